Background: an optimization exercise with open tools, aiming at small area. Do not read the settings as production practice. In this exercise RTL edits were held to simulation tests only and were not proved equivalent to the original. Order is by start time. A run may have started before the one above it ended, and the first run may already hold edits. Not every run is shown, and edits may drop behaviour that the tests do not exercise. Power figures rest on the tool's default switching activity, not on a simulated workload.

==> design/flow/design.v <==
module dlc_fifo #(parameter W = 32) (
	input clk, input reset_n,
	input wr_en, input rd_en,
	input [W-1:0] din,
	output [W-1:0] rdata,    
	output popped,           
	output [3:0] count,
	output empty, output full, output wr_err, output rd_err
);
	reg [3:0] cnt;
	reg [2:0] last, tail;    
	reg rd_q, werr_q, rerr_q;
	reg [W-1:0] mem [0:7];
	wire do_wr = wr_en & ~rd_en & ~cnt[3];
	wire do_rd = rd_en & ~wr_en & (cnt != 4'd0);
	always @(posedge clk or negedge reset_n) begin
		if (!reset_n) begin
			cnt <= 4'd0; last <= 3'd7; tail <= 3'd0;
			rd_q <= 1'b0; werr_q <= 1'b0; rerr_q <= 1'b0;
		end else begin
			if (do_wr) begin cnt <= cnt + 4'd1; tail <= tail + 3'd1; end
			if (do_rd) begin cnt <= cnt - 4'd1; last <= last + 3'd1; end
			rd_q <= do_rd;
			werr_q <= wr_en & ~rd_en & cnt[3];
			rerr_q <= rd_en & ~wr_en & (cnt == 4'd0);
		end
	end
	always @(posedge clk)
		if (do_wr) mem[tail] <= din;
	assign rdata = mem[last];
	assign popped = rd_q;
	assign count = cnt;
	assign empty = (cnt == 4'd0);
	assign full = cnt[3];
	assign wr_err = werr_q;
	assign rd_err = rerr_q;
endmodule
module dlc_top(clk, reset_n, M0_req, M0_wr, M0_address, M0_dout, M0_grant, F_interrupt, D_interrupt, M_din);
	input clk, reset_n;
	input M0_req, M0_wr;
	input [7:0] M0_address;
	input [31:0] M0_dout;
	output M0_grant;
	output F_interrupt;
	output D_interrupt;
	output [31:0] M_din;
	reg arb;                          
	wire M1_req, M1_wr;
	wire [7:0] M1_address;
	wire [31:0] M1_dout;
	always @(posedge clk or negedge reset_n)
		if (!reset_n) arb <= 1'b0;
		else if (!arb) arb <= ~M0_req & M1_req;
		else arb <= ~(~M1_req & M0_req);
	assign M0_grant = ~arb;
	wire S_wr = arb ? M1_wr : M0_wr;
	wire [7:0] S_address = arb ? M1_address : M0_address;
	wire [31:0] S_din = arb ? M1_dout : M0_dout;
	wire [3:0] off = S_address[3:0];
	wire sel0 = (S_address[7:4] == 4'h0);
	wire sel1 = (S_address[7:4] == 4'h1);
	wire sel2 = (S_address[7:5] == 3'b001);
	wire sel3 = (S_address[7:5] == 3'b010);
	reg sel1_q, selr_q, p2, p3;
	always @(posedge clk or negedge reset_n)
		if (!reset_n) begin sel1_q <= 1'b0; selr_q <= 1'b0; end
		else begin sel1_q <= sel1; selr_q <= sel0 | sel2 | sel3; end
	always @(posedge clk) begin p2 <= sel2; p3 <= sel3; end
	reg [31:0] mem [0:63];
	wire [5:0] maddr = {S_address[6], S_address[4:0]};
	always @(posedge clk)
		if ((sel2 | sel3) & S_wr) mem[maddr] <= S_din;
	wire d_wsel = sel0 & S_wr;
	reg [2:0] mstate;
	reg [2:0] m_next;
	wire d_op_done = (mstate == 3'd5);
	reg d_oc0, d_os0, d_push, d_done_q;
	reg [31:0] d_ien, d_src, d_dst, d_dsz, d_size, d_mode;
	wire d_op_clear = d_op_done & d_oc0;
	always @(posedge clk or negedge reset_n) begin
		if (!reset_n) begin
			d_oc0 <= 1'b0; d_os0 <= 1'b0; d_push <= 1'b0; d_done_q <= 1'b0;
			d_ien <= 32'd0; d_src <= 32'd0; d_dst <= 32'd0; d_dsz <= 32'd0;
			d_size <= 32'd0; d_mode <= 32'd0;
		end else if (d_op_clear) begin
			d_oc0 <= 1'b0; d_os0 <= 1'b0; d_push <= 1'b0; d_done_q <= 1'b0;
			d_ien <= 32'd0; d_src <= 32'd0; d_dst <= 32'd0; d_dsz <= 32'd0;
			d_size <= 32'd0; d_mode <= 32'd0;
		end else begin
			if (d_wsel && off == 4'h0) d_oc0 <= S_din[0];
			if (d_wsel && off == 4'h1) d_os0 <= S_din[0];
			if (d_wsel && off == 4'h2) d_ien <= S_din;
			if (d_wsel && off == 4'h3) d_src <= S_din;
			if (d_wsel && off == 4'h4) d_dst <= S_din;
			d_push <= d_wsel && off == 4'h5 && S_din[0];
			if (d_wsel && off == 4'h5 && S_din[0]) d_dsz <= d_dsz + 32'd1;
			else if (m_next == 3'd1) d_dsz <= d_dsz - 32'd1;
			if (d_wsel && off == 4'h7) d_size <= S_din;
			if (d_wsel && off == 4'h8) d_mode <= S_din;
			d_done_q <= d_op_done;
		end
	end
	assign D_interrupt = d_ien[0] & d_op_done;
	reg [31:0] d_rd;
	always @(*) begin
		d_rd = 32'd0;
		if (!S_wr)
			case (off)
				4'h2: d_rd = d_ien;
				4'h3: d_rd = d_src;
				4'h4: d_rd = d_dst;
				4'h6: d_rd = d_dsz;
				4'h7: d_rd = d_size;
				4'h8: d_rd = d_mode;
				4'h9: d_rd = {31'd0, d_done_q};
				default: d_rd = 32'd0;
			endcase
	end
	wire [47:0] df_rdata;
	wire df_popped;
	wire df_rd = (m_next == 3'd1);
	dlc_fifo #(.W(48)) u_dfifo(.clk(clk), .reset_n(reset_n), .wr_en(d_push), .rd_en(df_rd),
		.din({d_size, d_dst[7:0], d_src[7:0]}), .rdata(df_rdata), .popped(df_popped),
		.count(), .empty(), .full(), .wr_err(), .rd_err());
	wire [31:0] df_size = df_popped ? df_rdata[47:16] : 32'd0;
	reg [7:0] m_src, m_dst;
	reg [31:0] m_size;
	wire d_cnt_nz = (d_dsz[3:0] != 4'd0);
	wire m_size_nz = (m_size != 32'd0);
	wire df_size_nz = (df_size != 32'd0);
	wire M1_grant = arb;
	always @(*) begin
		case (mstate)
			3'd0: m_next = d_os0 ? 3'd1 : 3'd0;
			3'd1: m_next = df_size_nz ? 3'd2 : (d_cnt_nz ? 3'd1 : 3'd5);
			3'd2: m_next = M1_grant ? 3'd3 : 3'd2;
			3'd3: m_next = 3'd4;
			3'd4: m_next = m_size_nz ? 3'd3 : (d_cnt_nz ? 3'd1 : 3'd5);
			3'd5: m_next = d_op_clear ? 3'd0 : 3'd5;
			default: m_next = 3'd0;
		endcase
	end
	always @(posedge clk or negedge reset_n)
		if (!reset_n) mstate <= 3'd0;
		else mstate <= m_next;
	always @(posedge clk) begin
		case (mstate)
			3'd1: begin m_src <= df_rdata[7:0]; m_dst <= df_rdata[15:8]; m_size <= df_size; end
			3'd3: m_size <= m_size - 32'd1;
			3'd4: begin
				if (d_mode[0]) m_src <= m_src + 8'd1;
				if (d_mode[1] | d_mode[2]) m_dst <= m_dst + 8'd1;
			end
			default: ;
		endcase
	end
	assign M1_req = (mstate == 3'd2) | (mstate == 3'd3) | (mstate == 3'd4);
	assign M1_wr = (mstate == 3'd4);
	assign M1_address = (mstate == 3'd3) ? m_src : (mstate == 3'd4) ? m_dst : 8'd0;
	assign M1_dout = (mstate == 3'd4 && !d_mode[2]) ? M_din : 32'd0;
	localparam F_IDLE = 4'd0, F_POP = 4'd1, F_EXEC = 4'd2, F_PUSH1 = 4'd3, F_PUSH2 = 4'd4,
	           F_MW1 = 4'd5, F_MW2 = 4'd6, F_STOP1 = 4'd7, F_DONE = 4'd8, F_STOP2 = 4'd9;
	reg [3:0] fstate, f_next;
	wire f_wsel = sel1 & S_wr;
	wire f_rsel = sel1 & ~S_wr;
	wire f_rd4 = f_rsel & (off == 4'h4);
	reg f_oc0, f_oc1, f_ien, f_os0, f_nwr, f_done;
	reg [31:0] f_ndin;
	wire n_popped, n_empty, n_full, n_werr, n_rerr;
	wire [3:0] n_count;
	wire [31:0] n_rdata;
	dlc_fifo #(.W(32)) u_nfifo(.clk(clk), .reset_n(reset_n), .wr_en(f_nwr), .rd_en(f_next == F_POP),
		.din(f_ndin), .rdata(n_rdata), .popped(n_popped),
		.count(n_count), .empty(n_empty), .full(n_full), .wr_err(n_werr), .rd_err(n_rerr));
	wire [31:0] n_dout = n_popped ? n_rdata : 32'd0;
	reg [63:0] fac;
	reg [5:0] fmul;
	reg f_fod;
	wire r1_popped, r2_popped, r2_empty, r2_full, r2_werr, r2_rerr;
	wire [3:0] r1_count, r2_count;
	wire [31:0] r1_rdata, r2_rdata;
	dlc_fifo #(.W(32)) u_r1fifo(.clk(clk), .reset_n(reset_n), .wr_en(f_next == F_PUSH1), .rd_en(f_next == F_MW1),
		.din(fac[63:32]), .rdata(r1_rdata), .popped(r1_popped),
		.count(r1_count), .empty(), .full(), .wr_err(), .rd_err());
	dlc_fifo #(.W(32)) u_r2fifo(.clk(clk), .reset_n(reset_n), .wr_en(f_next == F_PUSH2), .rd_en(f_next == F_MW2),
		.din(fac[31:0]), .rdata(r2_rdata), .popped(r2_popped),
		.count(r2_count), .empty(r2_empty), .full(r2_full), .wr_err(r2_werr), .rd_err(r2_rerr));
	always @(*) begin
		case (fstate)
			F_IDLE: f_next = (f_os0 & ~n_empty) ? F_POP : F_IDLE;
			F_POP: f_next = F_EXEC;
			F_EXEC: f_next = f_fod ? F_PUSH1 : F_EXEC;
			F_PUSH1: f_next = F_PUSH2;
			F_PUSH2: f_next = (f_done & f_rd4) ? F_MW1 : f_done ? F_STOP1 : F_POP;
			F_MW1: f_next = (~r2_empty & f_rd4) ? F_MW2 : F_STOP2;
			F_STOP2: f_next = (~r2_empty & f_rd4) ? F_MW2 : F_STOP2;
			F_MW2: f_next = (~r2_empty & f_rd4) ? F_MW1 : r2_empty ? F_DONE : F_STOP1;
			F_STOP1: f_next = (~r2_empty & f_rd4) ? F_MW1 : F_STOP1;
			F_DONE: f_next = f_oc1 ? F_IDLE : F_DONE;
			default: f_next = F_IDLE;
		endcase
	end
	always @(posedge clk or negedge reset_n) begin
		if (!reset_n) begin
			fstate <= F_IDLE;
			f_oc0 <= 1'b0; f_oc1 <= 1'b0; f_ien <= 1'b0; f_os0 <= 1'b0; f_nwr <= 1'b0; f_done <= 1'b0;
		end else begin
			fstate <= f_next;
			f_oc0 <= f_wsel & (off == 4'h0) & (fstate == F_DONE) & S_din[0];
			f_oc1 <= f_wsel & (off == 4'h0) & (fstate == F_DONE) & (S_din == 32'd1);
			if (f_wsel && off == 4'h1 && !f_oc0) f_ien <= S_din[0];
			else if (f_oc0) f_ien <= 1'b0;
			f_os0 <= f_wsel & (off == 4'h2) & (fstate == F_IDLE) & ~f_oc0 & S_din[0];
			f_nwr <= f_wsel & (off == 4'h3) & (fstate == F_IDLE) & ~f_oc0;
			if (f_next == F_PUSH1 && n_empty && !f_oc0) f_done <= 1'b1;
			else if (f_oc0) f_done <= 1'b0;
		end
	end
	always @(posedge clk) f_ndin <= S_din;
	assign F_interrupt = f_ien & f_done;
	reg [1:0] mstate_x;      
	reg [1:0] mcount;
	reg m_op_done;
	reg [6:0] mx;            
	reg [67:0] uv;           
	wire m_step = (mstate_x == 2'd1) & (mcount != 2'd3);
	wire [2:0] dig = mx[2:0];
	wire d_zero = (dig == 3'b000) | (dig == 3'b111);
	wire d_two = (dig == 3'b011) | (dig == 3'b100);
	wire d_neg = dig[2] & ~d_zero;
	wire [63:0] bsel = d_zero ? 64'd0 : d_two ? {fac[62:0], 1'b0} : fac;
	wire [63:0] usum = {uv[67], uv[67], uv[67:6]} + (bsel ^ {64{d_neg}}) + {63'd0, d_neg};
	wire [63:0] mtp_result = uv[63:0];
	always @(posedge clk or negedge reset_n)
		if (!reset_n) mstate_x <= 2'd0;
		else case (mstate_x)
			2'd0: mstate_x <= (fstate == F_EXEC) ? 2'd1 : 2'd0;
			2'd1: mstate_x <= (mcount == 2'd3) ? 2'd2 : 2'd1;
			2'd2: mstate_x <= (fmul != 6'd2) ? 2'd0 : 2'd2;
			default: mstate_x <= 2'd0;
		endcase
	always @(posedge clk) begin
		m_op_done <= (mstate_x == 2'd1) & (mcount == 2'd3);
		if (mstate_x == 2'd0) begin
			mx <= {fmul, 1'b0};
			mcount <= 2'd0;
			uv <= 68'd0;
		end else if (m_step) begin
			mx <= {2'b00, mx[6:2]};
			mcount <= mcount + 2'd1;
			uv <= {usum[63:0], uv[5:2]};
		end
	end
	wire f_m2 = (fmul == 6'd2);
	wire f_mgt2 = (fmul > 6'd2);
	always @(posedge clk) begin
		case (fstate)
			F_POP: begin fac <= {32'd0, n_dout}; fmul <= n_dout[5:0] - 6'd1; f_fod <= 1'b0; end
			F_EXEC: begin
				if (f_m2 & m_op_done) begin fac <= mtp_result; f_fod <= 1'b1; end
				else if (m_op_done & f_mgt2) begin fac <= mtp_result; fmul <= fmul - 6'd1; f_fod <= 1'b0; end
				else if (fac < 64'd3) f_fod <= 1'b1;
				else f_fod <= 1'b0;
			end
			default: begin fac <= 64'd0; fmul <= 6'd0; f_fod <= 1'b0; end
		endcase
	end
	wire f_mw = (fstate == F_MW1) | (fstate == F_MW2);
	wire [4:0] r_total = {1'b0, r1_count} + {1'b0, r2_count};
	reg [31:0] f_rd;
	always @(*) begin
		if (f_rsel && off == 4'h3 && !f_mw) f_rd = n_dout;
		else if (fstate == F_MW1) f_rd = r1_popped ? r1_rdata : 32'd0;
		else if (fstate == F_MW2) f_rd = r2_popped ? r2_rdata : 32'd0;
		else if (f_rsel && off == 4'h5) f_rd = {28'd0, n_count};
		else if (f_rsel && off == 4'h6) f_rd = {28'd0, n_empty, n_full, n_rerr, n_werr};
		else if (f_rsel && off == 4'h7) f_rd = {27'd0, r_total};
		else if (f_rsel && off == 4'h8) f_rd = {28'd0, r2_empty, r2_full, r2_rerr, r2_werr};
		else if (f_rsel && off == 4'h9) f_rd = {31'd0, f_done};
		else f_rd = 32'd0;
	end
	reg [31:0] rq;
	wire ram_wr = (sel2 | sel3) & S_wr;
	wire ram_keep = (sel2 & p2) | (sel3 & p3);
	always @(posedge clk)
		if (ram_wr) rq <= ram_keep ? rq : 32'd0;
		else if (sel0) rq <= d_rd;
		else rq <= mem[maddr];
	assign M_din = sel1_q ? f_rd : (selr_q ? rq : 32'd0);
endmodule
==> design/flow/run.sh <==
#!/bin/bash
# synth_recipe.tcl (not shown) runs the flow's synth.tcl, then flattens the netlist and writes it again
# the make line also repeats each setting of config.mk as NAME=value (left out here)
make -C /OpenROAD-flow-scripts/flow DESIGN_CONFIG=/design/flow/config.mk WORK_HOME=/design/flow/orfs CLKGATE_MAP_FILE= SYNTH_SCRIPT=/design/flow/synth_recipe.tcl finish
==> design/flow/config.mk <==
export PLATFORM = sky130hd
export DESIGN_NAME = dlc_top
export DESIGN_NICKNAME = dlc_top
export VERILOG_FILES = /design/flow/design.v
export SDC_FILE = /design/flow/constraint.sdc
export NUM_CORES = 4
export LEC_CHECK = 0
export CAP_MARGIN = 35
export CORE_MARGIN = 2
export CORE_UTILIZATION = 35
export SLEW_MARGIN = 35
==> design/flow/constraint.sdc <==
create_clock -name core_clock -period 20.0 [get_ports {clk}]
set_input_delay 4.0000 -clock core_clock [delete_from_list [all_inputs] [get_ports {clk}]]
set_output_delay 4.0000 -clock core_clock [all_outputs]
set_load 0.01 [all_outputs]
==> results of run 1 <==
-- area by class of cell --
cell class,instances,area share
multi-input cells,4251,0.237
inverters,77,0.00168
flip-flops and latches,3725,0.632
clock buffers,456,0.0561
well taps,5710,0.0413
repair buffers,381,0.0195
clock inverters,213,0.0122
diodes,9,0.000130
-- stage by stage --
| step | instances | instance area [um^2] | setup slack, ns |
|---|---|---|---|
| finish | 14800 | 173000 | 8.52 |
| global route | 14800 | 173000 | 8.39 |
| CTS | 14800 | 173000 | 8.41 |
| detailed placement | 14100 | 161000 | 8.41 |
| global placement | 14100 | 161000 | 8.51 |
| floorplan | 8554 | 152000 | 10.35 |
-- path summary, 6_finish.rpt --
kind	startpoint	end	slack (ns)	depth (start not counted)
min in group asynchronous	reset_n	u_r2fifo.cnt[0]	2.94	1
worst max register to register	mstate[1]	d_dsz[31]	12.09	24
worst min-delay path	uv[0]	uv[0]	0.46	2
worst min register to register	uv[0]	uv[0]	0.46	2
max in group asynchronous	reset_n	u_dfifo.tail[2]	15.82	3
worst max-delay path	M0_address[2]	M_din[2]	8.52	8
-- report_power, final --
part	leakage, nW	internal, mW	switching (mW)
registers	35.2	9.38	0.634
logic	15.0	2.32	4.08
clock network	5.78	3.90	2.96
total	56.0	15.6	7.68
-- metal layers --
layer / routed length (um) / vias up / GRT usage
met4: 17300 / 12 / 0.0682
met1: 171000 / 44700 / 0.255
met5: 232 / - / 0.00304
met2: 202000 / 3907 / 0.305
met3: 43500 / 683 / 0.0514
li1: - / 35100 / -
-- flip-flops by register name, summed over array words and instances (netlist names), 64 cells and up --
register	count
fac	64
mem	2048
u_dfifo.mem	384
u_nfifo.mem	256
u_r1fifo.mem	256
u_r2fifo.mem	256
uv	68
-- layout by cell type, fill, tap and decap left out, drive strengths merged, types with 41 or more instances in the layout --
cell,n
xor2,128
o21ai,259
nand2,541
xnor2,95
a21o,67
o22ai,107
nor2,454
nor3,44
mux4,800
a31oi,84
nand3,137
nor4,61
edfxtp,3356
and2,53
a211oi,181
clkinv,153
a21oi,269
dfxtp,107
a22oi,210
buf,304
clkbuf,456
ha,124
dfrtp,250
mux2,41
inv,91
mux2i,216
clkdlybuf4s50,77
-- tightest hold or removal path: stages, from the launching register on --
cell and delay, ns:
dfxtp_1 0.31, nand3_1 0.06, nand2_1 0.05
-- cell families (layout without fill, tap and decap cells) --
family,after synthesis,in the layout
buf+inv,578,1127
mux,1057,1057
flops,3725,3725
simple gates,1459,1459
xor+xnor,223,223
compound gates,1380,1380
other cells,1,10
fa+ha+maj,131,131
==> results by group, run 1 <==
Setup path
  • Cell family with most CP delay: compound AO/OA/AOI/OAI gates
  • WS Path Type: in2out
  • CP required: 16.00 ns
  • Crit path top cell by count: clkdlybuf4s50_1
  • Crit start category: primary input
  • WP buf/inv: 2
  • Endpoint type of the worst setup path: output port
  • CP arrival: 7.48 ns
  • Crit-path cells: clkdlybuf4s50_1 -> nor3_1 -> a31o_4 -> nand2_2 -> or3_1 -> o22a_1 -> a31oi_1 -> clkdlybuf4s50_1
  • CP max stage delay: 0.62 ns
  • CP max FO: 21
  • CP max stage cell: a31o_4

Global route
  • First-pass GRT wire length: 616 mm
  • Initial antenna violation count: 25
  • Grt ovf: 0
  • GR Util All Layers: 0.192
  • Largest net degree at the start of global routing: 154
  • Vias in the first global route: 83600

Clock network
  • Max clock buf depth: 4
  • Htree depth: 5
  • Total CTS buffers: 368
  • Clock Latency Late Sink: 0.96 ns
  • # Post-CTS Setup Buffers: 0
  • Post-cts resize count: 0
  • CTS Hold Buffers Added: 0
  • CTS tree: yes
  • Clk root buf: clkbuf_16
  • CTS clock-pin slew for the worst setup and hold paths: 0.06 ns
  • CTS Sinks: 3725

Logic synthesis
  • Synth async-reset ratio: 0.0703
  • Top-count cell post-synth: edfxtp_1
  • Commonest cells post-synth: edfxtp_1, mux4_2, nand2_1, nor2_1, clkbuf_1
  • Synth cell types: 92
  • Most used DFF post-synth: edfxtp_1
  • Largest family of logic cells by synthesized area: multiplexers
  • Post-Synth Simple-Gate Area: 0.0433
  • Cells after Synth: 8554
  • Synth Register Bits: 3725
  • Syn. warnings: 3
  • Seq/Total Area, Yosys: 0.722
  • Synth area leaders: edfxtp_1, mux4_2, dfrtp_1, mux2i_1, dfxtp_1
  • Xor/xnor share of the synthesized area: 0.0129
  • Share of the synthesized area in the top cell type: 0.664
  • Post-synth top area cell: edfxtp_1
  • Adder-cell share of the synthesized area: 0.0111
  • Cell area after synthesis: 152000 um^2
  • Post-synthesis mux area share: 0.136
  • Post-synth EDFFs: 3356
  • Complex-gate fraction of the synthesized area: 0.0597
  • Avg Cell Area, Syn: 17.7 um^2

Detailed routing
  • Drt initial violations: 10800
  • TritonRoute pass-1 iters: 7
  • Remaining DRCs: 0
  • DRT Wirelength: 434 mm
  • Avg WL per Cell: 29.3 um
  • Final antenna-violating net count: 0
  • Vias per cell: 5.69
  • Vias: 84400

Placement
  • Input/output buffers: 78
  • Dpl hpwl: 260 mm
  • RD Place Congestion: 0.910

Timing
  • Hold slack: 0.461 ns
  • Final worst path period need: 11.48 ns
  • Setup TNS: 0 ns
  • Tcrit/Tclk final: 0.574
  • Final setup viols: 0
  • Fin. max-slew vios: 0
  • Fmax: 87.1 MHz
  • Skew final: 0.0800 ns
  • RSZ-0062 raised after global routing: no
  • Final Hold Fails: 0
  • Worst slew pin tran: 1.01 ns
  • Slew HR: 0.330

Die
  • Initial Util: 0.352
  • Core ar.: 431000 um^2
  • Num ports: 79
  • Die Height: 662 um
  • Die W: 662 um
  • Cell row count: 241
  • Die area: 439000 um^2

Finish
  • Post-layout net count: 8979
  • Layout cells sized above 1: 0.210
  • FILL cells: 38300
  • Layout Utilization: 0.402
  • Multi-input logic area: 41000 um^2
  • Area Overhead vs Synth: 14.1%
  • Flip-flop and latch area: 110000 um^2

Worst hold path
  • Hold Path Class: reg2reg

Power and ir drop
  • Peak VDD IR: 0.0899 mV
  • Power per cell area: 134 nW/um^2
  • Leak: 56.0 nW
  • Power Total: 23.3 mW

Status
  • Status: timing/DRC/antenna clean

Job
  • Max cap viols: 0
==> run 2, diff against run 1 <==
--- a/design/flow/design.v
+++ b/design/flow/design.v
@@ -27,7 +27,14 @@
 	end
 	always @(posedge clk)
 		if (do_wr) mem[tail] <= din;
-	assign rdata = mem[last];
+	reg [W-1:0] rd_or;
+	integer j;
+	always @(*) begin
+		rd_or = {W{1'b0}};
+		for (j = 0; j < 8; j = j + 1)
+			rd_or = rd_or | (mem[j] & {W{last == j}});
+	end
+	assign rdata = rd_or;
 	assign popped = rd_q;
 	assign count = cnt;
 	assign empty = (cnt == 4'd0);
@@ -45,6 +52,7 @@
 	output D_interrupt;
 	output [31:0] M_din;
 	reg arb;                          
+	reg [31:0] rq;                    
 	wire M1_req, M1_wr;
 	wire [7:0] M1_address;
 	wire [31:0] M1_dout;
@@ -75,31 +83,45 @@
 	reg [2:0] m_next;
 	wire d_op_done = (mstate == 3'd5);
 	reg d_oc0, d_os0, d_push, d_done_q;
-	reg [31:0] d_ien, d_src, d_dst, d_dsz, d_size, d_mode;
+	reg [31:0] d_dsz;
+	reg [31:0] d_ien_r, d_src_r, d_dst_r, d_size_r, d_mode_r;
+	reg v_ien, v_src, v_dst, v_size, v_mode;
 	wire d_op_clear = d_op_done & d_oc0;
 	always @(posedge clk or negedge reset_n) begin
 		if (!reset_n) begin
 			d_oc0 <= 1'b0; d_os0 <= 1'b0; d_push <= 1'b0; d_done_q <= 1'b0;
-			d_ien <= 32'd0; d_src <= 32'd0; d_dst <= 32'd0; d_dsz <= 32'd0;
-			d_size <= 32'd0; d_mode <= 32'd0;
+			d_dsz <= 32'd0;
+			v_ien <= 1'b0; v_src <= 1'b0; v_dst <= 1'b0; v_size <= 1'b0; v_mode <= 1'b0;
 		end else if (d_op_clear) begin
 			d_oc0 <= 1'b0; d_os0 <= 1'b0; d_push <= 1'b0; d_done_q <= 1'b0;
-			d_ien <= 32'd0; d_src <= 32'd0; d_dst <= 32'd0; d_dsz <= 32'd0;
-			d_size <= 32'd0; d_mode <= 32'd0;
+			d_dsz <= 32'd0;
+			v_ien <= 1'b0; v_src <= 1'b0; v_dst <= 1'b0; v_size <= 1'b0; v_mode <= 1'b0;
 		end else begin
 			if (d_wsel && off == 4'h0) d_oc0 <= S_din[0];
 			if (d_wsel && off == 4'h1) d_os0 <= S_din[0];
-			if (d_wsel && off == 4'h2) d_ien <= S_din;
-			if (d_wsel && off == 4'h3) d_src <= S_din;
-			if (d_wsel && off == 4'h4) d_dst <= S_din;
+			if (d_wsel && off == 4'h2) v_ien <= 1'b1;
+			if (d_wsel && off == 4'h3) v_src <= 1'b1;
+			if (d_wsel && off == 4'h4) v_dst <= 1'b1;
 			d_push <= d_wsel && off == 4'h5 && S_din[0];
 			if (d_wsel && off == 4'h5 && S_din[0]) d_dsz <= d_dsz + 32'd1;
 			else if (m_next == 3'd1) d_dsz <= d_dsz - 32'd1;
-			if (d_wsel && off == 4'h7) d_size <= S_din;
-			if (d_wsel && off == 4'h8) d_mode <= S_din;
+			if (d_wsel && off == 4'h7) v_size <= 1'b1;
+			if (d_wsel && off == 4'h8) v_mode <= 1'b1;
 			d_done_q <= d_op_done;
 		end
 	end
+	always @(posedge clk) begin
+		if (d_wsel && off == 4'h2) d_ien_r <= S_din;
+		if (d_wsel && off == 4'h3) d_src_r <= S_din;
+		if (d_wsel && off == 4'h4) d_dst_r <= S_din;
+		if (d_wsel && off == 4'h7) d_size_r <= S_din;
+		if (d_wsel && off == 4'h8) d_mode_r <= S_din;
+	end
+	wire [31:0] d_ien = d_ien_r & {32{v_ien}};
+	wire [31:0] d_src = d_src_r & {32{v_src}};
+	wire [31:0] d_dst = d_dst_r & {32{v_dst}};
+	wire [31:0] d_size = d_size_r & {32{v_size}};
+	wire [31:0] d_mode = d_mode_r & {32{v_mode}};
 	assign D_interrupt = d_ien[0] & d_op_done;
 	reg [31:0] d_rd;
 	always @(*) begin
@@ -122,12 +144,12 @@
 	dlc_fifo #(.W(48)) u_dfifo(.clk(clk), .reset_n(reset_n), .wr_en(d_push), .rd_en(df_rd),
 		.din({d_size, d_dst[7:0], d_src[7:0]}), .rdata(df_rdata), .popped(df_popped),
 		.count(), .empty(), .full(), .wr_err(), .rd_err());
-	wire [31:0] df_size = df_popped ? df_rdata[47:16] : 32'd0;
+	wire [31:0] df_size = df_rdata[47:16];
 	reg [7:0] m_src, m_dst;
 	reg [31:0] m_size;
 	wire d_cnt_nz = (d_dsz[3:0] != 4'd0);
 	wire m_size_nz = (m_size != 32'd0);
-	wire df_size_nz = (df_size != 32'd0);
+	wire df_size_nz = df_popped & (df_size != 32'd0);
 	wire M1_grant = arb;
 	always @(*) begin
 		case (mstate)
@@ -165,12 +187,11 @@
 	wire f_rsel = sel1 & ~S_wr;
 	wire f_rd4 = f_rsel & (off == 4'h4);
 	reg f_oc0, f_oc1, f_ien, f_os0, f_nwr, f_done;
-	reg [31:0] f_ndin;
 	wire n_popped, n_empty, n_full, n_werr, n_rerr;
 	wire [3:0] n_count;
 	wire [31:0] n_rdata;
 	dlc_fifo #(.W(32)) u_nfifo(.clk(clk), .reset_n(reset_n), .wr_en(f_nwr), .rd_en(f_next == F_POP),
-		.din(f_ndin), .rdata(n_rdata), .popped(n_popped),
+		.din(rq), .rdata(n_rdata), .popped(n_popped),
 		.count(n_count), .empty(n_empty), .full(n_full), .wr_err(n_werr), .rd_err(n_rerr));
 	wire [31:0] n_dout = n_popped ? n_rdata : 32'd0;
 	reg [63:0] fac;
@@ -216,7 +237,6 @@
 			else if (f_oc0) f_done <= 1'b0;
 		end
 	end
-	always @(posedge clk) f_ndin <= S_din;
 	assign F_interrupt = f_ien & f_done;
 	reg [1:0] mstate_x;      
 	reg [1:0] mcount;
@@ -279,12 +299,19 @@
 		else if (f_rsel && off == 4'h9) f_rd = {31'd0, f_done};
 		else f_rd = 32'd0;
 	end
-	reg [31:0] rq;
+	reg [31:0] memrd;
+	integer j;
+	always @(*) begin
+		memrd = 32'd0;
+		for (j = 0; j < 64; j = j + 1)
+			memrd = memrd | (mem[j] & {32{maddr == j}});
+	end
 	wire ram_wr = (sel2 | sel3) & S_wr;
 	wire ram_keep = (sel2 & p2) | (sel3 & p3);
 	always @(posedge clk)
 		if (ram_wr) rq <= ram_keep ? rq : 32'd0;
 		else if (sel0) rq <= d_rd;
-		else rq <= mem[maddr];
+		else if (sel1) rq <= S_din;
+		else rq <= memrd;
 	assign M_din = sel1_q ? f_rd : (selr_q ? rq : 32'd0);
 endmodule
==> design/flow/flow/run.sh (new file) <==
#!/bin/bash
# Standard layout (standard.sh, unchanged synthesis and steps) with one change to clock
# tree synthesis: clkbuf_8 buffers, sink clusters of at most 16 flops within 60 um, and no
# dummy loads. Each step's full log stays in orfs/logs/; make's own output goes to standard.log.
set -euo pipefail
export CTS_ARGS="-sink_clustering_enable -repair_clock_nets -dont_use_dummy_load -buf_list sky130_fd_sc_hd__clkbuf_8 -sink_clustering_size 16 -sink_clustering_max_diameter 60"
bash standard.sh > standard.log 2>&1
==> design/flow/standard.sh (new file) <==
#!/bin/bash
# synth_recipe.tcl (not shown) runs the flow's synth.tcl, then flattens the netlist and writes it again
# the make line also repeats each setting of config.mk as NAME=value (left out here)
make -C /OpenROAD-flow-scripts/flow DESIGN_CONFIG=/design/flow/config.mk WORK_HOME=/design/flow/orfs CLKGATE_MAP_FILE= SYNTH_SCRIPT=/design/flow/synth_recipe.tcl "${@:-finish}"
==> design/flow/config.mk (replaced) <==
export PLATFORM = sky130hd
export DESIGN_NAME = dlc_top
export DESIGN_NICKNAME = dlc_top
export VERILOG_FILES = /design/flow/design.v
export SDC_FILE = /design/flow/constraint.sdc
export NUM_CORES = 4
export LEC_CHECK = 0
export CAP_MARGIN = 10
export CORE_MARGIN = 2
export CORE_UTILIZATION = 65
export PLACE_DENSITY = 0.75
export SLEW_MARGIN = 10
removed: design/flow/run.sh
==> run 2 against run 1 <==
- the layout now fails its checks (capacitance limit, slew limit)
- cell area decreased by 9.4%
- die area decreased by 48%
- fmax decreased by 11%
- cell count decreased by 17%
- critical path type unchanged
- core utilization increased by 30 points
- critical path depth increased by 3
- sequential cell count decreased by 27
- worst setup slack got worse by 1.4 ns
- sequential share of layout area increased by 6.8 points
- combinational power decreased by about 30%
- global-route usage increased by 26 points
- clock power decreased by 47%
==> results by group, run 2 <==
Power and ir drop
  • Switching power share of the total: 0.334 (+0.00438)
  • Logic pwr share: 0.252 (-0.023)
  • Flop pwr share: 0.543 (+0.113)
  • Int Pwr: 11.8 mW (-24%)
  • Leak: 50.5 nW (-9.9%)
  • Clock Power Share: 0.205 (-0.090)
  • Peak VDD IR: 0.118 mV (+32%)
  • Psw: 5.95 mW (-23%)
  • Power per cell area: 113 nW/um^2 (-16%)

Finish
  • Layout cells sized above 1: 0.131 (-0.0791)
  • Fin cells: 12400 (-17%)
  • Commonest non-fill, non-tap cells in the layout: edfxtp_1, a22oi_1, nand2_1
  • Biggest register: mem
  • Commonest non-fill, non-tap cell in the layout: edfxtp_1
  • FILL cells: 14300 (-63%)
  • Max FFs per register: 2048 (unchanged)
  • Post-layout net count: 9522 (+6.0%)
  • Area Overhead vs Synth: 7.34%
  • Regs by FF count: mem x2048, u_dfifo.mem x384

Clock network
  • # Post-CTS Setup Buffers: 0 (unchanged)
  • CTS clock-pin slew for the worst setup and hold paths: 0.05 ns (about the same)
  • CTS Sinks: 3698 (-0.72%)
  • Max clock buf depth: 4 (unchanged)
  • Clk root buf: clkbuf_8
  • CTS tree: yes
  • Clock Latency Late Sink: 1.16 ns (+0.20 ns)
  • Total CTS buffers: 292 (-21%)
  • CTS Hold Buffers Added: 0 (unchanged)
  • Htree depth: 5 (unchanged)
  • Post-cts resize count: 0 (unchanged)

Status
  • Status: failed layout checks
  • Layout Check Fails: capacitance limit, slew limit

Detailed routing
  • DR WL met3: 90.2 mm (+110%)
  • Final antenna-violating net count: 0 (unchanged)
  • Vias per cell: 7.87 (+38%)
  • DRT Wirelength: 520 mm (+20%)
  • TritonRoute pass-1 iters: 10 (+3)
  • Avg WL per Cell: 42.1 um (+44%)
  • Vias: 97200 (+15%)
  • Remaining DRCs: 0 (unchanged)
  • M1 WL: 166 mm (-3.4%)
  • Drt initial violations: 19000 (+76%)
  • Metal2 WL: 216 mm (+7.2%)
  • Max layer used: met5

Global route
  • GR Util All Layers: 0.449 (+0.257)
  • Grt ovf: 0 (unchanged)
  • Vias in the first global route: 89800 (+7.4%)
  • Largest net degree at the start of global routing: 72 (-53%)
  • First-pass GRT wire length: 707 mm (+15%)
  • Initial antenna violation count: 42 (+68%)

Timing
  • Skew final: 0.113 ns (+0.0330 ns)
  • Fin. max-slew vios: 2 (+2)
  • Final setup viols: 0 (unchanged)
  • Fmax: 77.4 MHz (-11%)
  • Final worst path period need: 12.93 ns (+1.44 ns)
  • RSZ-0062 raised after global routing: no
  • Tcrit/Tclk final: 0.646 (+0.0722)
  • Final Hold Fails: 0 (unchanged)
  • Hold slack: 0.458 ns (-0.00353 ns)
  • Setup TNS: 0 ns (unchanged)
  • Setup ws final: 7.07 ns (-1.44 ns)
  • Slew HR: -0.0204 (-0.350)
  • Worst slew pin tran: 1.52 ns (+0.514 ns)

Logic synthesis
  • Most used DFF post-synth: edfxtp_1
  • Synth area leaders: edfxtp_1, a22oi_1, mux2_2, dfrtp_1, a221oi_1
  • Synth async-reset ratio: 0.0289 (-0.0414)
  • Cell area after synthesis: 146000 um^2 (-3.7%)
  • Seq/Total Area, Yosys: 0.751 (+0.0299)
  • Avg Cell Area, Syn: 16.0 um^2 (-9.8%)
  • Share of the synthesized area in the top cell type: 0.723 (+0.0586)
  • Post-synth EDFFs: 3516 (+4.8%)
  • Post-synth top area cell: edfxtp_1
  • Cells after Synth: 9132 (+6.8%)
  • Commonest cells post-synth: edfxtp_1, a22oi_1, clkbuf_1, nand2_1, a21oi_1
  • Syn. warnings: 3 (unchanged)
  • Synth Register Bits: 3698 (-0.72%)
  • Synth cell types: 99 (+7.6%)
  • Top-count cell post-synth: edfxtp_1

Placement
  • RD Place Congestion: 0.965 (+6.0%)
  • Dpl hpwl: 307 mm (+18%)
  • DP Cell Count: 12000 (-15%)
  • Input/output buffers: 78 (unchanged)
  • Dpl ws: 7.36 ns (-1.05 ns)

Die
  • Die area: 229000 um^2 (-48%)
  • Die W: 478 um (-28%)
  • Initial Util: 0.652 (+0.300)
  • Die Height: 478 um (-28%)
  • Cell row count: 174 (-28%)
  • Num ports: 79 (unchanged)
  • Core ar.: 224000 um^2 (-48%)

Setup path
  • CP max stage cell: and3_1
  • Cell family with most CP delay: simple AND/OR/NAND/NOR gates
  • Crit start category: primary input
  • CP max FO: 33 (+57%)
  • WP buf/inv: 3 (+1)
  • CP arrival: 8.93 ns (+1.45 ns)
  • CP max stage delay: 0.82 ns (+0.20 ns)
  • Endpoint type of the worst setup path: output port
  • WS Path Type: in2out
  • CP required: 16.00 ns (about the same)
  • Crit-path cells: clkdlybuf4s50_1 -> nor2b_1 -> a221oi_2 -> nand2b_2 -> buf_4 -> nor3_2 -> and3_1 -> a21oi_1 -> nor2b_1 -> o21ai_0 -> clkdlybuf4s50_1

Worst hold path
  • Hold Path Class: reg2reg

Job
  • Max cap viols: 2 (+2)
[run 2: cell types whose count changed after synthesis, moves of 194 or more]
cell | previous run | this run
a222oi_1 | 11 | 208
a22o_1 | 21 | 215
mux4_2 | 800 | 0
a221oi_1 | 39 | 257
a22oi_1 | 209 | 730
mux2_2 | 41 | 270
[run 2: tightest hold or removal path, cell delays in order, from the launching register on]
cell and delay [ns]:
dfxtp_1 0.33, nand2_1 0.05, o21ai_0 0.05
[run 2: logic make-up (layout without fill, tap and decap cells)]
logic type / after synthesis / after routing / synth area share
xor+xnor: 211 / 211 / 0.0127
flops: 3698 / 3698 / 0.751
mux: 342 / 342 / 0.0258
simple gates: 1681 / 1681 / 0.0579
buf+inv: 634 / 834 / 0.0167
other cells: 1 / 28 / 0.0000257
fa+ha+maj: 144 / 144 / 0.0127
compound gates: 2421 / 2421 / 0.123
[run 2: final cells by class]
type | count | area [um^2] | share of cell area
Multi-Input combinational cell | 4800 | 35300 | 0.225
Clock buffer | 292 | 4020 | 0.0256
Sequential cell | 3698 | 110000 | 0.700
Timing Repair Buffer | 447 | 3550 | 0.0227
Inverter | 95 | 357 | 0.00227
Antenna cell | 27 | 67.6 | 0.000431
Tap cell | 2992 | 3740 | 0.0239
[run 2: worst paths after layout]
path | cells past startpoint | from | end | slack (ns)
worst max-delay path | 11 | M0_address[4] | M_din[1] | 7.07
worst min-delay path | 2 | uv[66] | uv[66] | 0.46
worst max register to register | 22 | u_r2fifo.last[2] | d_dsz[30] | 12.57
worst min register to register | 2 | uv[66] | uv[66] | 0.46
max in group asynchronous | 2 | reset_n | d_dsz[17] | 15.80
min in group asynchronous | 1 | reset_n | arb | 2.85
[run 2: power groups by stage]
| stage | logic (mW) | clock network, mW | registers (mW) |
|---|---|---|---|
| after floorplan | 2.51 | 0 | 9.61 |
| after global placement | 4.16 | 0 | 9.79 |
| after detailed placement | 4.24 | 0 | 9.81 |
| after CTS | 4.26 | 3.61 | 9.64 |
| after global routing | 4.63 | 3.87 | 9.69 |
| final | 4.48 | 3.64 | 9.67 |
[run 2: per-stage QoR]
step	power [mW]	utilization	area (um^2)
after floorplan	12.1	-	146000
after global placement	13.9	0.682	153000
after detailed placement	14.1	0.682	153000
after CTS	17.5	0.700	157000
after global routing	18.2	0.700	157000
final	17.8	0.700	157000
[run 2: layer usage]
| metal | global-route usage | vias up |
|---|---|---|
| met1 | 0.572 | 47700 |
| met2 | 0.629 | 9708 |
| met4 | 0.315 | 51 |
| met5 | 0.00798 | - |
| li1 | - | 37300 |
| met3 | 0.184 | 2435 |
==> run 3, diff against run 2 <==
--- a/design/flow/design.v
+++ b/design/flow/design.v
@@ -5,7 +5,8 @@
 	output [W-1:0] rdata,    
 	output popped,           
 	output [3:0] count,
-	output empty, output full, output wr_err, output rd_err
+	output empty, output full, output wr_err, output rd_err,
+	output [2:0] tail_o, output [2:0] last_o
 );
 	reg [3:0] cnt;
 	reg [2:0] last, tail;    
@@ -41,6 +42,8 @@
 	assign full = cnt[3];
 	assign wr_err = werr_q;
 	assign rd_err = rerr_q;
+	assign tail_o = tail;
+	assign last_o = last;
 endmodule
 module dlc_top(clk, reset_n, M0_req, M0_wr, M0_address, M0_dout, M0_grant, F_interrupt, D_interrupt, M_din);
 	input clk, reset_n;
@@ -143,7 +146,7 @@
 	wire df_rd = (m_next == 3'd1);
 	dlc_fifo #(.W(48)) u_dfifo(.clk(clk), .reset_n(reset_n), .wr_en(d_push), .rd_en(df_rd),
 		.din({d_size, d_dst[7:0], d_src[7:0]}), .rdata(df_rdata), .popped(df_popped),
-		.count(), .empty(), .full(), .wr_err(), .rd_err());
+		.count(), .empty(), .full(), .wr_err(), .rd_err(), .tail_o(), .last_o());
 	wire [31:0] df_size = df_rdata[47:16];
 	reg [7:0] m_src, m_dst;
 	reg [31:0] m_size;
@@ -192,20 +195,32 @@
 	wire [31:0] n_rdata;
 	dlc_fifo #(.W(32)) u_nfifo(.clk(clk), .reset_n(reset_n), .wr_en(f_nwr), .rd_en(f_next == F_POP),
 		.din(rq), .rdata(n_rdata), .popped(n_popped),
-		.count(n_count), .empty(n_empty), .full(n_full), .wr_err(n_werr), .rd_err(n_rerr));
+		.count(n_count), .empty(n_empty), .full(n_full), .wr_err(n_werr), .rd_err(n_rerr), .tail_o(), .last_o());
 	wire [31:0] n_dout = n_popped ? n_rdata : 32'd0;
 	reg [63:0] fac;
 	reg [5:0] fmul;
 	reg f_fod;
-	wire r1_popped, r2_popped, r2_empty, r2_full, r2_werr, r2_rerr;
-	wire [3:0] r1_count, r2_count;
-	wire [31:0] r1_rdata, r2_rdata;
-	dlc_fifo #(.W(32)) u_r1fifo(.clk(clk), .reset_n(reset_n), .wr_en(f_next == F_PUSH1), .rd_en(f_next == F_MW1),
-		.din(fac[63:32]), .rdata(r1_rdata), .popped(r1_popped),
-		.count(r1_count), .empty(), .full(), .wr_err(), .rd_err());
+	wire r2_popped, r2_empty, r2_full, r2_werr, r2_rerr;
+	wire [3:0] r2_count;
+	wire [2:0] r2_tail, r2_last;
+	wire [31:0] r2_rdata;
 	dlc_fifo #(.W(32)) u_r2fifo(.clk(clk), .reset_n(reset_n), .wr_en(f_next == F_PUSH2), .rd_en(f_next == F_MW2),
 		.din(fac[31:0]), .rdata(r2_rdata), .popped(r2_popped),
-		.count(r2_count), .empty(r2_empty), .full(r2_full), .wr_err(r2_werr), .rd_err(r2_rerr));
+		.count(r2_count), .empty(r2_empty), .full(r2_full), .wr_err(r2_werr), .rd_err(r2_rerr),
+		.tail_o(r2_tail), .last_o(r2_last));
+	reg [31:0] rhi [0:7];
+	always @(posedge clk)
+		if ((f_next == F_PUSH1) & ~r2_full) rhi[r2_tail] <= fac[63:32];
+	wire [2:0] r1_idx = r2_last + 3'd1;
+	reg [31:0] r1_rdata;
+	integer ri;
+	always @(*) begin
+		r1_rdata = 32'd0;
+		for (ri = 0; ri < 8; ri = ri + 1)
+			r1_rdata = r1_rdata | (rhi[ri] & {32{r1_idx == ri}});
+	end
+	wire r1_ahead = (fstate == F_PUSH1) & ~r2_full;
+	wire r1_behind = (fstate == F_MW1) | (fstate == F_STOP2);
 	always @(*) begin
 		case (fstate)
 			F_IDLE: f_next = (f_os0 & ~n_empty) ? F_POP : F_IDLE;
@@ -286,11 +301,11 @@
 		endcase
 	end
 	wire f_mw = (fstate == F_MW1) | (fstate == F_MW2);
-	wire [4:0] r_total = {1'b0, r1_count} + {1'b0, r2_count};
+	wire [4:0] r_total = {r2_count, 1'b0} + {4'd0, r1_ahead} - {4'd0, r1_behind};
 	reg [31:0] f_rd;
 	always @(*) begin
 		if (f_rsel && off == 4'h3 && !f_mw) f_rd = n_dout;
-		else if (fstate == F_MW1) f_rd = r1_popped ? r1_rdata : 32'd0;
+		else if (fstate == F_MW1) f_rd = r1_rdata;
 		else if (fstate == F_MW2) f_rd = r2_popped ? r2_rdata : 32'd0;
 		else if (f_rsel && off == 4'h5) f_rd = {28'd0, n_count};
 		else if (f_rsel && off == 4'h6) f_rd = {28'd0, n_empty, n_full, n_rerr, n_werr};
--- a/design/flow/config.mk
+++ b/design/flow/config.mk
@@ -7,6 +7,6 @@
 export LEC_CHECK = 0
 export CAP_MARGIN = 10
 export CORE_MARGIN = 2
-export CORE_UTILIZATION = 65
-export PLACE_DENSITY = 0.75
+export CORE_UTILIZATION = 55
+export PLACE_DENSITY = 0.65
 export SLEW_MARGIN = 10
==> run 3 against run 2 <==
- still fails the layout checks on capacitance limit, slew limit
- worst hold slack got worse by 0.0033 ns
- sequential power rose by 0.4%
- die area rose by 17%
- clock-buffer cell count rose by 7
- non-clock buffer count fell by 35
- critical endpoint is now M_din[4]
==> results by group, run 3 <==
Setup path
  • R2R setup slack: 11.18 ns (-1.39 ns)
  • R2R Path End: d_dsz[31]
  • CP arrival: 9.05 ns (+0.12 ns)
  • Crit-path cells: clkdlybuf4s50_1 -> a2bb2oi_1 -> nand3_1 -> nor3_2 -> nand2_1 -> o22ai_1 -> nand2_1 -> o21ai_0 -> clkdlybuf4s50_1
  • Endpoint type of the worst setup path: output port
  • RR Startpoint: arb
  • Crit start category: primary input
  • CP required: 16.00 ns (about the same)
  • CP max stage cell: nor3_2
  • Cell family with most CP delay: simple AND/OR/NAND/NOR gates
  • WS Path Type: in2out
  • CP max stage delay: 0.88 ns (+0.06 ns)
  • CP max FO: 11 (-67%)
  • WP buf/inv: 2 (-1)
  • Reg2reg path depth: 24 (+9.1%)

Logic synthesis
  • Share of the synthesized area in the top cell type: 0.729 (+0.00593)
  • Synth area leaders: edfxtp_1, a22oi_1, a222oi_1, dfrtp_1, a22o_1
  • Top-count cell post-synth: edfxtp_1
  • Seq/Total Area, Yosys: 0.756 (+0.00424)
  • Post-synth EDFFs: 3516 (unchanged)
  • Synth Register Bits: 3687 (-0.30%)
  • Cells after Synth: 9070 (-0.68%)
  • Post-synth top area cell: edfxtp_1
  • Commonest cells post-synth: edfxtp_1, a22oi_1, nand2_1, clkbuf_1, a21oi_1
  • Synth async-reset ratio: 0.0260 (-0.00290)
  • Most used DFF post-synth: edfxtp_1
  • Avg Cell Area, Syn: 16.0 um^2 (-0.14%)
  • Cell area after synthesis: 145000 um^2 (-0.81%)
  • Synth cell types: 102 (+3.0%)
  • Syn. warnings: 3 (unchanged)

Global route
  • Initial antenna violation count: 39 (-7.1%)
  • Largest net degree at the start of global routing: 76 (+5.6%)
  • First-pass GRT wire length: 696 mm (-1.5%)
  • GR Util All Layers: 0.377 (-0.0721)
  • Vias in the first global route: 87200 (-2.9%)
  • Grt ovf: 0 (unchanged)

Detailed routing
  • Vias: 93500 (-3.9%)
  • TritonRoute pass-1 iters: 12 (+2)
  • Avg WL per Cell: 40.1 um (-4.8%)
  • Remaining DRCs: 0 (unchanged)
  • DRT Wirelength: 512 mm (-1.7%)
  • Final antenna-violating net count: 0 (unchanged)
  • DR WL met3: 69.9 mm (-22%)
  • Metal2 WL: 226 mm (+4.6%)
  • Drt initial violations: 17000 (-10%)
  • M1 WL: 179 mm (+8.4%)
  • Max layer used: met5
  • Vias per cell: 7.33 (-6.9%)

Die
  • Num ports: 79 (unchanged)
  • Die Height: 517 um (+8.2%)
  • Cell row count: 188 (+8.0%)
  • Die W: 517 um (+8.2%)
  • Initial Util: 0.552 (-0.0996)
  • Core ar.: 262000 um^2 (+17%)
  • Die area: 268000 um^2 (+17%)

Placement
  • Dpl hpwl: 300 mm (-2.0%)
  • DP Cell Count: 12400 (+3.4%)
  • Input/output buffers: 78 (unchanged)
  • Dpl ws: 7.28 ns (-0.0856 ns)
  • RD Place Congestion: 0.975 (+0.97%)

Power and ir drop
  • Peak VDD IR: 0.0807 mV (-32%)
  • Leak: 49.6 nW (-1.7%)
  • Power per cell area: 118 nW/um^2 (+3.6%)

Finish
  • Max FFs per register: 2048 (unchanged)
  • FILL cells: 19600 (+37%)
  • Post-layout net count: 9400 (-1.3%)
  • Commonest non-fill, non-tap cells in the layout: edfxtp_1, a22oi_1, nand2_1
  • Multi-input logic area: 34400 um^2 (-2.5%)
  • Regs by FF count: mem x2048, u_dfifo.mem x384
  • Layout cells sized above 1: 0.119 (-0.0118)
  • Flip-flop and latch area: 110000 um^2 (-0.26%)
  • Fin cells: 12800 (+3.3%)
  • Commonest non-fill, non-tap cell in the layout: edfxtp_1
  • Biggest register: mem
  • Area Overhead vs Synth: 7.70%

Timing
  • Fin. max-slew vios: 3 (+1)
  • Slew HR: -0.0799 (-0.0595)
  • Worst slew pin tran: 1.60 ns (+0.0840 ns)
  • Final Hold Fails: 0 (unchanged)
  • Fmax: 76.6 MHz (-0.95%)
  • RSZ-0062 raised after global routing: no
  • Setup TNS: 0 ns (unchanged)
  • Tcrit/Tclk final: 0.652 (+0.00617)
  • Skew final: 0.113 ns (-0.0000230 ns)
  • Setup ws final: 6.95 ns (-0.123 ns)
  • Final setup viols: 0 (unchanged)
  • Final worst path period need: 13.05 ns (+0.123 ns)

Clock network
  • CTS Hold Buffers Added: 0 (unchanged)
  • # Post-CTS Setup Buffers: 0 (unchanged)
  • Max clock buf depth: 4 (unchanged)
  • CTS tree: yes
  • CTS Sinks: 3687 (-0.30%)
  • Clock Latency Late Sink: 1.14 ns (-0.02 ns)
  • Htree depth: 5 (unchanged)
  • Total CTS buffers: 299 (+2.4%)
  • Post-cts resize count: 0 (unchanged)
  • CTS clock-pin slew for the worst setup and hold paths: 0.09 ns (+0.04 ns)
  • Clk root buf: clkbuf_8

Worst hold path
  • Worst hold path startpoint: uv[4]
  • Hold endpoint: uv[2]
  • Worst hold stages: 2 (unchanged)
  • Hold Path Class: reg2reg

Status
  • Layout Check Fails: capacitance limit, slew limit
  • Status: failed layout checks

Job
  • Max cap viols: 1 (-1)
## run 3: cell type report
type	count	share of cell area
clock buffers	299	0.0264
multi-input cells	4747	0.220
well taps	3515	0.0282
flip-flops and latches	3687	0.702
inverters	77	0.00185
repair buffers	412	0.0211
diodes	16	0.000257
## run 3: kinds of logic (layout without fill, tap and decap cells)
group | after synthesis | after routing | synth area share
adders and majority gates | 132 | 132 | 0.0117
and+or+nand+nor | 1727 | 1727 | 0.0590
xor gates and xnor gates | 212 | 212 | 0.0128
AOI/OAI and AO/OA | 2457 | 2457 | 0.127
DFF | 3687 | 3687 | 0.756
other | 1 | 17 | 0.0000259
muxes | 218 | 218 | 0.0167
buffers and inverters | 636 | 788 | 0.0171
## run 3: tightest hold or removal path: stages (launching register included)
cell and delay [ns]:
dfxtp_1 0.33, nand2_1 0.06, nand2_1 0.04
## run 3: per-stage QoR
stage / total power [mW] / util / hold WS [ns] / cell area [um^2]
finish: 18.3 / 0.595 / 0.454 / 156000
global route: 18.8 / 0.595 / 0.460 / 156000
CTS: 18.1 / 0.595 / 0.450 / 156000
detailed placement: 14.6 / 0.579 / 0.453 / 152000
global placement: 14.5 / 0.579 / 0.441 / 152000
floorplan: 12.3 / - / 0.418 / 145000
## run 3: worst max path at each step
stage / to / slack (ns) / cells after the start / startpoint
5_1_grt: M_din[4] / 7.02 / 9 / M0_address[2]
6_report: M_din[4] / 6.95 / 9 / M0_address[2]
3_5_place_dp: M_din[4] / 7.28 / 9 / M0_address[2]
4_1_cts: M_din[4] / 7.27 / 9 / M0_address[2]
3_3_place_gp: M_din[4] / 7.34 / 9 / M0_address[2]
2_1_floorplan: M_din[21] / 10.04 / 8 / M0_address[2]
## run 3: per-layer routing
metal	GRT usage	vias to the layer above
met1	0.502	47600
met4	0.215	24
li1	-	37100
met3	0.101	1430
met2	0.564	7377
met5	0	-
## run 3: power by group
part	internal [mW]	switching, mW	total, mW
Combinational	1.39	3.55	4.94
Clock	1.34	2.35	3.69
Sequential	9.25	0.466	9.71
==> run 4, diff against run 3 <==
--- a/design/flow/design.v
+++ b/design/flow/design.v
@@ -1,3 +1,55 @@
+module dlc_onehot #(parameter N = 3) (input [N-1:0] a, output [(1<<N)-1:0] y);
+	genvar i;
+	generate for (i = 0; i < (1 << N); i = i + 1) begin : g
+		assign y[i] = (a == i);
+	end endgenerate
+endmodule
+module dlc_andor #(parameter K = 8, parameter W = 32) (input [K*W-1:0] d, input [K-1:0] s, output [W-1:0] y);
+	reg [W-1:0] r;
+	integer j;
+	always @(*) begin
+		r = {W{1'b0}};
+		for (j = 0; j < K; j = j + 1)
+			r = r | (d[W*j +: W] & {W{s[j]}});
+	end
+	assign y = r;
+endmodule
+module dlc_add #(parameter W = 64) (input [W-1:0] a, input [W-1:0] b, input ci, output [W-1:0] s);
+	wire [W:0] c;
+	assign c[0] = ci;
+	genvar i;
+	generate for (i = 0; i < W; i = i + 1) begin : g
+		assign c[i+1] = (a[i] & b[i]) | (c[i] & (a[i] ^ b[i]));
+	end endgenerate
+	assign s = a ^ b ^ c[W-1:0];
+endmodule
+module dlc_step #(parameter W = 32) (input [W-1:0] a, input dec, output [W-1:0] s);
+	wire [W:0] c;
+	assign c[0] = 1'b1;
+	genvar i;
+	generate for (i = 0; i < W; i = i + 1) begin : g
+		assign c[i+1] = c[i] & (a[i] ^ dec);
+	end endgenerate
+	assign s = a ^ c[W-1:0];
+endmodule
+module dlc_inc #(parameter W = 8) (input [W-1:0] a, output [W-1:0] s);
+	wire [W:0] c;
+	assign c[0] = 1'b1;
+	genvar i;
+	generate for (i = 0; i < W; i = i + 1) begin : g
+		assign c[i+1] = c[i] & a[i];
+	end endgenerate
+	assign s = a ^ c[W-1:0];
+endmodule
+module dlc_dec #(parameter W = 8) (input [W-1:0] a, output [W-1:0] s);
+	wire [W:0] c;
+	assign c[0] = 1'b1;
+	genvar i;
+	generate for (i = 0; i < W; i = i + 1) begin : g
+		assign c[i+1] = c[i] & ~a[i];
+	end endgenerate
+	assign s = a ^ c[W-1:0];
+endmodule
 module dlc_fifo #(parameter W = 32) (
 	input clk, input reset_n,
 	input wr_en, input rd_en,
@@ -28,14 +80,14 @@
 	end
 	always @(posedge clk)
 		if (do_wr) mem[tail] <= din;
-	reg [W-1:0] rd_or;
-	integer j;
-	always @(*) begin
-		rd_or = {W{1'b0}};
-		for (j = 0; j < 8; j = j + 1)
-			rd_or = rd_or | (mem[j] & {W{last == j}});
-	end
-	assign rdata = rd_or;
+	wire [7:0] last_sel;
+	wire [8*W-1:0] mem_flat;
+	genvar gi;
+	generate for (gi = 0; gi < 8; gi = gi + 1) begin : gf
+		assign mem_flat[W*gi +: W] = mem[gi];
+	end endgenerate
+	dlc_onehot #(.N(3)) u_dec(.a(last), .y(last_sel));
+	dlc_andor #(.K(8), .W(W)) u_rd(.d(mem_flat), .s(last_sel), .y(rdata));
 	assign popped = rd_q;
 	assign count = cnt;
 	assign empty = (cnt == 4'd0);
@@ -87,6 +139,8 @@
 	wire d_op_done = (mstate == 3'd5);
 	reg d_oc0, d_os0, d_push, d_done_q;
 	reg [31:0] d_dsz;
+	wire [31:0] d_dsz_step;
+	dlc_step #(.W(32)) u_dsz_step(.a(d_dsz), .dec(~(d_wsel && off == 4'h5 && S_din[0])), .s(d_dsz_step));
 	reg [31:0] d_ien_r, d_src_r, d_dst_r, d_size_r, d_mode_r;
 	reg v_ien, v_src, v_dst, v_size, v_mode;
 	wire d_op_clear = d_op_done & d_oc0;
@@ -106,8 +160,7 @@
 			if (d_wsel && off == 4'h3) v_src <= 1'b1;
 			if (d_wsel && off == 4'h4) v_dst <= 1'b1;
 			d_push <= d_wsel && off == 4'h5 && S_din[0];
-			if (d_wsel && off == 4'h5 && S_din[0]) d_dsz <= d_dsz + 32'd1;
-			else if (m_next == 3'd1) d_dsz <= d_dsz - 32'd1;
+			if ((d_wsel && off == 4'h5 && S_din[0]) || m_next == 3'd1) d_dsz <= d_dsz_step;
 			if (d_wsel && off == 4'h7) v_size <= 1'b1;
 			if (d_wsel && off == 4'h8) v_mode <= 1'b1;
 			d_done_q <= d_op_done;
@@ -151,6 +204,11 @@
 	reg [7:0] m_src, m_dst;
 	reg [31:0] m_size;
 	wire d_cnt_nz = (d_dsz[3:0] != 4'd0);
+	wire [31:0] m_size_dec;
+	wire [7:0] m_src_inc, m_dst_inc;
+	dlc_dec #(.W(32)) u_msize_dec(.a(m_size), .s(m_size_dec));
+	dlc_inc #(.W(8)) u_msrc_inc(.a(m_src), .s(m_src_inc));
+	dlc_inc #(.W(8)) u_mdst_inc(.a(m_dst), .s(m_dst_inc));
 	wire m_size_nz = (m_size != 32'd0);
 	wire df_size_nz = df_popped & (df_size != 32'd0);
 	wire M1_grant = arb;
@@ -171,10 +229,10 @@
 	always @(posedge clk) begin
 		case (mstate)
 			3'd1: begin m_src <= df_rdata[7:0]; m_dst <= df_rdata[15:8]; m_size <= df_size; end
-			3'd3: m_size <= m_size - 32'd1;
+			3'd3: m_size <= m_size_dec;
 			3'd4: begin
-				if (d_mode[0]) m_src <= m_src + 8'd1;
-				if (d_mode[1] | d_mode[2]) m_dst <= m_dst + 8'd1;
+				if (d_mode[0]) m_src <= m_src_inc;
+				if (d_mode[1] | d_mode[2]) m_dst <= m_dst_inc;
 			end
 			default: ;
 		endcase
@@ -212,13 +270,15 @@
 	always @(posedge clk)
 		if ((f_next == F_PUSH1) & ~r2_full) rhi[r2_tail] <= fac[63:32];
 	wire [2:0] r1_idx = r2_last + 3'd1;
-	reg [31:0] r1_rdata;
-	integer ri;
-	always @(*) begin
-		r1_rdata = 32'd0;
-		for (ri = 0; ri < 8; ri = ri + 1)
-			r1_rdata = r1_rdata | (rhi[ri] & {32{r1_idx == ri}});
-	end
+	wire [31:0] r1_rdata;
+	wire [7:0] r1_sel;
+	wire [255:0] rhi_flat;
+	genvar ri;
+	generate for (ri = 0; ri < 8; ri = ri + 1) begin : grh
+		assign rhi_flat[32*ri +: 32] = rhi[ri];
+	end endgenerate
+	dlc_onehot #(.N(3)) u_r1dec(.a(r1_idx), .y(r1_sel));
+	dlc_andor #(.K(8), .W(32)) u_r1rd(.d(rhi_flat), .s(r1_sel), .y(r1_rdata));
 	wire r1_ahead = (fstate == F_PUSH1) & ~r2_full;
 	wire r1_behind = (fstate == F_MW1) | (fstate == F_STOP2);
 	always @(*) begin
@@ -264,7 +324,8 @@
 	wire d_two = (dig == 3'b011) | (dig == 3'b100);
 	wire d_neg = dig[2] & ~d_zero;
 	wire [63:0] bsel = d_zero ? 64'd0 : d_two ? {fac[62:0], 1'b0} : fac;
-	wire [63:0] usum = {uv[67], uv[67], uv[67:6]} + (bsel ^ {64{d_neg}}) + {63'd0, d_neg};
+	wire [63:0] usum;
+	dlc_add #(.W(64)) u_uadd(.a({uv[67], uv[67], uv[67:6]}), .b(bsel ^ {64{d_neg}}), .ci(d_neg), .s(usum));
 	wire [63:0] mtp_result = uv[63:0];
 	always @(posedge clk or negedge reset_n)
 		if (!reset_n) mstate_x <= 2'd0;
@@ -287,14 +348,18 @@
 		end
 	end
 	wire f_m2 = (fmul == 6'd2);
-	wire f_mgt2 = (fmul > 6'd2);
+	wire f_mgt2 = (fmul[5:2] != 4'd0) | (fmul[1] & fmul[0]);
+	wire f_lt3 = (fac[63:2] == 62'd0) & ~(fac[1] & fac[0]);
+	wire [5:0] fmul_dec, n_dec;
+	dlc_dec #(.W(6)) u_fmul_dec(.a(fmul), .s(fmul_dec));
+	dlc_dec #(.W(6)) u_n_dec(.a(n_dout[5:0]), .s(n_dec));
 	always @(posedge clk) begin
 		case (fstate)
-			F_POP: begin fac <= {32'd0, n_dout}; fmul <= n_dout[5:0] - 6'd1; f_fod <= 1'b0; end
+			F_POP: begin fac <= {32'd0, n_dout}; fmul <= n_dec; f_fod <= 1'b0; end
 			F_EXEC: begin
 				if (f_m2 & m_op_done) begin fac <= mtp_result; f_fod <= 1'b1; end
-				else if (m_op_done & f_mgt2) begin fac <= mtp_result; fmul <= fmul - 6'd1; f_fod <= 1'b0; end
-				else if (fac < 64'd3) f_fod <= 1'b1;
+				else if (m_op_done & f_mgt2) begin fac <= mtp_result; fmul <= fmul_dec; f_fod <= 1'b0; end
+				else if (f_lt3) f_fod <= 1'b1;
 				else f_fod <= 1'b0;
 			end
 			default: begin fac <= 64'd0; fmul <= 6'd0; f_fod <= 1'b0; end
@@ -314,13 +379,15 @@
 		else if (f_rsel && off == 4'h9) f_rd = {31'd0, f_done};
 		else f_rd = 32'd0;
 	end
-	reg [31:0] memrd;
-	integer j;
-	always @(*) begin
-		memrd = 32'd0;
-		for (j = 0; j < 64; j = j + 1)
-			memrd = memrd | (mem[j] & {32{maddr == j}});
-	end
+	wire [31:0] memrd;
+	wire [63:0] msel;
+	wire [2047:0] mem_flat;
+	genvar mi;
+	generate for (mi = 0; mi < 64; mi = mi + 1) begin : gm
+		assign mem_flat[32*mi +: 32] = mem[mi];
+	end endgenerate
+	dlc_onehot #(.N(6)) u_mdec(.a(maddr), .y(msel));
+	dlc_andor #(.K(64), .W(32)) u_mrd(.d(mem_flat), .s(msel), .y(memrd));
 	wire ram_wr = (sel2 | sel3) & S_wr;
 	wire ram_keep = (sel2 & p2) | (sel3 & p3);
 	always @(posedge clk)
==> design/flow/flow/run.sh (replaced) <==
#!/bin/bash
# Standard layout (standard.sh: unchanged synthesis script and steps) with two changes:
# - port buffers are buf_1 cells (every input and output still gets its own buffer);
# - clock tree synthesis uses clkbuf_8 buffers, sink clusters of at most 16 flops within
#   60 um, and no dummy loads.
# Each step's full log stays in orfs/logs/; make's own output goes to standard.log.
set -euo pipefail
export BUFFER_PORTS_ARGS="-buffer_cell sky130_fd_sc_hd__buf_1"
export CTS_ARGS="-sink_clustering_enable -repair_clock_nets -dont_use_dummy_load -buf_list sky130_fd_sc_hd__clkbuf_8 -sink_clustering_size 16 -sink_clustering_max_diameter 60"
bash standard.sh > standard.log 2>&1
==> design/flow/config.mk (replaced) <==
export PLATFORM = sky130hd
export DESIGN_NAME = dlc_top
export DESIGN_NICKNAME = dlc_top
export VERILOG_FILES = /design/flow/design.v
export SDC_FILE = /design/flow/constraint.sdc
export NUM_CORES = 4
export LEC_CHECK = 0
export CAP_MARGIN = 20
export CORE_MARGIN = 2
export CORE_UTILIZATION = 45
export PLACE_DENSITY = 0.6
export SLEW_MARGIN = 20
export SYNTH_HIERARCHICAL = 1
==> run 4 against run 3 <==
- fails the layout checks on setup timing
- worst hold slack gained 0.0094 ns
- clock skew increased by 0.0053 ns
- non-clock buffer count down 19
- critical path type is now reg2reg
==> results by group, run 4 <==
Power and ir drop
  • Power Total: 17.6 mW (-4.0%)
  • Leak: 48.8 nW (-1.6%)
  • Power per cell area: 115 nW/um^2 (-2.3%)
  • Peak VDD IR: 0.0818 mV (+1.4%)

Detailed routing
  • Remaining DRCs: 0 (unchanged)
  • TritonRoute pass-1 iters: 9 (-3)
  • DRT Wirelength: 425 mm (-17%)
  • Final antenna-violating net count: 0 (unchanged)
  • Vias per cell: 6.50 (-11%)
  • Avg WL per Cell: 33.3 um (-17%)
  • Drt initial violations: 11000 (-35%)
  • Vias: 83000 (-11%)

Setup path
  • CP max stage delay: 0.50 ns (-0.38 ns)
  • Endpoint type of the worst setup path: register
  • CP required: 20.90 ns (+4.90 ns)
  • CP max stage cell: edfxtp_1
  • RR Startpoint: mx[2]
  • Crit start category: register
  • R2R Path End: uv[67]
  • R2R setup slack: -3.21 ns (-14.39 ns)
  • Crit path top cell by count: fa_2
  • Reg2reg path depth: 71 (+200%)
  • WS Path Type: reg2reg
  • CP arrival: 24.11 ns (+15.06 ns)
  • CP max FO: 7 (-4)

Clock network
  • Htree depth: 5 (unchanged)
  • Total CTS buffers: 299 (unchanged)
  • CTS Sinks: 3687 (unchanged)
  • Max clock buf depth: 4 (unchanged)
  • CTS clock-pin slew for the worst setup and hold paths: 0.10 ns (about the same)
  • CTS tree: yes
  • Clock Latency Late Sink: 1.10 ns (-0.04 ns)
  • Clk root buf: clkbuf_8

Timing
  • Tcrit/Tclk final: 1.16 (+0.508)
  • Setup ws final: -3.21 ns (-10.16 ns)
  • Final Hold Fails: 0 (unchanged)
  • Final worst path period need: 23.21 ns (+10.16 ns)
  • Setup TNS: -19.48 ns (-19.48 ns)
  • Final setup viols: 11 (+11)
  • Fmax: 43.1 MHz (-44%)
  • Skew final: 0.118 ns (+0.00525 ns)
  • Worst slew pin tran: 1.24 ns (-0.366 ns)
  • Fin. max-slew vios: 0 (-3)
  • Slew HR: 0.176 (+0.255)
  • RSZ-0062 raised after global routing: yes

Die
  • Core ar.: 315000 um^2 (+20%)
  • Die area: 321000 um^2 (+20%)
  • Cell row count: 206 (+9.6%)
  • Num ports: 79 (unchanged)
  • Die W: 567 um (+9.5%)
  • Initial Util: 0.452 (-0.100)
  • Die Height: 567 um (+9.5%)

Job
  • Max cap viols: 0 (-1)

Global route
  • GR Util All Layers: 0.258 (-0.120)
  • Largest net degree at the start of global routing: 77 (+1.3%)
  • M1 GR Usage: 0.347 (-0.155)
  • Met2 usage: 0.404 (-0.161)
  • First-pass GRT wire length: 598 mm (-14%)
  • Vias in the first global route: 79000 (-9.4%)
  • GR peak layer: met2
  • Grt ovf: 0 (unchanged)
  • Met3 Resource Use GR: 0.0567 (-0.0444)
  • Initial antenna violation count: 27 (-31%)

Placement
  • Input/output buffers: 78 (unchanged)
  • Dpl hpwl: 247 mm (-18%)
  • RD Place Congestion: 0.925 (-5.0%)

Finish
  • Commonest non-fill, non-tap cells in the layout: edfxtp_1, a22oi_1, a22o_1
  • Regs by FF count: mem x2048, u_dfifo.mem x384
  • Layout Utilization: 0.487 (-0.108)
  • Area Overhead vs Synth: 7.75% (about the same)
  • Commonest non-fill, non-tap cell in the layout: edfxtp_1
  • Biggest register: mem
  • Max FFs per register: 2048 (unchanged)
  • Post-layout net count: 8774 (-6.7%)
  • Layout cells sized above 1: 0.118 (-0.000543)

Worst hold path
  • Hold endpoint: uv[2]
  • Worst hold stages: 2 (unchanged)
  • Worst hold path startpoint: uv[4]
  • Hold Path Class: reg2reg

Status
  • Layout Check Fails: setup timing
  • Status: failed layout checks

Logic synthesis
  • Cells after Synth: 8416 (-7.2%)
  • Avg Cell Area, Syn: 16.9 um^2 (+5.9%)
  • Cell area after synthesis: 142000 um^2 (-1.7%)
  • Syn. warnings: 12 (+9)
[run 4: cell types whose count changed in the layout (fill, tap and decap cells not counted), sizes merged, moves of 73 or more]
cell           previous run  this run
a22o                    227       552
clkdlybuf4s50            77         0
o21ai                   271       152
mux2                    173        27
a222oi                  248         7
nand4                   161       296
nand3                   226        56
nor3                    169        34
a21oi                   303       176
a221oi                  224       522
and3                     87        14
[run 4: worst max-delay path by stage]
stage / cells after the start / start / end
floorplan: 72 / fac[0] / uv[67]
global placement: 72 / mx[1] / uv[67]
detailed placement: 72 / fac[0] / uv[67]
CTS: 72 / fac[0] / uv[67]
global route: 72 / mx[1] / uv[67]
finish: 71 / mx[2] / uv[67]
[run 4: per-layer routing]
metal  up-vias  part of all wire
met3       815              0.10
met2      4485              0.46
li1      34700                 -
met5         -           0.00081
met4        12             0.048
met1     43100              0.39
[run 4: layout make-up]
cell class | count | area (um^2)
Clock buffer | 299 | 4120
Inverter | 134 | 503
Antenna cell | 24 | 60.1
Timing Repair Buffer | 393 | 2920
Multi-Input combinational cell | 4083 | 31100
Fill cell | 26100 | 162000
Sequential cell | 3687 | 109000
Tap cell | 4160 | 5200
[run 4: critical path, delay by kind of cell, from the launching register on]
kind / cells / cell delay [ns]
buf+inv: 2 / 0.10
compound gates: 3 / 0.28
xor+xnor: 1 / 0.20
fa+ha+maj: 63 / 21.78
simple gates: 2 / 0.18
flops: 1 / 0.50
[run 4: report_power, final]
group	internal, mW	leakage (nW)	switching (mW)
registers	9.34	34.4	0.493
logic	1.07	12.2	3.03
clock network	1.34	2.15	2.33
[run 4: repair_timing]
item,CTS,global route
setup buffers,0,0
gates resized for setup,11,2
hold buffers,0,0
setup endpoints to repair,11,12
pin swaps,3,1
[run 4: per-stage QoR]
step	area, um^2	std cells	worst slack [ns]	hold WS [ns]
finish	153000	12800	-3.21	0.464
global route	153000	12800	-3.61	0.481
CTS	153000	12700	-3.21	0.464
detailed placement	149000	12400	-3.49	0.456
global placement	149000	12400	-3.36	0.446
floorplan	143000	8416	-2.76	0.427
==> run 5, diff against run 4 <==
--- a/design/flow/config.mk
+++ b/design/flow/config.mk
@@ -5,9 +5,9 @@
 export SDC_FILE = /design/flow/constraint.sdc
 export NUM_CORES = 4
 export LEC_CHECK = 0
-export CAP_MARGIN = 20
+export CAP_MARGIN = 35
 export CORE_MARGIN = 2
 export CORE_UTILIZATION = 45
 export PLACE_DENSITY = 0.6
-export SLEW_MARGIN = 20
+export SLEW_MARGIN = 35
 export SYNTH_HIERARCHICAL = 1
==> run 5 against run 4 <==
- still fails the layout checks on setup timing
- clock skew up 0.015 ns
- clock-buffer cell count fell by 4
- register-to-register slack got worse by 0.06 ns
- global-route usage hardly changed
- first-iteration DRC count up 0.35%
- synthesized cell count unchanged
==> results by group, run 5 <==
Status
  • Status: failed layout checks
  • Layout Check Fails: setup timing

Die
  • Core ar.: 315000 um^2 (unchanged)
  • Die Height: 567 um (unchanged)
  • Cell row count: 206 (unchanged)
  • Die area: 321000 um^2 (unchanged)
  • Initial Util: 0.452 (unchanged)
  • Die W: 567 um (unchanged)
  • Num ports: 79 (unchanged)

Finish
  • Commonest non-fill, non-tap cells in the layout: edfxtp_1, a22oi_1, a22o_1
  • Layout cells sized above 1: 0.121 (+0.00285)
  • Commonest non-fill, non-tap cell in the layout: edfxtp_1
  • Fin area: 154000 um^2 (+0.39%)
  • Regs by FF count: mem x2048, u_dfifo.mem x384
  • Biggest register: mem
  • Area Overhead vs Synth: 8.17%
  • Fin cells: 12800 (+0.12%)
  • Post-layout net count: 8795 (+0.24%)
  • Max FFs per register: 2048 (unchanged)

Clock network
  • Clock Latency Late Sink: 1.09 ns (about the same)
  • Max clock buf depth: 4 (unchanged)
  • CTS Hold Buffers Added: 0 (unchanged)
  • CTS Sinks: 3687 (unchanged)
  • CTS tree: yes
  • Clk root buf: clkbuf_8
  • Total CTS buffers: 295 (-1.3%)
  • Htree depth: 5 (unchanged)
  • CTS clock-pin slew for the worst setup and hold paths: 0.11 ns (about the same)

Timing
  • RSZ-0062 raised after global routing: yes
  • Final worst path period need: 23.27 ns (+0.0574 ns)
  • Worst slew pin tran: 0.955 ns (-0.282 ns)
  • Final setup viols: 11 (unchanged)
  • Final Hold Fails: 0 (unchanged)
  • Setup ws final: -3.27 ns (-0.0574 ns)
  • Setup TNS: -20.06 ns (-0.578 ns)
  • Skew final: 0.133 ns (+0.0149 ns)
  • Fin. max-slew vios: 0 (unchanged)
  • Tcrit/Tclk final: 1.16 (+0.00287)
  • Fmax: 43.0 MHz (-0.25%)
  • Slew HR: 0.364 (+0.188)

Setup path
  • CP arrival: 24.13 ns (+0.02 ns)
  • Cell family with most CP delay: adder cells
  • R2R setup slack: -3.27 ns (-0.06 ns)
  • RR Startpoint: mx[1]
  • CP required: 20.86 ns (-0.04 ns)
  • Endpoint type of the worst setup path: register
  • WP buf/inv: 2 (unchanged)
  • WS Path Type: reg2reg
  • CP max stage cell: edfxtp_1
  • Crit path top cell by count: fa_2
  • Crit start category: register
  • CP max FO: 2 (-5)
  • CP startpoint: mx[1]
  • CP max stage delay: 0.41 ns (-0.09 ns)

Placement
  • Input/output buffers: 78 (unchanged)
  • DP Cell Count: 12500 (+0.16%)
  • Post-Place Cell Area: 150000 um^2 (+0.38%)
  • Dpl hpwl: 249 mm (+0.84%)
  • RD Place Congestion: 0.925 (unchanged)

Detailed routing
  • DRT Wirelength: 425 mm (about the same)
  • Vias per cell: 6.49 (about the same)
  • Avg WL per Cell: 33.2 um (-0.19%)
  • Vias: 83100 (+0.039%)
  • Final antenna-violating net count: 0 (unchanged)
  • Drt initial violations: 11100 (+0.35%)
  • TritonRoute pass-1 iters: 6 (-3)
  • Remaining DRCs: 0 (unchanged)

Global route
  • First-pass GRT wire length: 598 mm (+0.11%)
  • Vias in the first global route: 79200 (+0.25%)
  • GR Util All Layers: 0.258 (about the same)
  • Grt ovf: 0 (unchanged)
  • Initial antenna violation count: 30 (+11%)
  • Largest net degree at the start of global routing: 77 (unchanged)

Logic synthesis
  • Avg Cell Area, Syn: 16.9 um^2 (unchanged)
  • Syn. warnings: 12 (unchanged)
  • Cell area after synthesis: 142000 um^2 (unchanged)
  • Cells after Synth: 8416 (unchanged)

Power and ir drop
  • Power Total: 17.6 mW (+0.13%)
  • Leak: 49.0 nW (+0.52%)
  • Power per cell area: 114 nW/um^2 (-0.26%)
  • Peak VDD IR: 0.0881 mV (+7.7%)

Worst hold path
  • Hold Path Class: reg2reg
  • Worst hold path startpoint: f_oc0

Job
  • Max cap viols: 0 (unchanged)
-- run 5: area by class of cell --
type	instances	area [um^2]
multi-input cells	4083	31200
diodes	18	45.0
flip-flops and latches	3687	109000
well taps	4160	5200
inverters	134	503
clock buffers	295	4060
repair buffers	418	3550
fillers	26100	161000
-- run 5: metrics by stage --
step	setup slack, ns	utilization	hold slack (ns)
global placement	-3.36	0.472	0.446
finish	-3.27	0.489	0.475
global route	-3.69	0.489	0.482
detailed placement	-3.49	0.475	0.449
CTS	-3.26	0.488	0.456
floorplan	-2.76	-	0.427
-- run 5: repair_timing --
item	in CTS	in global routing
cloned	0	0
endpoints found under the setup margin	11	12
pin swaps	1	0
setup buffers	0	1
resized for setup	5	0
-- run 5: worst reg2reg max path: cells and delay by family, from the launching register on --
kind            cells  cell delay (ns)
compound gates      4             0.42
xor+xnor            1             0.18
fa+ha+maj          63            21.77
buf+inv             2             0.12
flops               1             0.41
simple gates        2             0.15
-- run 5: routing by layer --
layer / share of wire / track usage / vias up
li1: - / - / 34700
met1: 0.39 / 0.349 / 43100
met2: 0.46 / 0.401 / 4414
met3: 0.099 / 0.0552 / 821
met4: 0.051 / 0.117 / 18
met5: 0.00031 / 0 / -
-- run 5: where the power goes --
part	internal (mW)	leakage, nW	switching, mW	total (mW)
clock network	1.32	2.12	2.32	3.65
registers	9.33	34.4	0.494	9.83
logic	1.11	12.5	3.05	4.16
total	11.8	49.0	5.87	17.6
-- run 5: path summary, 6_finish.rpt --
path | to | depth (start not counted)
min | f_done | 1
min in group asynchronous | u_dfifo.tail[2] | 1
max | uv[67] | 72
min reg2reg | f_done | 1
max reg2reg | uv[67] | 72
max in group asynchronous | u_r2fifo.rerr_q | 2
==> run 6, diff against run 5 <==
--- a/design/flow/design.v
+++ b/design/flow/design.v
@@ -4,17 +4,31 @@
 		assign y[i] = (a == i);
 	end endgenerate
 endmodule
+module dlc_aoi3(input a0, input s0, input a1, input s1, input a2, input s2, output y);
+	assign y = ~((a0 & s0) | (a1 & s1) | (a2 & s2));
+endmodule
+module dlc_orfin #(parameter N = 3, parameter R = 0) (input [N-1:0] t, input a0, input s0, input a1, input s1, output y);
+	wire x0 = (R >= 1) ? (a0 & s0) : 1'b0;
+	wire x1 = (R >= 2) ? (a1 & s1) : 1'b0;
+	assign y = ~&t | x0 | x1;
+endmodule
 module dlc_andor #(parameter K = 8, parameter W = 32) (input [K*W-1:0] d, input [K-1:0] s, output [W-1:0] y);
-	reg [W-1:0] r;
-	integer j;
-	always @(*) begin
-		r = {W{1'b0}};
-		for (j = 0; j < K; j = j + 1)
-			r = r | (d[W*j +: W] & {W{s[j]}});
-	end
-	assign y = r;
+	localparam G3 = K / 3;
+	localparam R = K % 3;
+	wire [K*W+2*W-1:0] dx = {{(2*W){1'b0}}, d};
+	wire [K+1:0] sx = {2'b00, s};
+	genvar b, g;
+	generate for (b = 0; b < W; b = b + 1) begin : bit_
+		wire [G3-1:0] t;
+		for (g = 0; g < G3; g = g + 1) begin : grp
+			dlc_aoi3 u(.a0(d[W*(3*g) + b]), .s0(s[3*g]), .a1(d[W*(3*g+1) + b]), .s1(s[3*g+1]),
+				.a2(d[W*(3*g+2) + b]), .s2(s[3*g+2]), .y(t[g]));
+		end
+		dlc_orfin #(.N(G3), .R(R)) u_or(.t(t), .a0(dx[W*(3*G3) + b]), .s0(sx[3*G3]),
+			.a1(dx[W*(3*G3+1) + b]), .s1(sx[3*G3+1]), .y(y[b]));
+	end endgenerate
 endmodule
-module dlc_add #(parameter W = 64) (input [W-1:0] a, input [W-1:0] b, input ci, output [W-1:0] s);
+module dlc_add #(parameter W = 32) (input [W-1:0] a, input [W-1:0] b, input ci, output [W-1:0] s, output co);
 	wire [W:0] c;
 	assign c[0] = ci;
 	genvar i;
@@ -22,6 +36,28 @@
 		assign c[i+1] = (a[i] & b[i]) | (c[i] & (a[i] ^ b[i]));
 	end endgenerate
 	assign s = a ^ b ^ c[W-1:0];
+	assign co = c[W];
+endmodule
+module dlc_prefix #(parameter W = 32) (input [W-1:0] a, output [W-1:0] p);
+	wire [W:0] c;
+	assign c[0] = 1'b1;
+	genvar i;
+	generate for (i = 0; i < W; i = i + 1) begin : g
+		assign c[i+1] = c[i] & a[i];
+	end endgenerate
+	assign p = c[W-1:0];
+endmodule
+module dlc_cinc #(parameter W = 32) (input [W-1:0] a, input [W-1:0] p, input ci, output [W-1:0] s);
+	assign s = a ^ (p & {W{ci}});
+endmodule
+module dlc_add64 (input [63:0] a, input [63:0] b, input ci, output [63:0] s);
+	wire c32;
+	wire [31:0] h0;
+	dlc_add #(.W(32)) u_lo(.a(a[31:0]), .b(b[31:0]), .ci(ci), .s(s[31:0]), .co(c32));
+	dlc_add #(.W(32)) u_hi(.a(a[63:32]), .b(b[63:32]), .ci(1'b0), .s(h0), .co());
+	wire [31:0] hp;
+	dlc_prefix #(.W(32)) u_pre(.a(h0), .p(hp));
+	dlc_cinc #(.W(32)) u_inc(.a(h0), .p(hp), .ci(c32), .s(s[63:32]));
 endmodule
 module dlc_step #(parameter W = 32) (input [W-1:0] a, input dec, output [W-1:0] s);
 	wire [W:0] c;
@@ -325,7 +361,7 @@
 	wire d_neg = dig[2] & ~d_zero;
 	wire [63:0] bsel = d_zero ? 64'd0 : d_two ? {fac[62:0], 1'b0} : fac;
 	wire [63:0] usum;
-	dlc_add #(.W(64)) u_uadd(.a({uv[67], uv[67], uv[67:6]}), .b(bsel ^ {64{d_neg}}), .ci(d_neg), .s(usum));
+	dlc_add64 u_uadd(.a({uv[67], uv[67], uv[67:6]}), .b(bsel ^ {64{d_neg}}), .ci(d_neg), .s(usum));
 	wire [63:0] mtp_result = uv[63:0];
 	always @(posedge clk or negedge reset_n)
 		if (!reset_n) mstate_x <= 2'd0;
@@ -390,10 +426,22 @@
 	dlc_andor #(.K(64), .W(32)) u_mrd(.d(mem_flat), .s(msel), .y(memrd));
 	wire ram_wr = (sel2 | sel3) & S_wr;
 	wire ram_keep = (sel2 & p2) | (sel3 & p3);
-	always @(posedge clk)
-		if (ram_wr) rq <= ram_keep ? rq : 32'd0;
-		else if (sel0) rq <= d_rd;
-		else if (sel1) rq <= S_din;
-		else rq <= memrd;
+	wire d_rsel = sel0 & ~S_wr;
+	wire [9:0] rq_sel = {
+		ram_wr & ram_keep,                            
+		d_rsel & (off == 4'h2) & v_ien,
+		d_rsel & (off == 4'h3) & v_src,
+		d_rsel & (off == 4'h4) & v_dst,
+		d_rsel & (off == 4'h6),
+		d_rsel & (off == 4'h7) & v_size,
+		d_rsel & (off == 4'h8) & v_mode,
+		d_rsel & (off == 4'h9),
+		sel1,
+		(sel2 | sel3) & ~S_wr};
+	wire [319:0] rq_src = {rq, d_ien_r, d_src_r, d_dst_r, d_dsz, d_size_r, d_mode_r,
+		{31'd0, d_done_q}, S_din, memrd};
+	wire [31:0] rq_next;
+	dlc_andor #(.K(10), .W(32)) u_rqmux(.d(rq_src), .s(rq_sel), .y(rq_next));
+	always @(posedge clk) rq <= rq_next;
 	assign M_din = sel1_q ? f_rd : (selr_q ? rq : 32'd0);
 endmodule
--- a/design/flow/config.mk
+++ b/design/flow/config.mk
@@ -5,9 +5,9 @@
 export SDC_FILE = /design/flow/constraint.sdc
 export NUM_CORES = 4
 export LEC_CHECK = 0
-export CAP_MARGIN = 35
+export CAP_MARGIN = 20
 export CORE_MARGIN = 2
 export CORE_UTILIZATION = 45
 export PLACE_DENSITY = 0.6
-export SLEW_MARGIN = 35
+export SLEW_MARGIN = 20
 export SYNTH_HIERARCHICAL = 1
==> run 6 against run 5 <==
- the run now finishes clean
- register-to-register slack improved by 7.7 ns
- cell area decreased by 2.0%
- area after synthesis shrank 2.8%
- sequential share of layout area rose by 1.2 points
- synthesized cell count fell by 7.9%
- combinational power is 9.6% lower
- fmax rose by 50%
- total power is 4.2% lower
- core utilization up 0.41 points
- die area decreased by 2.8%
- clock skew is 0.012 ns lower
- critical path type unchanged
- sequential power is 3.2% lower
==> results by group, run 6 <==
Status
  • Status: timing/DRC/antenna clean

Power and ir drop
  • Power Total: 16.9 mW (-4.2%)
  • Peak VDD IR: 0.0703 mV (-20%)
  • Power per cell area: 112 nW/um^2 (-2.3%)
  • Leak: 48.5 nW (-1.1%)

Timing
  • Final worst path period need: 15.54 ns (-7.73 ns)
  • Final Hold Fails: 0 (unchanged)
  • Skew final: 0.121 ns (-0.0121 ns)
  • Fmax: 64.4 MHz (+50%)
  • Slew HR: 0.155 (-0.208)
  • Tcrit/Tclk final: 0.777 (-0.387)
  • Final setup viols: 0 (-11)
  • RSZ-0062 raised after global routing: no
  • Worst slew pin tran: 1.23 ns (+0.280 ns)
  • Setup TNS: 0 ns (+20.06 ns)
  • Fin. max-slew vios: 0 (unchanged)

Clock network
  • # Post-CTS Setup Buffers: 0 (unchanged)
  • Post-cts resize count: 0 (-5)
  • Total CTS buffers: 292 (-1.0%)
  • CTS tree: yes
  • Clock Latency Late Sink: 1.09 ns (about the same)
  • CTS clock-pin slew for the worst setup and hold paths: 0.10 ns (about the same)
  • Max clock buf depth: 4 (unchanged)
  • Clk root buf: clkbuf_8
  • CTS Hold Buffers Added: 0 (unchanged)
  • CTS Sinks: 3687 (unchanged)
  • Htree depth: 5 (unchanged)

Detailed routing
  • Avg WL per Cell: 34.0 um (+2.5%)
  • Final antenna-violating net count: 0 (unchanged)
  • TritonRoute pass-1 iters: 13 (+7)
  • Drt initial violations: 15100 (+37%)
  • Vias per cell: 6.67 (+2.7%)
  • Remaining DRCs: 0 (unchanged)
  • Vias: 82600 (-0.57%)
  • DRT Wirelength: 421 mm (-0.80%)

Die
  • Die Height: 559 um (-1.4%)
  • Num ports: 79 (unchanged)
  • Cell row count: 203 (-1.5%)
  • Core ar.: 306000 um^2 (-2.8%)
  • Die area: 312000 um^2 (-2.8%)
  • Initial Util: 0.452 (about the same)
  • Die W: 559 um (-1.4%)

Global route
  • Grt ovf: 0 (unchanged)
  • M1 GR Usage: 0.365 (+0.0155)
  • Initial antenna violation count: 18 (-40%)
  • First-pass GRT wire length: 586 mm (-2.0%)
  • GR Util All Layers: 0.263 (+0.00527)
  • GR peak layer: met2
  • Met3 Resource Use GR: 0.0609 (+0.00570)
  • Vias in the first global route: 78000 (-1.6%)
  • Largest net degree at the start of global routing: 74 (-3.9%)
  • Met2 usage: 0.407 (+0.00589)

Logic synthesis
  • Cells after Synth: 7751 (-7.9%)
  • Avg Cell Area, Syn: 17.9 um^2 (+5.6%)
  • Syn. warnings: 9 (-3)
  • Cell area after synthesis: 138000 um^2 (-2.8%)

Finish
  • FILL cells: 25200 (-3.5%)
  • Fin cells: 12400 (-3.2%)
  • Area Overhead vs Synth: 9.05%
  • Regs by FF count: mem x2048, u_dfifo.mem x384
  • Layout cells sized above 1: 0.109 (-0.0123)
  • Layout Utilization: 0.493 (+0.00414)
  • Post-layout net count: 8434 (-4.1%)
  • Fin area: 151000 um^2 (-2.0%)
  • Max FFs per register: 2048 (unchanged)
  • Biggest register: mem
  • Commonest non-fill, non-tap cells in the layout: edfxtp_1, a222oi_1, nand2_1
  • Commonest non-fill, non-tap cell in the layout: edfxtp_1

Setup path
  • CP max FO: 62 (+60)
  • R2R setup slack: 4.46 ns (+7.73 ns)
  • WP buf/inv: 7 (+5)
  • CP max stage cell: buf_4
  • Crit start category: register
  • Endpoint type of the worst setup path: register
  • WS Path Type: reg2reg
  • CP arrival: 16.45 ns (-7.68 ns)
  • CP max stage delay: 0.61 ns (+0.20 ns)
  • RR Startpoint: mx[2]
  • Cell family with most CP delay: adder cells
  • Crit path top cell by count: fa_1
  • Reg2reg path depth: 45 (-38%)
  • R2R Path End: uv[65]
  • CP required: 20.92 ns (+0.06 ns)

Placement
  • DP Cell Count: 12100 (-3.3%)
  • Dpl hpwl: 238 mm (-4.1%)
  • Post-Place Cell Area: 147000 um^2 (-2.0%)
  • Input/output buffers: 78 (unchanged)
  • RD Place Congestion: 0.892 (-3.6%)

Worst hold path
  • Hold endpoint: uv[1]
  • Worst hold path startpoint: uv[1]
  • Worst hold stages: 2 (+1)
  • Hold Path Class: reg2reg

Job
  • Max cap viols: 0 (unchanged)
-- run 6: cell types whose count changed in the layout (fill, tap and decap cells not counted), moves of 105 or more --
cell and delta:
a222oi_1 +1049, a22oi_1 -528, a22o_1 -515, a221oi_1 -510, nand3_1 +158, nand2_1 +122
nand4_1 -105
-- run 6: metal layers --
layer | vias to the layer above | wire, um
met5 | - | 13
met4 | 2 | 17500
met3 | 723 | 49200
met2 | 5110 | 192000
met1 | 42700 | 163000
li1 | 34100 | -
-- run 6: final cells by class --
class	count	area, um^2	area share
clock buffers	292	4020	0.0266
repair buffers	345	2540	0.0168
diodes	27	67.6	0.000448
multi-input cells	3783	29400	0.195
flip-flops and latches	3687	109000	0.723
inverters	148	556	0.00368
well taps	4100	5130	0.0340
-- run 6: how the worst max path moves through the flow --
stage	from	endpoint	slack (ns)	cells past startpoint
global placement	mx[2]	uv[67]	4.83	45
CTS	mx[2]	uv[65]	4.60	45
global route	mx[2]	uv[60]	3.89	45
floorplan	mx[2]	uv[67]	6.18	45
finish	mx[2]	uv[65]	4.46	45
detailed placement	mx[2]	uv[60]	4.58	45
-- run 6: tightest hold or removal path, stage by stage, from the launching register on --
cell	delay (ns)
dfxtp_1	0.33
nand2_1	0.05
a21oi_1	0.05
-- run 6: power breakdown --
| group | internal [mW] | total, mW | switching [mW] |
|---|---|---|---|
| sequential | 9.11 | 9.52 | 0.404 |
| combinational | 0.922 | 3.76 | 2.84 |
| clock | 1.31 | 3.61 | 2.30 |
-- run 6: stage by stage --
step	hold slack [ns]	setup WS [ns]
2_1_floorplan	0.419	6.18
3_3_place_gp	0.445	4.83
3_5_place_dp	0.459	4.58
4_1_cts	0.472	4.60
5_1_grt	0.488	3.89
6_report	0.470	4.46
==> run 7, diff against run 6 <==
--- a/design/flow/config.mk
+++ b/design/flow/config.mk
@@ -5,9 +5,9 @@
 export SDC_FILE = /design/flow/constraint.sdc
 export NUM_CORES = 4
 export LEC_CHECK = 0
-export CAP_MARGIN = 20
+export CAP_MARGIN = 35
 export CORE_MARGIN = 2
 export CORE_UTILIZATION = 45
 export PLACE_DENSITY = 0.6
-export SLEW_MARGIN = 20
+export SLEW_MARGIN = 35
 export SYNTH_HIERARCHICAL = 1
==> run 7 against run 6 <==
- critical endpoint is now uv[60]
- highest routed layer unchanged
- register-to-register slack gained 0.31 ns
- cell area grew 0.40%
- total power rose by 0.23%
- synthesized cell count is the same
- still clean
- critical path depth did not move
- via count shrank 0.23%
- clock skew down 0.0058 ns
==> results by group, run 7 <==
Timing
  • Setup TNS: 0 ns (unchanged)
  • RSZ-0062 raised after global routing: no
  • Final setup viols: 0 (unchanged)
  • Tcrit/Tclk final: 0.761 (-0.0154)
  • Setup ws final: 4.77 ns (+0.307 ns)
  • Final Hold Fails: 0 (unchanged)
  • Skew final: 0.115 ns (-0.00581 ns)
  • Fmax: 65.7 MHz (+2.0%)
  • Slew HR: 0.304 (+0.149)
  • Final worst path period need: 15.23 ns (-0.307 ns)
  • Fin. max-slew vios: 0 (unchanged)
  • Worst slew pin tran: 1.04 ns (-0.192 ns)

Setup path
  • CP max stage delay: 0.62 ns (about the same)
  • CP required: 20.95 ns (+0.03 ns)
  • CP arrival: 16.18 ns (-0.27 ns)
  • CP max FO: 62 (unchanged)
  • WS Path Type: reg2reg
  • CP max stage cell: buf_4
  • Endpoint type of the worst setup path: register
  • Crit path top cell by count: fa_1
  • R2R setup slack: 4.77 ns (+0.31 ns)
  • Crit start category: register

Global route
  • GR Util All Layers: 0.264 (+0.000749)
  • Grt ovf: 0 (unchanged)
  • First-pass GRT wire length: 588 mm (+0.37%)
  • Largest net degree at the start of global routing: 74 (unchanged)
  • Initial antenna violation count: 15 (-3)
  • Vias in the first global route: 78000 (+0.080%)

Placement
  • RD Place Congestion: 0.892 (unchanged)
  • Input/output buffers: 78 (unchanged)
  • Post-Place Cell Area: 147000 um^2 (+0.50%)
  • Dpl hpwl: 245 mm (+2.6%)
  • Dpl ws: 4.88 ns (+0.296 ns)

Detailed routing
  • Vias: 82400 (-0.23%)
  • TritonRoute pass-1 iters: 13 (unchanged)
  • Remaining DRCs: 0 (unchanged)
  • Avg WL per Cell: 34.0 um (about the same)
  • Final antenna-violating net count: 0 (unchanged)
  • Vias per cell: 6.65 (-0.35%)
  • DRT Wirelength: 422 mm (about the same)
  • Drt initial violations: 15300 (+0.89%)

Clock network
  • Htree depth: 5 (unchanged)
  • CTS Sinks: 3687 (unchanged)
  • # Post-CTS Setup Buffers: 0 (unchanged)
  • Clk root buf: clkbuf_8
  • CTS tree: yes
  • Post-cts resize count: 0 (unchanged)
  • Total CTS buffers: 292 (unchanged)
  • Max clock buf depth: 4 (unchanged)
  • CTS clock-pin slew for the worst setup and hold paths: 0.10 ns (about the same)
  • CTS Hold Buffers Added: 0 (unchanged)
  • Clock Latency Late Sink: 1.08 ns (about the same)

Finish
  • Layout Utilization: 0.495 (+0.00199)
  • Post-layout net count: 8460 (+0.31%)
  • Max FFs per register: 2048 (unchanged)
  • Fin area: 152000 um^2 (+0.40%)
  • Commonest non-fill, non-tap cells in the layout: edfxtp_1, a222oi_1, nand2_1
  • Biggest register: mem
  • Commonest non-fill, non-tap cell in the layout: edfxtp_1
  • Regs by FF count: mem x2048, u_dfifo.mem x384
  • Layout cells sized above 1: 0.113 (+0.00449)
  • Area Overhead vs Synth: 9.49%

Power and ir drop
  • Power per cell area: 112 nW/um^2 (-0.17%)
  • Leak: 48.7 nW (+0.51%)
  • Peak VDD IR: 0.112 mV (+60%)

Die
  • Core ar.: 306000 um^2 (unchanged)
  • Initial Util: 0.452 (unchanged)
  • Die Height: 559 um (unchanged)
  • Die W: 559 um (unchanged)
  • Cell row count: 203 (unchanged)
  • Num ports: 79 (unchanged)
  • Die area: 312000 um^2 (unchanged)

Logic synthesis
  • Syn. warnings: 9 (unchanged)
  • Cell area after synthesis: 138000 um^2 (unchanged)
  • Avg Cell Area, Syn: 17.9 um^2 (unchanged)
  • Cells after Synth: 7751 (unchanged)

Worst hold path
  • Hold Path Class: reg2reg

Status
  • Status: timing/DRC/antenna clean

Job
  • Max cap viols: 0 (unchanged)
-- run 7: final cells by class --
cell class / count / area, um^2
antenna: 15 / 37.5
clock buffer: 292 / 4020
fill: 25000 / 155000
inverter: 148 / 556
multi-input combinational: 3783 / 29500
sequential: 3687 / 109000
tap: 4100 / 5130
timing repair buffer: 371 / 3100
-- run 7: routing by layer --
metal | share of wire | wire, um | vias to the layer above | track usage
li1 | - | - | 34100 | -
met1 | 0.39 | 164000 | 42500 | 0.371
met2 | 0.46 | 192000 | 5207 | 0.408
met3 | 0.12 | 49200 | 642 | 0.0559
met4 | 0.039 | 16300 | 2 | 0.0917
met5 | 0.000043 | 18 | - | 0
-- run 7: metrics by stage --
| step | total power, mW | std cells | hold slack [ns] |
|---|---|---|---|
| CTS | 16.9 | 12400 | 0.468 |
| detailed placement | 13.4 | 12100 | 0.454 |
| floorplan | 11.4 | 7781 | 0.419 |
| finish | 16.9 | 12400 | 0.466 |
| global route | 17.5 | 12400 | 0.483 |
| global placement | 13.2 | 12000 | 0.445 |
-- run 7: worst paths after layout --
path                                   from  cells past startpoint         endpoint
worst min register to register  d_src_r[15]                      2           rq[15]
max in group asynchronous           reset_n                      2           v_size
min in group asynchronous           reset_n                      1  u_dfifo.tail[2]
worst min-delay path            d_src_r[15]                      2           rq[15]
worst max-delay path                  mx[2]                     45           uv[60]
worst max register to register        mx[2]                     45           uv[60]
-- run 7: worst max-delay path, delay by kind of cell, from the launching register on --
kind / cells / cell delay [ns]
adder cells (fa/ha/maj): 31 / 11.77
AO/OA/AOI/OAI: 3 / 0.58
XOR/XNOR: 1 / 0.13
buffers and inverters: 7 / 1.81
AND/OR/NAND/NOR: 3 / 0.51
flip-flops: 1 / 0.32
-- run 7: report_power, final --
group	switching (mW)	internal [mW]	total, mW
Clock	2.31	1.31	3.62
Combinational	2.85	0.957	3.80
Sequential	0.404	9.11	9.51
==> run 8, diff against run 7 <==
--- a/design/flow/design.v
+++ b/design/flow/design.v
@@ -403,18 +403,6 @@
 	end
 	wire f_mw = (fstate == F_MW1) | (fstate == F_MW2);
 	wire [4:0] r_total = {r2_count, 1'b0} + {4'd0, r1_ahead} - {4'd0, r1_behind};
-	reg [31:0] f_rd;
-	always @(*) begin
-		if (f_rsel && off == 4'h3 && !f_mw) f_rd = n_dout;
-		else if (fstate == F_MW1) f_rd = r1_rdata;
-		else if (fstate == F_MW2) f_rd = r2_popped ? r2_rdata : 32'd0;
-		else if (f_rsel && off == 4'h5) f_rd = {28'd0, n_count};
-		else if (f_rsel && off == 4'h6) f_rd = {28'd0, n_empty, n_full, n_rerr, n_werr};
-		else if (f_rsel && off == 4'h7) f_rd = {27'd0, r_total};
-		else if (f_rsel && off == 4'h8) f_rd = {28'd0, r2_empty, r2_full, r2_rerr, r2_werr};
-		else if (f_rsel && off == 4'h9) f_rd = {31'd0, f_done};
-		else f_rd = 32'd0;
-	end
 	wire [31:0] memrd;
 	wire [63:0] msel;
 	wire [2047:0] mem_flat;
@@ -443,5 +431,21 @@
 	wire [31:0] rq_next;
 	dlc_andor #(.K(10), .W(32)) u_rqmux(.d(rq_src), .s(rq_sel), .y(rq_next));
 	always @(posedge clk) rq <= rq_next;
-	assign M_din = sel1_q ? f_rd : (selr_q ? rq : 32'd0);
+	wire [7:0] f_sel = {
+		f_rsel & (off == 4'h3) & ~f_mw & n_popped,
+		fstate == F_MW1,
+		(fstate == F_MW2) & r2_popped,
+		f_rsel & (off == 4'h5) & ~f_mw,
+		f_rsel & (off == 4'h6) & ~f_mw,
+		f_rsel & (off == 4'h7) & ~f_mw,
+		f_rsel & (off == 4'h8) & ~f_mw,
+		f_rsel & (off == 4'h9) & ~f_mw};
+	wire [3:0] m_hsel = {sel1_q & f_sel[7], sel1_q & f_sel[6], sel1_q & f_sel[5], selr_q};
+	dlc_andor #(.K(4), .W(27)) u_dhi(.d({n_rdata[31:5], r1_rdata[31:5], r2_rdata[31:5], rq[31:5]}),
+		.s(m_hsel), .y(M_din[31:5]));
+	wire [8:0] m_lsel = {sel1_q & f_sel[7], sel1_q & f_sel[6], sel1_q & f_sel[5], sel1_q & f_sel[4],
+		sel1_q & f_sel[3], sel1_q & f_sel[2], sel1_q & f_sel[1], sel1_q & f_sel[0], selr_q};
+	dlc_andor #(.K(9), .W(5)) u_dlo(.d({n_rdata[4:0], r1_rdata[4:0], r2_rdata[4:0], {1'b0, n_count},
+		{1'b0, n_empty, n_full, n_rerr, n_werr}, r_total, {1'b0, r2_empty, r2_full, r2_rerr, r2_werr},
+		{4'd0, f_done}, rq[4:0]}), .s(m_lsel), .y(M_din[4:0]));
 endmodule
--- a/design/flow/config.mk
+++ b/design/flow/config.mk
@@ -5,9 +5,9 @@
 export SDC_FILE = /design/flow/constraint.sdc
 export NUM_CORES = 4
 export LEC_CHECK = 0
-export CAP_MARGIN = 35
+export CAP_MARGIN = 20
 export CORE_MARGIN = 2
 export CORE_UTILIZATION = 45
 export PLACE_DENSITY = 0.6
-export SLEW_MARGIN = 35
+export SLEW_MARGIN = 20
 export SYNTH_HIERARCHICAL = 1
==> run 8 against run 7 <==
- still clean on timing, DRC and antenna
- sequential power shrank 0.9%
- cell area is 1.1% lower
- sequential cell count is the same
- first-iteration DRC count decreased by 2.2%
- critical endpoint is now uv[67]
==> results by group, run 8 <==
Status
  • Status: timing/DRC/antenna clean

Detailed routing
  • Avg WL per Cell: 34.7 um (+2.0%)
  • TritonRoute pass-1 iters: 14 (+1)
  • Vias: 81200 (-1.5%)
  • Drt initial violations: 14900 (-2.2%)
  • DRT Wirelength: 422 mm (about the same)
  • Vias per cell: 6.68 (+0.40%)
  • Remaining DRCs: 0 (unchanged)
  • Final antenna-violating net count: 0 (unchanged)

Setup path
  • Endpoint type of the worst setup path: register
  • CP max stage cell: edfxtp_1
  • CP max FO: 63 (+1.6%)
  • R2R setup slack: 4.23 ns (-0.54 ns)
  • Crit path top cell by count: fa_1
  • CP max stage delay: 0.82 ns (+0.20 ns)
  • CP required: 20.88 ns (-0.07 ns)
  • WS Path Type: reg2reg
  • CP arrival: 16.65 ns (+0.47 ns)
  • Crit start category: register

Clock network
  • # Post-CTS Setup Buffers: 0 (unchanged)
  • Max clock buf depth: 4 (unchanged)
  • CTS tree: yes
  • CTS clock-pin slew for the worst setup and hold paths: 0.09 ns (about the same)
  • Total CTS buffers: 287 (-1.7%)
  • Htree depth: 5 (unchanged)
  • Clock Latency Late Sink: 1.08 ns (about the same)
  • CTS Hold Buffers Added: 0 (unchanged)
  • CTS Sinks: 3687 (unchanged)
  • Clk root buf: clkbuf_8
  • Post-cts resize count: 0 (unchanged)

Placement
  • RD Place Congestion: 0.907 (+1.6%)
  • Dpl ws: 4.23 ns (-0.649 ns)
  • DP Cell Count: 11800 (-1.9%)
  • Dpl hpwl: 241 mm (-1.4%)
  • Input/output buffers: 78 (unchanged)

Timing
  • Fin. max-slew vios: 0 (unchanged)
  • Setup ws final: 4.23 ns (-0.539 ns)
  • Fmax: 63.4 MHz (-3.4%)
  • Tcrit/Tclk final: 0.788 (+0.0270)
  • Skew final: 0.127 ns (+0.0120 ns)
  • RSZ-0062 raised after global routing: no
  • Worst slew pin tran: 1.26 ns (+0.215 ns)
  • Setup TNS: 0 ns (unchanged)
  • Final Hold Fails: 0 (unchanged)
  • Final worst path period need: 15.77 ns (+0.539 ns)
  • Final setup viols: 0 (unchanged)
  • Slew HR: 0.161 (-0.143)

Finish
  • Layout cells sized above 1: 0.111 (-0.00263)
  • Regs by FF count: mem x2048, u_dfifo.mem x384
  • Biggest register: mem
  • Commonest non-fill, non-tap cell in the layout: edfxtp_1
  • Commonest non-fill, non-tap cells in the layout: edfxtp_1, a222oi_1, nand2_1
  • Fin cells: 12200 (-1.9%)
  • Post-layout net count: 8241 (-2.6%)
  • Max FFs per register: 2048 (unchanged)
  • Area Overhead vs Synth: 9.02%

Job
  • Max cap viols: 0 (unchanged)

Global route
  • Vias in the first global route: 77500 (-0.66%)
  • GR Util All Layers: 0.265 (+0.00125)
  • First-pass GRT wire length: 585 mm (-0.47%)
  • Grt ovf: 0 (unchanged)
  • Initial antenna violation count: 29 (+14)
  • Largest net degree at the start of global routing: 76 (+2.7%)

Die
  • Die W: 557 um (-0.32%)
  • Die area: 310000 um^2 (-0.63%)
  • Core ar.: 304000 um^2 (-0.82%)
  • Die Height: 557 um (-0.32%)
  • Initial Util: 0.453 (+0.000842)
  • Cell row count: 202 (-0.49%)
  • Num ports: 79 (unchanged)

Logic synthesis
  • Cell area after synthesis: 138000 um^2 (-0.64%)
  • Cells after Synth: 7528 (-2.9%)
  • Avg Cell Area, Syn: 18.3 um^2 (+2.3%)
  • Syn. warnings: 9 (unchanged)

Worst hold path
  • Hold Path Class: reg2reg

Power and ir drop
  • Power per cell area: 109 nW/um^2 (-2.1%)
  • Leak: 48.0 nW (-1.5%)
  • Power Total: 16.4 mW (-3.2%)
  • Peak VDD IR: 0.105 mV (-6.4%)
run 8: worst paths after layout:
| kind | start | cells after the start | endpoint |
|---|---|---|---|
| max in group asynchronous | reset_n | 3 | u_dfifo.last[1] |
| min reg2reg | mcount[1] | 2 | mcount[1] |
| min | mcount[1] | 2 | mcount[1] |
| min in group asynchronous | reset_n | 1 | u_nfifo.tail[2] |
| max reg2reg | mx[2] | 44 | uv[67] |
| max | mx[2] | 44 | uv[67] |
run 8: layout make-up:
cell class | instances | area (um^2)
inverter | 141 | 529
sequential | 3687 | 109000
timing repair buffer | 352 | 2530
fill | 24800 | 154000
antenna | 21 | 52.6
multi-input combinational | 3595 | 28600
clock buffer | 287 | 3950
tap | 4080 | 5100
run 8: power by group:
group / internal (mW) / switching, mW
clock: 1.29 / 2.29
combinational: 0.812 / 2.58
sequential: 9.10 / 0.325
total: 11.2 / 5.19
run 8: worst max-delay path: cells and delay by family, from the launching register on:
family                   cells  cell delay (ns)
AO/OA/AOI/OAI                3             0.56
XOR/XNOR                     1             0.14
adder cells (fa/ha/maj)     31            12.06
buffers and inverters        4             1.27
flip-flops                   1             0.82
AND/OR/NAND/NOR              5             0.72
run 8: layer usage:
layer	track usage	part of all wire	vias to the layer above
met3	0.0617	0.11	693
met5	0	0.00018	-
li1	-	-	33400
met1	0.361	0.38	42200
met2	0.412	0.46	4876
met4	0.106	0.044	10
run 8: through the flow:
step,hold WS (ns),cell area (um^2),util
finish,0.474,150000,0.494
global route,0.506,150000,0.494
CTS,0.458,150000,0.493
detailed placement,0.453,146000,0.480
global placement,0.444,146000,0.480
floorplan,0.413,138000,-
==> run 9, diff against run 8 <==
==> design/flow/flow/run.sh (replaced) <==
#!/bin/bash
# Standard layout (standard.sh: unchanged synthesis script and steps) with two changes:
# - port buffers are buf_1 cells (every input and output still gets its own buffer);
# - clock tree synthesis uses clkbuf_8 buffers, sink clusters of at most 18 flops within
#   60 um, and no dummy loads.
# Each step's full log stays in orfs/logs/; make's own output goes to standard.log.
set -euo pipefail
export BUFFER_PORTS_ARGS="-buffer_cell sky130_fd_sc_hd__buf_1"
export CTS_ARGS="-sink_clustering_enable -repair_clock_nets -dont_use_dummy_load -buf_list sky130_fd_sc_hd__clkbuf_8 -sink_clustering_size 18 -sink_clustering_max_diameter 60"
bash standard.sh > standard.log 2>&1
==> run 9 against run 8 <==
- clock skew rose by 0.054 ns
- routed wire length decreased by 0.23%
- area after synthesis is the same
- still clean on timing, DRC and antenna
- clock power down 3%
- critical endpoint unchanged
- core utilization down 0.068 points
- global-route usage is 0.076 points lower
- worst setup slack lost 0.49 ns
==> results by group, run 9 <==
Clock network
  • Max clock buf depth: 4 (unchanged)
  • Post-cts resize count: 0 (unchanged)
  • CTS tree: yes
  • Clk root buf: clkbuf_8
  • Clock Latency Late Sink: 1.11 ns (+0.03 ns)
  • # Post-CTS Setup Buffers: 0 (unchanged)
  • CTS Sinks: 3687 (unchanged)
  • CTS clock-pin slew for the worst setup and hold paths: 0.09 ns (about the same)
  • CTS Hold Buffers Added: 0 (unchanged)
  • Htree depth: 5 (unchanged)
  • Total CTS buffers: 269 (-6.3%)

Power and ir drop
  • Int Pwr: 11.1 mW (-0.63%)
  • Peak VDD IR: 0.105 mV (+0.27%)
  • Psw: 5.15 mW (-0.82%)
  • Clock Power Share: 0.213 (-0.005)
  • Switching power share of the total: 0.316 (-0.000404)
  • Logic pwr share: 0.208 (about the same)
  • Leak: 47.9 nW (-0.27%)
  • Flop pwr share: 0.579 (+0.004)
  • Power per cell area: 109 nW/um^2 (-0.56%)

Setup path
  • WS Path Type: reg2reg
  • CP max stage delay: 0.82 ns (about the same)
  • CP arrival: 17.15 ns (+0.50 ns)
  • RR Startpoint: mx[2]
  • Crit path top cell by count: fa_1
  • R2R Path End: uv[67]
  • CP required: 20.89 ns (about the same)
  • Crit start category: register
  • CP max FO: 63 (unchanged)
  • Endpoint type of the worst setup path: register
  • Reg2reg path depth: 44 (unchanged)
  • CP startpoint: mx[2]
  • R2R setup slack: 3.74 ns (-0.49 ns)
  • Worst setup path endpoint: uv[67]
  • CP max stage cell: edfxtp_1

Detailed routing
  • Avg WL per Cell: 34.6 um (-0.18%)
  • Final antenna-violating net count: 0 (unchanged)
  • Vias per cell: 6.69 (+0.24%)
  • TritonRoute pass-1 iters: 14 (unchanged)
  • DRT Wirelength: 421 mm (-0.23%)
  • Vias: 81400 (+0.19%)
  • Drt initial violations: 14300 (-4.4%)
  • Remaining DRCs: 0 (unchanged)

Global route
  • First-pass GRT wire length: 584 mm (-0.24%)
  • GR Util All Layers: 0.264 (-0.000755)
  • Initial antenna violation count: 27 (-6.9%)
  • Grt ovf: 0 (unchanged)
  • Largest net degree at the start of global routing: 76 (unchanged)
  • Vias in the first global route: 77400 (-0.10%)

Timing
  • Worst slew pin tran: 1.22 ns (-0.0415 ns)
  • Setup TNS: 0 ns (unchanged)
  • Slew HR: 0.189 (+0.0277)
  • Final setup viols: 0 (unchanged)
  • Fmax: 61.5 MHz (-3.0%)
  • RSZ-0062 raised after global routing: no
  • Final Hold Fails: 0 (unchanged)
  • Final worst path period need: 16.26 ns (+0.488 ns)
  • Skew final: 0.181 ns (+0.0537 ns)
  • Tcrit/Tclk final: 0.813 (+0.0244)
  • Hold slack: 0.431 ns (-0.0428 ns)
  • Fin. max-slew vios: 0 (unchanged)

Logic synthesis
  • Cell area after synthesis: 138000 um^2 (unchanged)
  • Cells after Synth: 7528 (unchanged)
  • Syn. warnings: 9 (unchanged)
  • Avg Cell Area, Syn: 18.3 um^2 (unchanged)

Placement
  • Dpl hpwl: 241 mm (unchanged)
  • Input/output buffers: 78 (unchanged)
  • RD Place Congestion: 0.907 (unchanged)
  • DP Cell Count: 11800 (unchanged)

Finish
  • Flip-flop and latch area: 109000 um^2 (unchanged)
  • Layout Utilization: 0.493 (-0.000676)
  • Post-layout net count: 8224 (-0.21%)
  • Area Overhead vs Synth: 8.87%
  • Fin cells: 12200 (-0.049%)
  • Multi-input logic area: 28600 um^2 (about the same)
  • Layout cells sized above 1: 0.109 (-0.00188)
  • FILL cells: 24800 (-0.0081%)
  • Regs by FF count: mem x2048, u_dfifo.mem x384
  • Max FFs per register: 2048 (unchanged)
  • Commonest non-fill, non-tap cell in the layout: edfxtp_1
  • Commonest non-fill, non-tap cells in the layout: edfxtp_1, a222oi_1, nand2_1
  • Biggest register: mem

Die
  • Num ports: 79 (unchanged)
  • Core ar.: 304000 um^2 (unchanged)
  • Cell row count: 202 (unchanged)
  • Die W: 557 um (unchanged)
  • Die Height: 557 um (unchanged)
  • Die area: 310000 um^2 (unchanged)
  • Initial Util: 0.453 (unchanged)

Worst hold path
  • Hold Path Class: reg2reg

Status
  • Status: timing/DRC/antenna clean

Job
  • Max cap viols: 0 (unchanged)
run 9: cell types whose count changed in the layout (fill, tap and decap cells not counted), sizes merged:
cell    before  now
clkbuf     288  270
clkinv       0    1
buf        351  352
diode       21   32
inv        141  140
run 9: how the worst min path moves through the flow:
| stage | cells past startpoint | start | slack [ns] | to |
|---|---|---|---|---|
| 2_1_floorplan | 1 | f_oc0 | 0.41 | f_ien |
| 3_3_place_gp | 2 | uv[1] | 0.44 | uv[1] |
| 3_5_place_dp | 2 | uv[1] | 0.45 | uv[1] |
| 4_1_cts | 2 | d_src_r[20] | 0.41 | rq[20] |
| 5_1_grt | 2 | d_src_r[20] | 0.49 | rq[20] |
| 6_report | 2 | d_src_r[20] | 0.43 | rq[20] |
run 9: cell type report:
class                      count  share of cell area
antenna                       32            0.000535
inverter                     141             0.00353
clock buffer                 269              0.0247
sequential                  3687               0.729
tap                         4080              0.0341
timing repair buffer         353              0.0170
multi-input combinational   3595               0.191
run 9: power groups by stage:
stage	logic, mW	clock network [mW]	registers [mW]
global placement	3.23	0	9.58
global route	3.52	3.78	9.44
finish	3.39	3.47	9.42
floorplan	1.62	0	9.42
CTS	3.31	3.53	9.42
detailed placement	3.30	0	9.59
run 9: through the flow:
stage	power, mW	worst slack, ns	instance area, um^2
after global placement	12.8	4.41	146000
after global routing	16.7	3.09	150000
after CTS	16.3	4.17	149000
final	16.3	3.74	150000
after floorplan	11.0	6.18	138000
after detailed placement	12.9	4.23	146000
run 9: critical path: cells and delay by family, from the launching register on:
family,cells,cell delay (ns)
AOI/OAI and AO/OA,3,0.55
xor gates and xnor gates,1,0.15
adders and majority gates,31,11.77
buffers and inverters,6,2.10
DFF,1,0.82
and+or+nand+nor,3,0.68
run 9: layer usage:
metal | vias to the layer above | share of wire | global-route usage
li1 | 33400 | - | -
met4 | 10 | 0.044 | 0.105
met3 | 745 | 0.11 | 0.0620
met1 | 42200 | 0.38 | 0.359
met2 | 4992 | 0.46 | 0.413
met5 | - | 0.00034 | 0.00232
==> run 10, diff against run 9 <==
==> design/flow/flow/run.sh (replaced) <==
#!/bin/bash
# Standard layout (standard.sh: unchanged synthesis script and steps) with two changes:
# - port buffers are buf_1 cells (every input and output still gets its own buffer);
# - clock tree synthesis uses clkbuf_8 buffers, sink clusters of at most 16 flops within
#   60 um, and no dummy loads.
# Each step's full log stays in orfs/logs/; make's own output goes to standard.log.
set -euo pipefail
export BUFFER_PORTS_ARGS="-buffer_cell sky130_fd_sc_hd__buf_1"
export CTS_ARGS="-sink_clustering_enable -repair_clock_nets -dont_use_dummy_load -buf_list sky130_fd_sc_hd__clkbuf_8 -sink_clustering_size 16 -sink_clustering_max_diameter 60"
bash standard.sh > standard.log 2>&1
--- a/design/flow/config.mk
+++ b/design/flow/config.mk
@@ -7,7 +7,7 @@
 export LEC_CHECK = 0
 export CAP_MARGIN = 20
 export CORE_MARGIN = 2
-export CORE_UTILIZATION = 45
-export PLACE_DENSITY = 0.6
+export CORE_UTILIZATION = 50
+export PLACE_DENSITY = 0.7
 export SLEW_MARGIN = 20
 export SYNTH_HIERARCHICAL = 1
==> run 10 against run 9 <==
- critical endpoint unchanged
- largest cell class unchanged
- non-clock buffer count decreased by 3
- register-to-register slack gained 1.0 ns
- sequential share of layout area is 0.25 points higher
- routed wire length shrank 4.4%
- core utilization rose by 5.2 points
==> results by group, run 10 <==
Finish
  • Post-layout net count: 8235 (+0.13%)
  • Max FFs per register: 2048 (unchanged)
  • Area Overhead vs Synth: 8.50%
  • FILL cells: 20700 (-17%)
  • Layout Utilization: 0.545 (+0.0521)
  • Regs by FF count: mem x2048, u_dfifo.mem x384
  • Multi-input logic area: 28500 um^2 (-0.41%)
  • Biggest register: mem
  • Flip-flop and latch area: 109000 um^2 (unchanged)
  • Commonest non-fill, non-tap cell in the layout: edfxtp_1
  • Layout cells sized above 1: 0.110 (+0.00134)
  • Commonest non-fill, non-tap cells in the layout: edfxtp_1, a222oi_1, nand2_1
  • Fin cells: 11700 (-4.1%)

Setup path
  • CP max stage delay: 0.85 ns (+0.03 ns)
  • Crit path top cell by count: fa_1
  • CP required: 20.84 ns (-0.05 ns)
  • CP max stage cell: edfxtp_1
  • WS Path Type: reg2reg
  • Endpoint type of the worst setup path: register
  • CP arrival: 16.09 ns (-1.06 ns)
  • Crit start category: register
  • CP max FO: 54 (-14%)

Clock network
  • CTS Sinks: 3687 (unchanged)
  • CTS Hold Buffers Added: 0 (unchanged)
  • # Post-CTS Setup Buffers: 0 (unchanged)
  • CTS tree: yes
  • Total CTS buffers: 283 (+5.2%)
  • Post-cts resize count: 0 (unchanged)
  • Clock Latency Late Sink: 1.05 ns (-0.06 ns)
  • Htree depth: 5 (unchanged)
  • Max clock buf depth: 4 (unchanged)
  • CTS clock-pin slew for the worst setup and hold paths: 0.09 ns (about the same)
  • Clk root buf: clkbuf_8

Global route
  • GR Util All Layers: 0.280 (+0.0160)
  • Vias in the first global route: 78200 (+1.0%)
  • First-pass GRT wire length: 565 mm (-3.3%)
  • Largest net degree at the start of global routing: 79 (+3.9%)
  • Grt ovf: 0 (unchanged)
  • Initial antenna violation count: 29 (+7.4%)

Die
  • Die area: 279000 um^2 (-9.9%)
  • Cell row count: 192 (-5.0%)
  • Num ports: 79 (unchanged)
  • Die W: 528 um (-5.1%)
  • Die Height: 528 um (-5.1%)
  • Initial Util: 0.503 (+0.0495)
  • Core ar.: 274000 um^2 (-9.9%)

Timing
  • Skew final: 0.164 ns (-0.0169 ns)
  • Tcrit/Tclk final: 0.763 (-0.0500)
  • Setup TNS: 0 ns (unchanged)
  • Final setup viols: 0 (unchanged)
  • Fin. max-slew vios: 0 (unchanged)
  • Fmax: 65.5 MHz (+6.6%)
  • RSZ-0062 raised after global routing: no
  • Final worst path period need: 15.26 ns (-1.00 ns)
  • Worst slew pin tran: 1.26 ns (+0.0442 ns)
  • Slew HR: 0.153 (-0.0365)
  • Final Hold Fails: 0 (unchanged)
  • Setup ws final: 4.74 ns (+1.00 ns)

Power and ir drop
  • Power per cell area: 109 nW/um^2 (+0.23%)
  • Power Total: 16.3 mW (-0.11%)
  • Leak: 47.9 nW (+0.13%)
  • Peak VDD IR: 0.0923 mV (-13%)

Detailed routing
  • Remaining DRCs: 0 (unchanged)
  • TritonRoute pass-1 iters: 15 (+1)
  • Vias: 82500 (+1.4%)
  • Final antenna-violating net count: 0 (unchanged)
  • Vias per cell: 7.07 (+5.7%)
  • DRT Wirelength: 402 mm (-4.4%)
  • Drt initial violations: 17100 (+20%)
  • Avg WL per Cell: 34.5 um (-0.38%)

Status
  • Status: timing/DRC/antenna clean

Logic synthesis
  • Avg Cell Area, Syn: 18.3 um^2 (unchanged)
  • Cell area after synthesis: 138000 um^2 (unchanged)
  • Cells after Synth: 7528 (unchanged)
  • Syn. warnings: 9 (unchanged)

Placement
  • Dpl hpwl: 230 mm (-4.7%)
  • Input/output buffers: 78 (unchanged)
  • RD Place Congestion: 0.914 (+0.76%)
  • Dpl ws: 4.84 ns (+0.611 ns)
  • DP Cell Count: 11400 (-4.2%)

Worst hold path
  • Hold Path Class: reg2reg

Job
  • Max cap viols: 0 (unchanged)
==> run 10: worst max-delay path: cells and delay by family (launching register included) <==
kind            cells  cell delay [ns]
buf+inv             5             1.10
compound gates      3             0.44
fa+ha+maj          32            12.30
xor+xnor            2             0.25
simple gates        1             0.06
flops               1             0.85
==> run 10: cell type report <==
cell class,count,share of cell area
antenna,17,0.000285
clock buffer,283,0.0261
inverter,141,0.00355
multi-input combinational,3595,0.191
sequential,3687,0.732
tap,3589,0.0301
timing repair buffer,350,0.0175
==> run 10: worst paths after layout <==
kind / startpoint / end / slack, ns / cells past startpoint
max: mx[2] / uv[67] / 4.74 / 43
min: uv[1] / uv[1] / 0.47 / 2
max reg2reg: mx[2] / uv[67] / 4.74 / 43
min reg2reg: uv[1] / uv[1] / 0.47 / 2
max in group asynchronous: reset_n / d_dsz[16] / 16.01 / 3
min in group asynchronous: reset_n / u_dfifo.tail[2] / 2.90 / 1
==> run 10: metrics by stage <==
step | hold WS, ns | instance area (um^2)
2_1_floorplan | 0.413 | 138000
3_3_place_gp | 0.443 | 145000
3_5_place_dp | 0.452 | 145000
4_1_cts | 0.468 | 149000
5_1_grt | 0.495 | 149000
6_report | 0.468 | 149000
==> run 10: metal layers <==
layer	track usage	share of wire	up-vias
li1	-	-	33500
met5	0.00294	0.00058	-
met2	0.422	0.45	6303
met4	0.132	0.052	20
met1	0.378	0.35	41800
met3	0.0802	0.15	939
==> run 10: where the power goes <==
group	internal [mW]	leakage (nW)	switching, mW
combinational	0.814	11.8	2.53
clock	1.27	2.03	2.26
sequential	9.10	34.1	0.290

## afterwards: timing with drivers on the ports
The results above use ideal ports. As a check the final layouts listed here were re-extracted and re-timed, cells and wires unchanged.
Step 1, drivers: a clkbuf_16 drives clk and a buf_2 each remaining input, both assumed.
Step 2 also shifts input and output timing later by t, the mid clock arrival at the registers, as if the neighbouring blocks saw the same clock.
Slacks: no drivers / after step 1 / after step 2; pairs: no drivers / after step 1.
run	shift t [ns]	setup WS [ns]	latest minus earliest clock arrival (ns)	worst slew at a driven data input, ns	pins driven straight from the clock port
run 1	1.038	8.519 / 8.480 / 8.480	0.081 / 0.082	0.06	1
run 2	1.208	7.074 / 7.037 / 7.037	0.120 / 0.120	0.08	1
run 3	1.188	6.950 / 6.846 / 6.846	0.132 / 0.132	0.21	1
run 4	1.136	-3.211 / -3.211 / -3.211	0.128 / 0.128	0.08	1
run 5	1.119	-3.268 / -3.268 / -3.268	0.135 / 0.135	0.08	1
run 6	1.131	4.464 / 4.464 / 4.464	0.137 / 0.137	0.11	1
run 7	1.122	4.771 / 4.771 / 4.771	0.116 / 0.116	0.12	1
run 8	1.123	4.232 / 4.232 / 4.232	0.144 / 0.145	0.12	1
run 9	1.113	3.744 / 3.744 / 3.744	0.181 / 0.181	0.12	1
run 10	1.081	4.744 / 4.744 / 4.744	0.172 / 0.173	0.12	1
For run 3, which loses most, drivers alone change the setup slack by -0.104 ns; drivers and shift together by -0.104 ns.
